This is an optimization exercise on Yosys and OpenROAD, whose aim is small area and a short achievable clock period, not a production implementation.
RTL that was checked went through simulation tests only; none was proved equivalent to the original.
Runs are listed by start time; runs that overlapped did not see each other's results, and the first one shown may already differ from the original design.
Not every run is shown, and edits may drop behaviour that the tests do not exercise.
Function not checked in run 2: the RTL went through the layout flow alone.
No activity file was given, so power comes from the tool's default toggle rates.

--- design/flow/run.sh ---
#!/bin/bash
# synth_recipe.tcl (not shown) runs the flow's synth.tcl, then flattens the netlist and writes it again
# the make line also repeats each setting of config.mk as NAME=value (left out here)
make -C /OpenROAD-flow-scripts/flow DESIGN_CONFIG=/design/flow/config.mk WORK_HOME=/design/flow/orfs CLKGATE_MAP_FILE= SYNTH_SCRIPT=/design/flow/synth_recipe.tcl finish
--- design/flow/config.mk ---
export PLATFORM = sky130hd
export DESIGN_NAME = riscv
export DESIGN_NICKNAME = riscv
export VERILOG_FILES = /design/flow/design.v
export SDC_FILE = /design/flow/constraint.sdc
export NUM_CORES = 4
export LEC_CHECK = 0
export CAP_MARGIN = 20
export CORE_MARGIN = 2
export CORE_UTILIZATION = 40
export PLACE_DENSITY = 0.6
export SLEW_MARGIN = 20
--- design/flow/constraint.sdc ---
create_clock -name core_clock -period 10.0 [get_ports {clk_i}]
set_input_delay 2.0000 -clock core_clock [delete_from_list [all_inputs] [get_ports {clk_i}]]
set_output_delay 2.0000 -clock core_clock [all_outputs]
set_load 0.01 [all_outputs]
--- design/flow/design.v ---
module adder #(
    parameter  DW = 32
)(
    input  [   1:0]    opcode_i,
    input  [DW-1:0]    data0_i ,
    input  [DW-1:0]    data1_i ,
    output [DW-1:0]    result_o
);
    logic signed [DW-1:0]    data0_signed   ;
    logic signed [DW-1:0]    data1_signed   ;
    logic signed [DW-1:0]    result_signed  ;
    logic        [DW-1:0]    result_unsigned;
    assign data0_signed = data0_i;
    assign data1_signed = data1_i;
    assign result_signed   = data0_signed + data1_signed;
    assign result_unsigned = data0_i + data1_i;
    assign result_o = opcode_i[0] ? result_signed   :
                      opcode_i[1] ? result_unsigned : 'h0;
endmodule
module subtractor#(
    parameter  DW = 32
)(
    input              enable_i,
    input  [DW-1:0]    data0_i ,
    input  [DW-1:0]    data1_i ,
    output [DW-1:0]    result_o
);
    logic signed [DW-1:0]    data0_signed   ;
    logic signed [DW-1:0]    data1_signed   ;
    logic signed [DW-1:0]    result_signed  ;
    assign data0_signed = data0_i;
    assign data1_signed = data1_i;
    assign result_signed = (enable_i) ? (data0_signed - data1_signed) : 'h0;
    assign result_o = enable_i ? result_signed : 'h0;
endmodule
module shifter #(
    parameter DW          = 32 ,
    parameter SHIFT_WIDTH = 5
)(
    input  [   2:0]    opcode_i,
    input  [DW-1:0]    data0_i ,
    input  [DW-1:0]    data1_i ,
    output [DW-1:0]    result_o
);
    logic signed [DW-1:0]    data0_signed;
    logic signed [DW-1:0]    sra_res     ;
    assign data0_signed = data0_i;
    assign sra_res      = (data0_signed >>> data1_i[SHIFT_WIDTH-1:0]);
    assign result_o = (opcode_i[0]) ? (data0_i << data1_i[SHIFT_WIDTH-1:0]) :
                      (opcode_i[1]) ? (data0_i >> data1_i[SHIFT_WIDTH-1:0]) :
                      (opcode_i[2]) ? sra_res : 'h0;
endmodule
module comparator#(
    parameter DW = 32
)(
    input  [   5:0]    opcode_i,
    input  [DW-1:0]    data0_i ,
    input  [DW-1:0]    data1_i ,
    output [DW-1:0]    result_o
);
    logic signed [DW-1:0]    data0_signed;
    logic signed [DW-1:0]    data1_signed;
    logic                    compare_res ;
    assign data0_signed = data0_i;
    assign data1_signed = data1_i;
    assign compare_res = opcode_i[0] ? (data0_i == data1_i          ) :
                         opcode_i[1] ? (data0_i != data1_i          ) :
                         opcode_i[2] ? (data0_signed < data1_signed ) :
                         opcode_i[3] ? (data0_i < data1_i           ) :
                         opcode_i[4] ? (data0_signed >= data1_signed) :
                         opcode_i[5] ? (data0_i >= data1_i          ) : 'h0;
    assign result_o = {{(DW-1){1'b0}},compare_res};
endmodule
module alu #(
    parameter DW          = 32      ,  
    parameter SHIFT_WIDTH = 32         
)(
    input              clk_i        ,  
    input              resetn_i     ,  
    input  [   1:0]    adder_op_i   ,
    input  [   5:0]    compare_op_i ,
    input  [   2:0]    shift_op_i   ,
    input              sub_en_i     ,
    input              xor_en_i     ,
    input              or_en_i      ,
    input              and_en_i     ,
    input  [DW-1:0]    data0_i      ,
    input  [DW-1:0]    data1_i      ,
    output [DW-1:0]    result_o     ,
    input  [DW-1:0]    compare_data0,
    input  [DW-1:0]    compare_data1,
    output [DW-1:0]    compare_res_o
);
    logic [DW-1:0]    adder_res;
    logic             adder_en ;
    adder #(
        .DW          (DW                )
    ) adder_inst(
        .opcode_i    (adder_op_i        ),
        .data0_i     (data0_i           ),
        .data1_i     (data1_i           ),
        .result_o    (adder_res         )
    );
    assign adder_en = |adder_op_i;
    logic [DW-1:0]    sub_res;
    subtractor #(
        .DW          (DW                )
    ) subtractor_inst(
        .enable_i    (sub_en_i          ),
        .data0_i     (data0_i           ),
        .data1_i     (data1_i           ),
        .result_o    (sub_res           )
    );
    logic [DW-1:0]    shift_res;
    logic             shift_en ;
    shifter #(
        .DW            (DW                 ),
        .SHIFT_WIDTH   (SHIFT_WIDTH        )
    ) shifter_inst(
        .opcode_i       (shift_op_i        ),
        .data0_i        (data0_i           ),
        .data1_i        (data1_i           ),
        .result_o       (shift_res         )
    );
    assign shift_en = |shift_op_i;
    logic [DW-1:0]    compare_res;
    logic             compare_en ;
    comparator #(
        .DW          (DW           )
    ) comparator_inst(
        .opcode_i    (compare_op_i ),
        .data0_i     (compare_data0),
        .data1_i     (compare_data1),
        .result_o    (compare_res  )
    );
    assign compare_en = |compare_op_i;
    logic [DW-1:0]    xor_res;
    logic [DW-1:0]    or_res ;
    logic [DW-1:0]    and_res;
    assign xor_res = data0_i ^ data1_i;
    assign or_res  = data0_i | data1_i;
    assign and_res = data0_i & data1_i;
    assign result_o = adder_en   ? adder_res   :
                      sub_en_i   ? sub_res     :
                      shift_en   ? shift_res   :
                      compare_en ? compare_res :
                      xor_en_i   ? xor_res     :
                      or_en_i    ? or_res      :
                      and_en_i   ? and_res     : 'h0;
    assign compare_res_o = compare_res;
endmodule
module instr_fetch(
    input                 clk_i         ,  
    input                 clk_2x_i      ,  
    input                 resetn_i      ,  
    input  [32-1:0]    instr_i       ,  
    input  [32-1:0]    branch_addr_i ,  
    input                 branch_valid_i,  
    input                 branch_taken_i,  
    output [32-1:0]    pc_o          ,  
    output [32-1:0]    instr_o          
);
    logic branch_valid_d;
    logic [32-1:0]    pc_reg[0:1];
    always_ff @(posedge clk_i)
        begin
        if(!resetn_i)
            begin
            pc_reg[0] <= 32'h0;
            end
        else
            begin
            if(branch_valid_d & !branch_taken_i)
                begin
                pc_reg[0] <= pc_reg[1] + 4;
                end
            else if(branch_valid_i)
                begin
                pc_reg[0] <= branch_addr_i;
                end
            else
                begin
                pc_reg[0] <= pc_reg[0] + 4;
                end
            end
        end
    always_ff @(posedge clk_i)
        begin
        if(!resetn_i)
            begin
            pc_reg[1] <= 32'h0;
            end
        else
            begin
            if(branch_valid_i)
                begin
                pc_reg[1] <= pc_reg[0] + 4;
                end
            end
        end
    always_ff @(posedge clk_i)
        begin
        if(!resetn_i)
            begin
            branch_valid_d <= 'h0;
            end
        else
            begin
            branch_valid_d <= branch_valid_i;
            end
        end
    assign pc_o    = (branch_valid_d & !branch_taken_i) ? pc_reg[1] : pc_reg[0];
    assign instr_o = instr_i;
endmodule
module instr_decode(
    input                           clk_i            ,  
    input                           resetn_i         ,  
    input                           halt_i           ,  
    input  [          32-1:0]    pc_i             ,  
    input  [          32-1:0]    instr_i          ,  
    input  [          32-1:0]    rs1_data_i       ,  
    input  [          32-1:0]    rs2_data_i       ,  
    input  [5-1:0]    forward_rd_addr_i,  
    input  [          32-1:0]    forward_rd_data_i,  
    output [          32-1:0]    pc_o             ,  
    output [  7-1:0]    opcode_o         ,  
    output [          32-1:0]    exec_op_o        ,  
    output [5-1:0]    rd_addr_o        ,  
    output [  3-1:0]    funct3_o         ,  
    output [5-1:0]    rs1_addr_o       ,  
    output [5-1:0]    rs2_addr_o       ,  
    output [          32-1:0]    rs1_data_o       ,  
    output [          32-1:0]    rs2_data_o       ,  
    output                          rs_read_en_o     ,  
    output [  7-1:0]    funct7_o         ,  
    output [          32-1:0]    imm_i_data_o     ,  
    output [          32-1:0]    imm_s_data_o     ,  
    output [          32-1:0]    imm_b_data_o     ,  
    output [          32-1:0]    imm_u_data_o     ,  
    output [          32-1:0]    imm_j_data_o     ,  
    output [          32-1:0]    branch_addr_o    ,
    output                          branch_valid_o
);
    logic [1:0]    resetn_pipe  ;
    logic          decode_enable;
    always_ff @(posedge clk_i)
        begin
        if(!resetn_i)
            begin
            resetn_pipe <= 'h0;
            end
        else
            begin
            resetn_pipe <= {resetn_pipe[0],resetn_i};
            end
        end
    assign decode_enable = resetn_pipe[0];
    logic [  7-1:0]    opcode     ;  
    logic [5-1:0]    rd_addr    ;  
    logic [  3-1:0]    funct3     ;  
    logic [5-1:0]    rs1_addr   ;  
    logic [5-1:0]    rs2_addr   ;  
    logic [  7-1:0]    funct7     ;  
    logic [          32-1:0]    imm_i_data ;  
    logic [          32-1:0]    imm_s_data ;  
    logic [          32-1:0]    imm_b_data ;  
    logic [          32-1:0]    imm_u_data ;  
    logic [          32-1:0]    imm_j_data ;  
    logic [          32-1:0]    branch_addr;  
    assign opcode     = instr_i[6:0 ];
    assign rd_addr    = instr_i[11:7 ];
    assign funct3     = instr_i[14:12 ];
    assign rs1_addr   = instr_i[19:15];
    assign rs2_addr   = instr_i[24:20];
    assign funct7     = instr_i[31:25 ];
    assign imm_i_data  = {{20{instr_i[31]}},instr_i[31:20]}; 
    assign imm_s_data  = {{20{instr_i[31]}},instr_i[31:25],instr_i[11:7]}; 
    assign imm_b_data  = {{20{instr_i[31]}},instr_i[7],instr_i[30:25],instr_i[11:8],1'b0};  
    assign imm_u_data  = {instr_i[31:12],12'b0};  
    assign imm_j_data  = {{12{instr_i[31]}},instr_i[19:12],instr_i[20],instr_i[30:21],1'b0};  
    assign branch_addr = pc_i + $signed(imm_b_data);
    localparam [32:0] NOP        = 32'h0000_0000,  
                      ALU_ADD    = 32'h0000_0001,  
                      ALU_ADDU   = 32'h0000_0002,  
                      ALU_SUB    = 32'h0000_0004,  
                      ALU_SLL    = 32'h0000_0008,  
                      ALU_SRL    = 32'h0000_0010,  
                      ALU_SRA    = 32'h0000_0020,  
                      ALU_SLT    = 32'h0000_0040,  
                      ALU_SLTU   = 32'h0000_0080,  
                      ALU_XOR    = 32'h0000_0100,  
                      ALU_OR     = 32'h0000_0200,  
                      ALU_AND    = 32'h0000_0400,  
                      ALU_BEQ    = 32'h0000_0800,  
                      ALU_BNE    = 32'h0000_1000,  
                      ALU_BLT    = 32'h0000_2000,  
                      ALU_BLTU   = 32'h0000_4000,  
                      ALU_BGE    = 32'h0000_8000,  
                      ALU_BGEU   = 32'h0001_0000,  
                      INSTR_JUMP = 32'h0002_0000,  
                      LUI_AUIPC  = 32'h0004_0000,  
                      MEM_LB     = 32'h0008_0000,  
                      MEM_LH     = 32'h0010_0000,  
                      MEM_LW     = 32'h0020_0000,  
                      MEM_LBU    = 32'h0040_0000,  
                      MEM_LHU    = 32'h0080_0000,  
                      MEM_SB     = 32'h0100_0000,  
                      MEM_SH     = 32'h0200_0000,  
                      MEM_SW     = 32'h0400_0000;  
    logic [32-1:0] exec_op     ;
    logic             imm_instr   ;
    logic             branch_instr;
    always_comb
        begin
        imm_instr    = 1'b0;
        branch_instr = 1'b0;
        case(opcode)
            7'b0110011 :
                begin
                case(funct3)
                    3'b000 : exec_op <= (funct7 == 7'b0000000) ? ALU_ADD  :
                                              (funct7 == 7'b0100000) ? ALU_SUB  : NOP;
                    3'b001     : exec_op <= (funct7 == 7'b0000000) ? ALU_SLL  : NOP;
                    3'b010     : exec_op <= (funct7 == 7'b0000000) ? ALU_SLT  : NOP;
                    3'b011    : exec_op <= (funct7 == 7'b0000000) ? ALU_SLTU : NOP;
                    3'b100     : exec_op <= (funct7 == 7'b0000000) ? ALU_XOR  : NOP;
                    3'b101 : exec_op <= (funct7 == 7'b0000000) ? ALU_SRL  :
                                              (funct7 == 7'b0100000) ? ALU_SRA  : NOP;
                    3'b110      : exec_op <= (funct7 == 7'b0000000) ? ALU_OR   : NOP;
                    3'b111     : exec_op <= (funct7 == 7'b0000000) ? ALU_AND  : NOP;
                    default      : exec_op <= NOP;
                endcase
                end
            7'b0010011 :
                begin
                imm_instr = 1'b1;
                case(funct3)
                    3'b000      : exec_op <= ALU_ADD;
                    3'b001      : exec_op <= (funct7 == 7'b0000000) ? ALU_SLL : NOP;
                    3'b010      : exec_op <= ALU_SLT ;
                    3'b011     : exec_op <= ALU_SLTU;
                    3'b100      : exec_op <= ALU_XOR ;
                    3'b101 : exec_op <= (funct7 == 7'b0000000) ? ALU_SRL :
                                                (funct7 == 7'b0100000) ? ALU_SRA : NOP;
                    3'b110       : exec_op <= ALU_OR ;
                    3'b111      : exec_op <= ALU_AND;
                    default        : exec_op <= NOP    ;
                endcase
                end
            7'b1100011 :
                begin
                branch_instr = 1'b1;
                case(funct3)
                    3'b000  : exec_op <= ALU_BEQ ;
                    3'b001  : exec_op <= ALU_BNE ;
                    3'b100  : exec_op <= ALU_BLT ;
                    3'b101  : exec_op <= ALU_BGE ;
                    3'b110 : exec_op <= ALU_BLTU;
                    3'b111 : exec_op <= ALU_BGEU;
                    default   : exec_op <= NOP;
                endcase
                end
            7'b0110111   : exec_op <= LUI_AUIPC ;
            7'b0010111 : exec_op <= LUI_AUIPC ;
            7'b1101111   : exec_op <= INSTR_JUMP;
            7'b1100111  : exec_op <= INSTR_JUMP;
            7'b0000011  :
                begin
                case(funct3)
                    3'b000  : exec_op <= MEM_LB ;
                    3'b001  : exec_op <= MEM_LH ;
                    3'b010  : exec_op <= MEM_LW ;
                    3'b100 : exec_op <= MEM_LBU;
                    3'b101 : exec_op <= MEM_LHU;
                    default  : exec_op <= NOP;
                endcase
                end
            7'b0100011 :
                begin
                case(funct3)
                    3'b000  : exec_op <= MEM_SB;
                    3'b001  : exec_op <= MEM_SH;
                    3'b010  : exec_op <= MEM_SW;
                    default  : exec_op <= NOP   ;
                endcase
                end
            default : exec_op <= NOP;
        endcase
        end
    logic [          32-1:0]    pc_reg        ;  
    logic [          32-1:0]    pc_d_reg      ;  
    logic [          32-1:0]    rs1_addr_reg  ;  
    logic [          32-1:0]    rs2_addr_reg  ;  
    logic [5-1:0]    rd_addr_reg   ;  
    logic [  7-1:0]    opcode_reg    ;  
    logic [          32-1:0]    exec_op_reg   ;  
    logic [  3-1:0]    funct3_reg    ;  
    logic [  7-1:0]    funct7_reg    ;  
    logic [          32-1:0]    imm_i_data_reg;  
    logic [          32-1:0]    imm_s_data_reg;  
    logic [          32-1:0]    imm_b_data_reg;  
    logic [          32-1:0]    imm_u_data_reg;  
    logic [          32-1:0]    imm_j_data_reg;  
    logic [                2:0]    imm_instr_reg ;
    always_ff @(posedge clk_i)
        begin
        if(!resetn_i)
            begin
            pc_reg         <= 'h0;
            pc_d_reg       <= 'h0;
            rs1_addr_reg   <= 'h0;
            rs2_addr_reg   <= 'h0;
            opcode_reg     <= 'h0;
            exec_op_reg    <= 'h0;
            rd_addr_reg    <= 'h0;
            funct3_reg     <= 'h0;
            funct7_reg     <= 'h0;
            imm_i_data_reg <= 'h0;
            imm_s_data_reg <= 'h0;
            imm_b_data_reg <= 'h0;
            imm_u_data_reg <= 'h0;
            imm_j_data_reg <= 'h0;
            imm_instr_reg  <= 'h0;
            end
        else
            begin
                pc_reg         <= pc_i      ;
                pc_d_reg       <= pc_reg    ;
                rs1_addr_reg   <= rs1_addr  ;
                rs2_addr_reg   <= rs2_addr  ;
                opcode_reg     <= opcode    ;
                funct3_reg     <= funct3    ;
                funct7_reg     <= funct7    ;
                imm_i_data_reg <= imm_i_data;
                imm_s_data_reg <= imm_s_data;
                imm_b_data_reg <= imm_b_data;
                imm_u_data_reg <= imm_u_data;
                imm_j_data_reg <= imm_j_data;
                imm_instr_reg  <= {imm_instr_reg[1:0],imm_instr};
            if(halt_i)
                begin
                rd_addr_reg <= 'h0;
                exec_op_reg <= NOP;
                end
            else
                begin
                rd_addr_reg <= rd_addr;
                exec_op_reg <= exec_op;
                end
            end
        end
    logic                forward_en          ;
    logic [      2:0]    forward_rs1         ;
    logic [      2:0]    forward_rs2         ;
    logic [32-1:0]    forward_rd_addr[0:1];
    logic [32-1:0]    forward_rd_data[0:1];
    always_ff @(posedge clk_i)
        begin
        if(!resetn_i)
            begin
            forward_en         <= 'h0;
            forward_rd_addr[0] <= 'h0;
            forward_rd_data[0] <= 'h0;
            forward_rd_addr[1] <= 'h0;
            forward_rd_data[1] <= 'h0;
            end
        else
            begin
            forward_en         <= decode_enable     ;
            forward_rd_addr[0] <= forward_rd_addr_i ;
            forward_rd_data[0] <= forward_rd_data_i ;
            forward_rd_addr[1] <= forward_rd_addr[0];
            forward_rd_data[1] <= forward_rd_data[0];
            end
        end
    assign forward_rs1[0] = (forward_rd_addr_i == rs1_addr_reg) ? forward_en : 1'b0;
    assign forward_rs2[0] = (forward_rd_addr_i == rs2_addr_reg) ? forward_en & ~imm_instr_reg[0] : 1'b0;
    assign forward_rs1[1] = (forward_rd_addr[0] == rs1_addr_reg) ? forward_en : 1'b0;
    assign forward_rs2[1] = (forward_rd_addr[0] == rs2_addr_reg) ? forward_en & ~imm_instr_reg[1] : 1'b0;
    assign forward_rs1[2] = (forward_rd_addr[1] == rs1_addr_reg) ? forward_en : 1'b0;
    assign forward_rs2[2] = (forward_rd_addr[1] == rs2_addr_reg) ? forward_en & ~imm_instr_reg[2] : 1'b0;
    assign pc_o         = decode_enable ? pc_d_reg       : 'h0;
    assign opcode_o     = decode_enable ? opcode_reg     : 'h0;
    assign exec_op_o    = decode_enable ? exec_op_reg    : 'h0;
    assign rd_addr_o    = decode_enable ? rd_addr_reg    : 'h0;
    assign funct3_o     = decode_enable ? funct3_reg     : 'h0;
    assign funct7_o     = decode_enable ? funct7_reg     : 'h0;
    assign imm_i_data_o = decode_enable ? imm_i_data_reg : 'h0;
    assign imm_s_data_o = decode_enable ? imm_s_data_reg : 'h0;
    assign imm_b_data_o = decode_enable ? imm_b_data_reg : 'h0;
    assign imm_u_data_o = decode_enable ? imm_u_data_reg : 'h0;
    assign imm_j_data_o = decode_enable ? imm_j_data_reg : 'h0;
    assign rs1_addr_o   = decode_enable ? rs1_addr       : 'h0;
    assign rs2_addr_o   = decode_enable ? rs2_addr       : 'h0;
    assign rs_read_en_o = decode_enable;
    assign rs1_data_o   = forward_rs1[0] ? forward_rd_data_i  :
                          forward_rs1[1] ? forward_rd_data[0] :
                          forward_rs1[2] ? forward_rd_data[1] : rs1_data_i;
    assign rs2_data_o   = forward_rs2[0] ? forward_rd_data_i  :
                          forward_rs2[1] ? forward_rd_data[0] :
                          forward_rs2[2] ? forward_rd_data[1] : rs2_data_i;
    assign branch_addr_o  = branch_addr ;
    assign branch_valid_o = branch_instr;
endmodule
module instr_exec(
    input                           clk_i           ,  
    input                           resetn_i        ,  
    input                           halt_i          ,  
    input  [          32-1:0]    pc_i            ,  
    input  [  7-1:0]    opcode_i        ,  
    input  [          32-1:0]    exec_op_i       ,  
    input  [  3-1:0]    funct3_i        ,  
    input  [  7-1:0]    funct7_i        ,  
    input  [5-1:0]    rd_addr_i       ,  
    input  [          32-1:0]    imm_i_data_i    ,  
    input  [          32-1:0]    imm_s_data_i    ,  
    input  [          32-1:0]    imm_b_data_i    ,  
    input  [          32-1:0]    imm_u_data_i    ,  
    input  [          32-1:0]    imm_j_data_i    ,  
    input  [          32-1:0]    rs1_data_i      ,  
    input  [          32-1:0]    rs2_data_i      ,  
    output                          branch_en_o     ,  
    output [          32-1:0]    branch_addr_o   ,  
    output [          32-1:0]    mem_addr_o      ,  
    output                          mem_read_en_o   ,  
    output                          mem_write_en_o  ,  
    output [          32-1:0]    mem_write_data_o,  
    output [5-1:0]    rd_addr_o       ,  
    output                          rd_write_en_o   ,  
    output [                4:0]    rd_write_fmt_o  ,  
    output [          32-1:0]    rd_data_o          
);
    logic [1:0]    resetn_pipe;
    logic          exec_enable;
    always_ff @(posedge clk_i)
        begin
        if(!resetn_i)
            begin
            resetn_pipe <= 'h0;
            end
        else
            begin
            resetn_pipe <= {resetn_pipe[0],resetn_i};
            end
        end
    assign exec_enable = resetn_pipe[1];
    logic [      1:0]    adder_op     ;
    logic [      5:0]    compare_op   ;
    logic [      2:0]    shift_op     ;
    logic                sub_en       ;
    logic                xor_en       ;
    logic                and_en       ;
    logic                or_en        ;
    logic                branch_en    ;
    logic                rd_write_en  ;
    logic                mem_read_en  ;
    logic                mem_write_en ;
    logic [32-1:0]    compare_data0;
    logic [32-1:0]    compare_data1;
    logic [32-1:0]    compare_res  ;
    logic [      4:0]    rd_write_fmt ;
    assign adder_op   = exec_op_i[ 1:0] | exec_op_i[18] | {1'b0,(branch_en | mem_read_en | mem_write_en)};
    assign sub_en     = exec_op_i[   2];
    assign shift_op   = exec_op_i[ 5:3];
    assign compare_op = {exec_op_i[7:6],2'b00} | exec_op_i[16:11];
    assign xor_en = exec_op_i[ 8];
    assign or_en  = exec_op_i[ 9];
    assign and_en = exec_op_i[10];
    assign rd_write_en  = |exec_op_i & !exec_op_i[16:11] & !mem_write_en;
    assign rd_write_fmt = exec_op_i[23:19] ;
    assign mem_read_en  = |exec_op_i[23:19];
    assign mem_write_en = |exec_op_i[26:24];
    assign branch_en = exec_op_i[17] | (exec_op_i[16:11] && compare_res[0]);
    logic [32-1:0]    data0         ;
    logic [32-1:0]    data1         ;
    logic [32-1:0]    mem_addr      ;
    logic [32-1:0]    mem_write_data;
    logic [32-1:0]    rd_data       ;
    logic [32-1:0]    alu_result    ;
    logic [32-1:0]    branch_addr   ;
    always_comb
        begin
        case(opcode_i)
            7'b0110011 :
                begin
                data0         <= rs1_data_i;
                data1         <= rs2_data_i;
                compare_data0 <= rs1_data_i;
                compare_data1 <= rs2_data_i;
                rd_data       <= alu_result;
                mem_addr      <= 'h0       ;
                branch_addr   <= 'h0       ;
                end
            7'b0010011 :
                begin
                data0         <= rs1_data_i  ;
                data1         <= imm_i_data_i;
                compare_data0 <= rs1_data_i  ;
                compare_data1 <= rs2_data_i  ;
                rd_data       <= alu_result  ;
                mem_addr      <= 'h0         ;
                branch_addr   <= 'h0         ;
                end
            7'b1100011 :
                begin
                data0         <= pc_i        ;
                data1         <= imm_b_data_i;
                compare_data0 <= rs1_data_i  ;
                compare_data1 <= rs2_data_i  ;
                rd_data       <= 'h0         ;
                mem_addr      <= 'h0         ;
                branch_addr   <= alu_result  ;
                end
            7'b0110111 :
                begin
                data0         <= 'h0         ;
                data1         <= 'h0         ;
                compare_data0 <= 'h0         ;
                compare_data1 <= 'h0         ;
                rd_data       <= imm_u_data_i;
                mem_addr      <= 'h0         ;
                branch_addr   <= 'h0         ;
                end
            7'b0010111 :
                begin
                data0         <= pc_i        ;
                data1         <= imm_u_data_i;
                rd_data       <= alu_result  ;
                compare_data0 <= 'h0         ;
                compare_data1 <= 'h0         ;
                mem_addr      <= 'h0         ;
                branch_addr   <= 'h0         ;
                end
            7'b1101111 :
                begin
                data0         <= pc_i          ;
                data1         <= imm_j_data_i  ;
                compare_data0 <= 'h0           ;
                compare_data1 <= 'h0           ;
                rd_data       <= pc_i + 4;
                mem_addr      <= 'h0           ;
                branch_addr   <= alu_result    ;
                end
            7'b1100111 :
                begin
                data0         <= rs1_data_i    ;
                data1         <= imm_i_data_i  ;
                compare_data0 <= 'h0           ;
                compare_data1 <= 'h0           ;
                rd_data       <= pc_i + 4;
                mem_addr      <= 'h0           ;
                branch_addr   <= alu_result    ;
                end
            7'b0000011 :
                begin
                data0         <= rs1_data_i  ;
                data1         <= imm_i_data_i;
                compare_data0 <= 'h0         ;
                compare_data1 <= 'h0         ;
                rd_data       <= 'h0         ;
                mem_addr      <= alu_result  ;
                branch_addr   <= 'h0         ;
                end
            7'b0100011 :
                begin
                data0         <= rs1_data_i  ;
                data1         <= imm_s_data_i;
                compare_data0 <= 'h0         ;
                compare_data1 <= 'h0         ;
                rd_data       <= 'h0         ;
                mem_addr      <= alu_result  ;
                branch_addr   <= 'h0         ;
                end
            default :
                begin
                data0         <= 'h0;
                data1         <= 'h0;
                compare_data0 <= 'h0;
                compare_data1 <= 'h0;
                rd_data       <= 'h0;
                mem_addr      <= 'h0;
                branch_addr   <= 'h0;
                end
        endcase
        end
    assign mem_write_data = exec_op_i[24] ? {{(32-8){1'b0}},rs2_data_i[7:0]}   :
                            exec_op_i[25] ? {{(32-16){1'b0}},rs2_data_i[15:0]} :
                            exec_op_i[26] ? rs2_data_i : 'h0;
    alu #(
        .DW              (32         ),
        .SHIFT_WIDTH     (5  )
    ) alu_inst(
        .clk_i           (clk_i         ),
        .resetn_i        (resetn_i      ),
        .adder_op_i      (adder_op      ),
        .compare_op_i    (compare_op    ),
        .shift_op_i      (shift_op      ),
        .sub_en_i        (sub_en        ),
        .xor_en_i        (xor_en        ),
        .and_en_i        (and_en        ),
        .or_en_i         (or_en         ),
        .data0_i         (data0         ),
        .data1_i         (data1         ),
        .compare_data0   (compare_data0 ),
        .compare_data1   (compare_data1 ),
        .compare_res_o   (compare_res   ),
        .result_o        (alu_result    )
    );
    logic                          branch_en_reg     ;
    logic [          32-1:0]    branch_addr_reg   ;
    logic                          mem_write_en_reg  ;
    logic                          mem_read_en_reg   ;
    logic [          32-1:0]    mem_addr_reg      ;
    logic [          32-1:0]    mem_write_data_reg;
    logic [5-1:0]    rd_addr_reg       ;
    logic [                4:0]    rd_write_fmt_reg  ;
    logic [          32-1:0]    rd_data_reg       ;
    logic                          rd_write_en_reg   ;
    always_ff @(posedge clk_i)
        begin
        if(!resetn_i)
            begin
            branch_en_reg      <= 'h0;
            branch_addr_reg    <= 'h0;
            rd_addr_reg        <= 'h0;
            rd_write_en_reg    <= 'h0;
            rd_write_fmt_reg   <= 'h0;
            rd_data_reg        <= 'h0;
            mem_addr_reg       <= 'h0;
            mem_read_en_reg    <= 'h0;
            mem_write_en_reg   <= 'h0;
            mem_write_data_reg <= 'h0;
            end
        else
            begin
            if(!halt_i)
                begin
                branch_addr_reg    <= branch_addr   ;
                branch_en_reg      <= branch_en     ;
                rd_addr_reg        <= rd_addr_i     ;
                rd_write_en_reg    <= rd_write_en   ;
                rd_write_fmt_reg   <= rd_write_fmt  ;
                rd_data_reg        <= rd_data       ;
                mem_addr_reg       <= mem_addr      ;
                mem_read_en_reg    <= mem_read_en   ;
                mem_write_en_reg   <= mem_write_en  ;
                mem_write_data_reg <= mem_write_data;
                end
            else
                begin
                branch_en_reg      <= branch_en     ;
                branch_addr_reg    <= branch_addr   ;
                rd_addr_reg        <= rd_addr_i     ;
                rd_write_en_reg    <= 'h0           ;
                rd_write_fmt_reg   <= 'h0           ;
                rd_data_reg        <= rd_data       ;
                mem_addr_reg       <= mem_addr      ;
                mem_read_en_reg    <= 'h0           ;
                mem_write_en_reg   <= 'h0           ;
                mem_write_data_reg <= mem_write_data;
                end
            end
        end
    assign branch_en_o      = branch_en         ;
    assign branch_addr_o    = branch_addr_reg   ;
    assign rd_data_o        = rd_data_reg       ;
    assign rd_write_en_o    = rd_write_en_reg & exec_enable;
    assign rd_write_fmt_o   = rd_write_fmt_reg  ;
    assign rd_addr_o        = rd_addr_reg       ;
    assign mem_addr_o       = mem_addr_reg      ;
    assign mem_read_en_o    = mem_read_en_reg & exec_enable;
    assign mem_write_en_o   = mem_write_en_reg & exec_enable;
    assign mem_write_data_o = mem_write_data_reg;
endmodule
module mem_access(
    input                           clk_i           ,  
    input                           resetn_i        ,  
    input                           halt_i          ,  
    input  [          32-1:0]    mem_addr_i      ,  
    input                           mem_read_en_i   ,  
    input  [          32-1:0]    mem_read_data_i ,  
    input                           mem_write_en_i  ,  
    input  [          32-1:0]    mem_write_data_i,  
    input  [5-1:0]    rd_addr_i       ,  
    input                           rd_write_en_i   ,  
    input  [                4:0]    rd_write_fmt_i  ,  
    input  [          32-1:0]    rd_data_i       ,  
    output [          32-1:0]    mem_addr_o      ,  
    output                          mem_read_en_o   ,  
    output                          mem_write_en_o  ,  
    output [          32-1:0]    mem_write_data_o,  
    output [5-1:0]    rd_addr_o       ,  
    output                          rd_write_en_o   ,  
    output [          32-1:0]    rd_data_o          
);
    logic [2:0]    resetn_pipe;
    logic          mem_enable ;
    always_ff @(posedge clk_i)
        begin
        if(!resetn_i)
            begin
            resetn_pipe <= 'h0;
            end
        else
            begin
            resetn_pipe <= {resetn_pipe[1:0],resetn_i};
            end
        end
    assign mem_enable = resetn_pipe[2];
    logic                          mem_read_en_reg ;
    logic [5-1:0]    rd_addr_reg     ;
    logic                          rd_write_en_reg ;
    logic [                4:0]    rd_write_fmt_reg;
    logic [          32-1:0]    rd_data_reg     ;
    always_ff @(posedge clk_i)
        begin
        if(!resetn_i)
            begin
            mem_read_en_reg  <= 'h0;
            rd_addr_reg      <= 'h0;
            rd_write_en_reg  <= 'h0;
            rd_write_fmt_reg <= 'h0;
            rd_data_reg      <= 'h0;
            end
        else
            begin
            mem_read_en_reg  <= mem_read_en_i ;
            rd_addr_reg      <= rd_addr_i     ;
            rd_write_en_reg  <= rd_write_en_i ;
            rd_write_fmt_reg <= rd_write_fmt_i;
            rd_data_reg      <= rd_data_i     ;
            end
        end
    logic [32-1:0]    mem_addr_reg        ;
    logic                mem_write_en_reg    ;
    logic [32-1:0]    mem_write_data_reg  ;
    logic [32-1:0]    mem_read_data       ;
    logic                forward_mem_en      ;
    logic                forward_mem_en_reg  ;
    logic [32-1:0]    forward_mem_data_reg;
    always_ff @(posedge clk_i)
        begin
        if(!resetn_i)
            begin
            mem_addr_reg         <= 'h0;
            mem_write_en_reg     <= 'h0;
            mem_write_data_reg   <= 'h0;
            forward_mem_en_reg   <= 'h0;
            forward_mem_data_reg <= 'h0;
            end
        else
            begin
            mem_addr_reg         <= mem_addr_i        ;
            mem_write_en_reg     <= mem_write_en_i    ;
            mem_write_data_reg   <= mem_write_data_i  ;
            forward_mem_en_reg   <= forward_mem_en    ;
            forward_mem_data_reg <= mem_write_data_reg;
            end
        end
    assign forward_mem_en = (mem_addr_reg == mem_addr_i) ? (mem_write_en_reg & mem_read_en_i): 'h0;
    assign mem_read_data  = forward_mem_en_reg ? forward_mem_data_reg : mem_read_data_i;
    logic [32-1:0]    mem2rd_data;
    assign mem2rd_data = (mem_enable & mem_read_en_reg & rd_write_fmt_reg[0]) ? {{(32-8){mem_read_data[7]}},mem_read_data[7:0]}    :
                         (mem_enable & mem_read_en_reg & rd_write_fmt_reg[1]) ? {{(32-16){mem_read_data[15]}},mem_read_data[15:0]} :
                         (mem_enable & mem_read_en_reg & rd_write_fmt_reg[2]) ? mem_read_data :
                         (mem_enable & mem_read_en_reg & rd_write_fmt_reg[3]) ? {{(32-8){1'b0}},mem_read_data[7:0]}   :
                         (mem_enable & mem_read_en_reg & rd_write_fmt_reg[4]) ? {{(32-16){1'b0}},mem_read_data[15:0]} : 'h0;
    assign mem_addr_o       = mem_enable ? mem_addr_i : 'h0;
    assign mem_read_en_o    = mem_read_en_i & !halt_i & mem_enable;
    assign mem_write_en_o   = mem_write_en_i & !halt_i & mem_enable;
    assign mem_write_data_o = mem_enable ? mem_write_data_i : 'h0;
    assign rd_data_o        = (mem_read_en_reg & mem_enable ) ? mem2rd_data :
                              (!mem_read_en_reg & mem_enable) ? rd_data_reg : 'h0;
    assign rd_addr_o        = mem_enable ? rd_addr_reg     : 'h0;
    assign rd_write_en_o    = mem_enable ? rd_write_en_reg : 'h0;
endmodule
module reg_write(
    input                           clk_i        ,  
    input                           resetn_i     ,  
    input                           halt_i       ,  
    input  [5-1:0]    rd_addr_i    ,  
    input                           rd_write_en_i,  
    input  [          32-1:0]    rd_data_i    ,  
    output [5-1:0]    rd_addr_o    ,  
    output                          rd_write_en_o,  
    output [          32-1:0]    rd_data_o       
);
    logic          reg_enable ;
    logic [2:0]    resetn_pipe;
    always_ff @(posedge clk_i)
        begin
        if(!resetn_i)
            begin
            resetn_pipe <= 'h0;
            end
        else
            begin
            resetn_pipe <= {resetn_pipe[1:0],resetn_i};
            end
        end
    assign reg_enable = resetn_pipe[2];
    assign rd_addr_o     = rd_addr_i;
    assign rd_write_en_o = reg_enable & rd_write_en_i & !halt_i;
    assign rd_data_o     = rd_data_i;
endmodule
module sys_regs(
    input                           clk_i        ,  
    input                           resetn_i     ,  
    input  [5-1:0]    rs1_addr_i   ,  
    input  [5-1:0]    rs2_addr_i   ,  
    input                           read_en_i    ,  
    input  [5-1:0]    rd_addr_i    ,  
    input                           rd_write_en_i,  
    input  [          32-1:0]    rd_data_i    ,  
    output [          32-1:0]    rs1_data_o   ,  
    output [          32-1:0]    rs2_data_o      
);
    logic [32-1:0]    x0 ;  
    logic [32-1:0]    x1 ;
    logic [32-1:0]    x2 ;
    logic [32-1:0]    x3 ;
    logic [32-1:0]    x4 ;
    logic [32-1:0]    x5 ;
    logic [32-1:0]    x6 ;
    logic [32-1:0]    x7 ;
    logic [32-1:0]    x8 ;
    logic [32-1:0]    x9 ;
    logic [32-1:0]    x10;
    logic [32-1:0]    x11;
    logic [32-1:0]    x12;
    logic [32-1:0]    x13;
    logic [32-1:0]    x14;
    logic [32-1:0]    x15;
    logic [32-1:0]    x16;
    logic [32-1:0]    x17;
    logic [32-1:0]    x18;
    logic [32-1:0]    x19;
    logic [32-1:0]    x20;
    logic [32-1:0]    x21;
    logic [32-1:0]    x22;
    logic [32-1:0]    x23;
    logic [32-1:0]    x24;
    logic [32-1:0]    x25;
    logic [32-1:0]    x26;
    logic [32-1:0]    x27;
    logic [32-1:0]    x28;
    logic [32-1:0]    x29;
    logic [32-1:0]    x30;
    logic [32-1:0]    x31;
    always_ff @(posedge clk_i)
        begin
        if(!resetn_i)
            begin
            x0  <= 32'h0;;
            x1  <= 32'h0;;
            x2  <= 32'h0;;
            x3  <= 32'h0;;
            x4  <= 32'h0;;
            x5  <= 32'h0;;
            x6  <= 32'h0;;
            x7  <= 32'h0;;
            x8  <= 32'h0;;
            x9  <= 32'h0;;
            x10 <= 32'h0;;
            x11 <= 32'h0;;
            x12 <= 32'h0;;
            x13 <= 32'h0;;
            x14 <= 32'h0;;
            x15 <= 32'h0;;
            x16 <= 32'h0;;
            x17 <= 32'h0;;
            x18 <= 32'h0;;
            x19 <= 32'h0;;
            x20 <= 32'h0;;
            x21 <= 32'h0;;
            x22 <= 32'h0;;
            x23 <= 32'h0;;
            x24 <= 32'h0;;
            x25 <= 32'h0;;
            x26 <= 32'h0;;
            x27 <= 32'h0;;
            x28 <= 32'h0;;
            x29 <= 32'h0;;
            x30 <= 32'h0;;
            x31 <= 32'h0;;
            end
        else
            begin
            if(rd_write_en_i)
                case(rd_addr_i)
                    5'h01  : x1  <= rd_data_i;
                    5'h02  : x2  <= rd_data_i;
                    5'h03  : x3  <= rd_data_i;
                    5'h04  : x4  <= rd_data_i;
                    5'h05  : x5  <= rd_data_i;
                    5'h06  : x6  <= rd_data_i;
                    5'h07  : x7  <= rd_data_i;
                    5'h08  : x8  <= rd_data_i;
                    5'h09  : x9  <= rd_data_i;
                    5'h0A : x10 <= rd_data_i;
                    5'h0B : x11 <= rd_data_i;
                    5'h0C : x12 <= rd_data_i;
                    5'h0D : x13 <= rd_data_i;
                    5'h0E : x14 <= rd_data_i;
                    5'h0F : x15 <= rd_data_i;
                    5'h10 : x16 <= rd_data_i;
                    5'h11 : x17 <= rd_data_i;
                    5'h12 : x18 <= rd_data_i;
                    5'h13 : x19 <= rd_data_i;
                    5'h14 : x20 <= rd_data_i;
                    5'h15 : x21 <= rd_data_i;
                    5'h16 : x22 <= rd_data_i;
                    5'h17 : x23 <= rd_data_i;
                    5'h18 : x24 <= rd_data_i;
                    5'h19 : x25 <= rd_data_i;
                    5'h1A : x26 <= rd_data_i;
                    5'h1B : x27 <= rd_data_i;
                    5'h1C : x28 <= rd_data_i;
                    5'h1D : x29 <= rd_data_i;
                    5'h1E : x30 <= rd_data_i;
                    5'h1F : x31 <= rd_data_i;
                    default : ;
                endcase
            end
        end
    logic [32-1:0]    rs1_data_reg;
    always_ff @(posedge clk_i)
        begin
        if(!resetn_i)
            begin
            rs1_data_reg <= 32'h0;
            end
        else
            begin
            if(read_en_i)
                begin
                case(rs1_addr_i)
                    5'h00  : rs1_data_reg <= 32'h0;
                    5'h01  : rs1_data_reg <= x1;
                    5'h02  : rs1_data_reg <= x2;
                    5'h03  : rs1_data_reg <= x3;
                    5'h04  : rs1_data_reg <= x4;
                    5'h05  : rs1_data_reg <= x5;
                    5'h06  : rs1_data_reg <= x6;
                    5'h07  : rs1_data_reg <= x7;
                    5'h08  : rs1_data_reg <= x8;
                    5'h09  : rs1_data_reg <= x9;
                    5'h0A : rs1_data_reg <= x10;
                    5'h0B : rs1_data_reg <= x11;
                    5'h0C : rs1_data_reg <= x12;
                    5'h0D : rs1_data_reg <= x13;
                    5'h0E : rs1_data_reg <= x14;
                    5'h0F : rs1_data_reg <= x15;
                    5'h10 : rs1_data_reg <= x16;
                    5'h11 : rs1_data_reg <= x17;
                    5'h12 : rs1_data_reg <= x18;
                    5'h13 : rs1_data_reg <= x19;
                    5'h14 : rs1_data_reg <= x20;
                    5'h15 : rs1_data_reg <= x21;
                    5'h16 : rs1_data_reg <= x22;
                    5'h17 : rs1_data_reg <= x23;
                    5'h18 : rs1_data_reg <= x24;
                    5'h19 : rs1_data_reg <= x25;
                    5'h1A : rs1_data_reg <= x26;
                    5'h1B : rs1_data_reg <= x27;
                    5'h1C : rs1_data_reg <= x28;
                    5'h1D : rs1_data_reg <= x29;
                    5'h1E : rs1_data_reg <= x30;
                    5'h1F : rs1_data_reg <= x31;
                    default : ;
                endcase
                end
            end
        end
    assign rs1_data_o = rs1_data_reg;
    logic [32-1:0]    rs2_data_reg;
    always_ff @(posedge clk_i)
        begin
        if(!resetn_i)
            begin
            rs2_data_reg <= 32'h0;
            end
        else
            begin
            if(read_en_i)
                begin
                case(rs2_addr_i)
                    5'h00  : rs2_data_reg <= 32'h0;
                    5'h01  : rs2_data_reg <= x1;
                    5'h02  : rs2_data_reg <= x2;
                    5'h03  : rs2_data_reg <= x3;
                    5'h04  : rs2_data_reg <= x4;
                    5'h05  : rs2_data_reg <= x5;
                    5'h06  : rs2_data_reg <= x6;
                    5'h07  : rs2_data_reg <= x7;
                    5'h08  : rs2_data_reg <= x8;
                    5'h09  : rs2_data_reg <= x9;
                    5'h0A : rs2_data_reg <= x10;
                    5'h0B : rs2_data_reg <= x11;
                    5'h0C : rs2_data_reg <= x12;
                    5'h0D : rs2_data_reg <= x13;
                    5'h0E : rs2_data_reg <= x14;
                    5'h0F : rs2_data_reg <= x15;
                    5'h10 : rs2_data_reg <= x16;
                    5'h11 : rs2_data_reg <= x17;
                    5'h12 : rs2_data_reg <= x18;
                    5'h13 : rs2_data_reg <= x19;
                    5'h14 : rs2_data_reg <= x20;
                    5'h15 : rs2_data_reg <= x21;
                    5'h16 : rs2_data_reg <= x22;
                    5'h17 : rs2_data_reg <= x23;
                    5'h18 : rs2_data_reg <= x24;
                    5'h19 : rs2_data_reg <= x25;
                    5'h1A : rs2_data_reg <= x26;
                    5'h1B : rs2_data_reg <= x27;
                    5'h1C : rs2_data_reg <= x28;
                    5'h1D : rs2_data_reg <= x29;
                    5'h1E : rs2_data_reg <= x30;
                    5'h1F : rs2_data_reg <= x31;
                    default : ;
                endcase
                end
            end
        end
    assign rs2_data_o  = rs2_data_reg;
endmodule
module halt_ctrl(
    input     clk_i           ,
    input     resetn_i        ,
    input     branch_en_i     ,
    output    halt_decode_o   ,
    output    halt_exec_o     ,
    output    halt_mem_o      ,
    output    halt_reg_write_o
);
    logic [3:0] halt_pipe;
    always_ff @(posedge clk_i)
        begin
        if(!resetn_i)
            begin
            halt_pipe <= 'h0;
            end
        else
            begin
            halt_pipe <= {halt_pipe[2:0],branch_en_i};
            end
        end
    assign halt_decode_o    = 1'b0; 
    assign halt_exec_o      = 1'b0; 
    assign halt_mem_o       = 1'b0; 
    assign halt_reg_write_o = 1'b0; 
endmodule
module riscv(
    input                 clk_i           ,  
    input                 resetn_i        ,  
    output [32-1:0]    instr_addr_o    ,  
    input  [32-1:0]    instr_i         ,  
    output [32-1:0]    mem_addr_o      ,  
    output                mem_read_en_o   ,  
    input  [32-1:0]    mem_read_data_i ,  
    output                mem_write_en_o  ,  
    output [32-1:0]    mem_write_data_o   
);
    logic [32-1:0]    fetch_instr   ;  
    logic [32-1:0]    fetch_pc      ;  
    logic [32-1:0]    fetch_rs1_data;  
    logic [32-1:0]    fetch_rs2_data;  
    logic [          32-1:0]    decode_pc          ;  
    logic [  7-1:0]    decode_opcode      ;  
    logic [          32-1:0]    decode_exec_op     ;  
    logic [5-1:0]    decode_rd_addr     ;  
    logic [  3-1:0]    decode_funct3      ;  
    logic [5-1:0]    decode_rs1_addr    ;  
    logic [5-1:0]    decode_rs2_addr    ;  
    logic                          decode_rs_read_en  ;  
    logic [  7-1:0]    decode_funct7      ;  
    logic [          32-1:0]    decode_rs1_data    ;  
    logic [          32-1:0]    decode_rs2_data    ;  
    logic [          32-1:0]    decode_imm_i_data  ;  
    logic [          32-1:0]    decode_imm_s_data  ;  
    logic [          32-1:0]    decode_imm_b_data  ;  
    logic [          32-1:0]    decode_imm_u_data  ;  
    logic [          32-1:0]    decode_imm_j_data  ;  
    logic [          32-1:0]    decode_branch_addr ;
    logic                          decode_branch_valid;
    logic [          32-1:0]    exec_mem_addr      ;  
    logic                          exec_mem_read_en   ;  
    logic                          exec_mem_write_en  ;  
    logic [          32-1:0]    exec_mem_write_data;  
    logic [5-1:0]    exec_rd_addr       ;  
    logic                          exec_rd_write_en   ;  
    logic [                4:0]    exec_rd_write_fmt  ;  
    logic [          32-1:0]    exec_rd_data       ;  
    logic                          exec_branch_en     ;  
    logic [          32-1:0]    exec_branch_addr   ;  
    logic [5-1:0]    mem_rd_addr    ;  
    logic                          mem_rd_write_en;  
    logic [          32-1:0]    mem_rd_data    ;  
    logic [          32-1:0]    mem_addr       ;  
    logic                          mem_read_en    ;  
    logic                          mem_write_en   ;  
    logic [          32-1:0]    mem_write_data ;  
    logic [5-1:0]    reg_write_rd_addr    ;  
    logic                          reg_write_rd_write_en;  
    logic [          32-1:0]    reg_write_rd_data    ;  
    logic    halt_decode    ;  
    logic    halt_exec      ;  
    logic    halt_mem       ;  
    logic    halt_reg_write ;  
    instr_fetch instr_fetch_inst(
        .clk_i             (clk_i                        ),
        .resetn_i          (resetn_i                     ),
        .instr_i           (instr_i                      ),
        .branch_valid_i    (decode_branch_valid          ),
        .branch_addr_i     (decode_branch_addr           ),
        .branch_taken_i    (exec_branch_en               ),
        .pc_o              (fetch_pc                     ),
        .instr_o           (fetch_instr                  )
    );
    assign instr_addr_o = fetch_pc;  
    instr_decode instr_decode_inst(
        .clk_i             (clk_i                        ),
        .resetn_i          (resetn_i                     ),
        .halt_i            (halt_decode                  ),
        .pc_i              (fetch_pc                     ),
        .instr_i           (fetch_instr                  ),
        .rs1_data_i        (fetch_rs1_data               ),
        .rs2_data_i        (fetch_rs2_data               ),
        .forward_rd_addr_i (exec_rd_addr                 ),
        .forward_rd_data_i (exec_rd_data                 ),
        .pc_o              (decode_pc                    ),
        .opcode_o          (decode_opcode                ),
        .exec_op_o         (decode_exec_op               ),
        .funct3_o          (decode_funct3                ),
        .funct7_o          (decode_funct7                ),
        .rs1_addr_o        (decode_rs1_addr              ),
        .rs2_addr_o        (decode_rs2_addr              ),
        .rs1_data_o        (decode_rs1_data              ),
        .rs2_data_o        (decode_rs2_data              ),
        .rs_read_en_o      (decode_rs_read_en            ),
        .rd_addr_o         (decode_rd_addr               ),
        .imm_i_data_o      (decode_imm_i_data            ),
        .imm_s_data_o      (decode_imm_s_data            ),
        .imm_b_data_o      (decode_imm_b_data            ),
        .imm_u_data_o      (decode_imm_u_data            ),
        .imm_j_data_o      (decode_imm_j_data            ),
        .branch_addr_o     (decode_branch_addr           ),
        .branch_valid_o    (decode_branch_valid          )
    );
    instr_exec instr_exec_inst (
        .clk_i             (clk_i                        ),
        .resetn_i          (resetn_i                     ),
        .halt_i            (halt_exec                    ),
        .pc_i              (decode_pc                    ),
        .opcode_i          (decode_opcode                ),
        .exec_op_i         (decode_exec_op               ),
        .funct3_i          (decode_funct3                ),
        .funct7_i          (decode_funct7                ),
        .rd_addr_i         (decode_rd_addr               ),
        .imm_i_data_i      (decode_imm_i_data            ),
        .imm_s_data_i      (decode_imm_s_data            ),
        .imm_b_data_i      (decode_imm_b_data            ),
        .imm_u_data_i      (decode_imm_u_data            ),
        .imm_j_data_i      (decode_imm_j_data            ),
        .rs1_data_i        (decode_rs1_data              ),
        .rs2_data_i        (decode_rs2_data              ),
        .branch_en_o       (exec_branch_en               ),
        .branch_addr_o     (exec_branch_addr             ),
        .mem_addr_o        (exec_mem_addr                ),
        .mem_read_en_o     (exec_mem_read_en             ),
        .mem_write_en_o    (exec_mem_write_en            ),
        .mem_write_data_o  (exec_mem_write_data          ),
        .rd_addr_o         (exec_rd_addr                 ),
        .rd_write_en_o     (exec_rd_write_en             ),
        .rd_write_fmt_o    (exec_rd_write_fmt            ),
        .rd_data_o         (exec_rd_data                 )
    );
    mem_access mem_access_inst(
        .clk_i             (clk_i                        ),
        .resetn_i          (resetn_i                     ),
        .halt_i            (halt_mem                     ),
        .mem_addr_i        (exec_mem_addr                ),
        .mem_read_en_i     (exec_mem_read_en             ),
        .mem_read_data_i   (mem_read_data_i              ),
        .mem_write_en_i    (exec_mem_write_en            ),
        .mem_write_data_i  (exec_mem_write_data          ),
        .rd_addr_i         (exec_rd_addr                 ),
        .rd_write_en_i     (exec_rd_write_en             ),
        .rd_write_fmt_i    (exec_rd_write_fmt            ),
        .rd_data_i         (exec_rd_data                 ),
        .mem_addr_o        (mem_addr                     ),
        .mem_read_en_o     (mem_read_en                  ),
        .mem_write_en_o    (mem_write_en                 ),
        .mem_write_data_o  (mem_write_data               ),
        .rd_addr_o         (mem_rd_addr                  ),
        .rd_write_en_o     (mem_rd_write_en              ),
        .rd_data_o         (mem_rd_data                  )
    );
    assign mem_addr_o       = mem_addr      ;
    assign mem_read_en_o    = mem_read_en   ;
    assign mem_write_en_o   = mem_write_en  ;
    assign mem_write_data_o = mem_write_data;
    reg_write reg_write_inst(
        .clk_i             (clk_i                        ),
        .resetn_i          (resetn_i                     ),
        .halt_i            (halt_reg_write               ),
        .rd_addr_i         (mem_rd_addr                  ),
        .rd_write_en_i     (mem_rd_write_en              ),
        .rd_data_i         (mem_rd_data                  ),
        .rd_addr_o         (reg_write_rd_addr            ),
        .rd_write_en_o     (reg_write_rd_write_en        ),
        .rd_data_o         (reg_write_rd_data            )
    );
    sys_regs sys_regs_inst(
        .clk_i             (clk_i                        ),
        .resetn_i          (resetn_i                     ),
        .read_en_i         (decode_rs_read_en            ),
        .rs1_addr_i        (decode_rs1_addr              ),
        .rs2_addr_i        (decode_rs2_addr              ),
        .rs1_data_o        (fetch_rs1_data               ),
        .rs2_data_o        (fetch_rs2_data               ),
        .rd_addr_i         (reg_write_rd_addr            ),
        .rd_write_en_i     (reg_write_rd_write_en        ),
        .rd_data_i         (reg_write_rd_data            )
    );
    halt_ctrl halt_ctrl_inst(
        .clk_i             (clk_i                        ),
        .resetn_i          (resetn_i                     ),
        .branch_en_i       (exec_branch_en               ),
        .halt_decode_o     (halt_decode                  ),
        .halt_exec_o       (halt_exec                    ),
        .halt_mem_o        (halt_mem                     ),
        .halt_reg_write_o  (halt_reg_write               )
    );
endmodule
==> results by group, run 1 <==
Clock tree
  – H-tree levels: 4
  – Root Driver: clkbuf_16
  – Num CTS Buffers: 167
  – Hold Buf Count CTS: 0
  – Worst-path clk slew: 0.06 ns
  – Clock Latency Late Sink: 0.90 ns
  – CTS Buffer Depth: 3
  – Clk sink count: 1537
  – CTS tree: built

Route
  – DR vias/cell: 7.05
  – Via count: 81800
  – Routed WL: 421000 µm
  – Wirelength per Cell: 36.3 µm
  – ANT nets after route: 0
  – 1st-iter DRT viols: 16400
  – TritonRoute pass-1 iters: 13
  – Post-route DRC: 0

Setup path
  – Critical Path AT: 7.53 ns
  – R2R Setup Slk: 1.07 ns
  – Worst r2r src: instr_decode_inst.imm_j_data_reg[1]$_SDFF_PN0_
  – CP Launch Type: register
  – Worst setup path class: register to output pin
  – Required @ worst endpoint: 8.00 ns
  – Reg2reg end: instr_fetch_inst.pc_reg[0][30]$_SDFF_PN0_
  – CP max FO: 47
  – Worst Setup End Kind: output pin
  – FF-to-FF path depth: 31

STA
  – Setup Viol. Count Final: 0
  – Post-route minimum period: 9.53 ns
  – RSZ-0062 raised after global routing: false
  – Least-Margin Pin Slew: 1.26 ns
  – Maximum clock rate: 105 MHz
  – Period utilization: 0.953
  – Fin Clk Skew: 0.0891 ns
  – Max Slew Vio Count: 0
  – Aggregate negative setup slack: 0 ns
  – Rel. slew slack: 0.159
  – Fin. Hold Viols: 0

Yosys
  – Number of flops mapped to enable cells by yosys: 0
  – Synthesized area: 77600 µm²
  – Asr flop ratio synth: 0
  – Post-Syn Area per Cell: 8.41 µm²
  – Synth cell types: 94
  – Prevailing post-synth register cell: dfxtp_1
  – Post-synth net total: 9455
  – #FFs+latches synth: 1537
  – Yosys warns: 10
  – Sequential area share after synthesis: 0.397
  – Mapped Cells: 9222

Floorplanning
  – DIE HEIGHT: 444 µm
  – Die outline width: 444 µm
  – Starting density of the core: 0.403
  – Top Ports: 164
  – Core area: 193000 µm²
  – Die footprint: 198000 µm²
  – Num rows: 161

Power
  – Combinational Power Share: 0.038
  – Leak: 29.2 nW
  – Part of the power in registers: 0.463
  – Pwr per Cell Area: 151 nW/µm²
  – Clock Power Share: 0.498
  – Switching power: 0.00323 W
  – VDD IR max: 0.147 mV
  – Sw Share: 0.243
  – P_int: 0.0101 W

Min path
  – Hold EP: mem_access_inst.forward_mem_data_reg[25]$_SDFF_PN0_
  – Worst Hold Class: register to register
  – Hold depth: 1
  – Hold wc startpoint: mem_access_inst.mem_write_data_reg[25]$_SDFF_PN0_

Cells and area
  – Share of cells above drive strength 1: 0.0866
  – Finished Core Util: 0.458
  – Max reg flops: 64
  – # nets final: 9153
  – Filler cells: 18600
  – Area growth, synth to finish: 13.6%

Global routing
  – Grt met2 use: 0.557
  – Total grt overflow: 0
  – Met3 GRT Util: 0.150
  – M1 GR Usage: 0.542
  – First-pass GRT wire length: 579000 µm
  – Total track usage: 0.407
  – Vias in the first global route: 74000
  – Global route hottest layer: met2
  – Initial antenna violation count: 32
  – Largest net degree at the start of global routing: 195

Placement
  – DP HPWL: 265000 µm
  – Port buffer count: 163
  – Routability cong.: 1.02

Flow run
  – Maxcap violations: 0

Run status
  – Status: complete, no violations
[power groups by stage]
stage | clock network [W] | logic (W) | registers [W]
after detailed placement | 0 | 0.000481 | 0.00630
after global placement | 0 | 0.000479 | 0.00630
after floorplan | 0 | 0.000271 | 0.00628
after CTS | 0.00664 | 0.000482 | 0.00616
final | 0.00663 | 0.000510 | 0.00616
after global routing | 0.00689 | 0.000517 | 0.00616
[layout make-up]
type | count | area (µm²) | area share
multi-input combinational | 6670 | 44200 | 0.501
sequential | 1537 | 30800 | 0.349
clock buffer | 231 | 4730 | 0.0537
timing repair buffer | 431 | 3720 | 0.0422
tap | 2526 | 3160 | 0.0358
clock inverter | 74 | 1130 | 0.0128
inverter | 113 | 433 | 0.00491
antenna | 27 | 67.6 | 0.000766
[worst max-delay path, cell delays in order (launching register included)]
cell	delay (ns)
dfxtp_1	0.53
xnor2_1	0.22
nand4_1	0.37
nor2_4	0.20
buf_4	0.21
mux2i_1	0.09
a211oi_1	0.24
a21oi_1	0.12
or2_2	0.33
ha_1	0.37
nand4_1	0.30
nor4_1	0.52
nand4_1	0.38
a211o_1	0.36
a211oi_1	0.39
or3b_2	0.32
a31o_2	0.37
buf_6	0.39
mux2i_1	0.37
inv_1	0.07
clkdlybuf4s50_1	0.48
[cell usage after synthesis (22+ instances only)]
| cell | instances | area, µm² |
|---|---|---|
| a21oi_1 | 341 | 1710 |
| nand2_1 | 365 | 1370 |
| o31ai_1 | 23 | 173 |
| o22ai_1 | 46 | 288 |
| o21a_1 | 41 | 308 |
| a221oi_1 | 212 | 1860 |
| nor4_1 | 22 | 138 |
| a22o_1 | 184 | 1610 |
| a31oi_1 | 60 | 375 |
| o211ai_1 | 70 | 526 |
| o21ai_0 | 169 | 846 |
| buf_2 | 45 | 225 |
| nand3_1 | 182 | 911 |
| nand4_1 | 184 | 1150 |
| a21o_1 | 29 | 218 |
| mux2i_1 | 244 | 2440 |
| nor2_1 | 1497 | 5620 |
| nor2b_1 | 22 | 138 |
| or2_2 | 41 | 257 |
| ha_1 | 164 | 2050 |
| clkbuf_1 | 783 | 2940 |
| and3_1 | 43 | 269 |
| o21bai_1 | 24 | 180 |
| buf_1 | 54 | 203 |
| a211oi_1 | 1104 | 8290 |
| nor3_1 | 187 | 936 |
| a222oi_1 | 145 | 1450 |
| a22oi_1 | 510 | 3830 |
| inv_1 | 108 | 405 |
| and2_1 | 322 | 2010 |
| xnor2_1 | 102 | 893 |
| xor2_1 | 72 | 631 |
| dfxtp_1 | 1537 | 30800 |
[metal layers]
metal / vias up / part of all wire
li1: 34100 / -
met1: 39000 / 0.39
met2: 6910 / 0.39
met3: 1803 / 0.15
met4: 26 / 0.070
met5: - / 0.00049
[layout by cell type, fill, tap and decap left out, drive strengths merged, types with 231 or more instances in the layout]
master	n
a211oi	1104
a21oi	344
a22oi	510
and2	322
buf	269
clkbuf	231
dfxtp	1537
mux2i	246
nand2	365
nor2	1497
[how the worst max path moves through the flow]
stage | start | end | slack, ns | cells past startpoint
finish | instr_decode_inst.imm_j_data_reg[1]$_SDFF_PN0_ | instr_addr_o[31] | 0.47 | 20
global route | instr_decode_inst.imm_j_data_reg[1]$_SDFF_PN0_ | instr_addr_o[31] | 0.06 | 20
CTS | instr_decode_inst.imm_j_data_reg[1]$_SDFF_PN0_ | instr_addr_o[31] | 0.04 | 20
detailed placement | instr_decode_inst.imm_j_data_reg[1]$_SDFF_PN0_ | instr_fetch_inst.pc_reg[0][30]$_SDFF_PN0_ | 0.93 | 31
global placement | instr_decode_inst.imm_j_data_reg[1]$_SDFF_PN0_ | instr_fetch_inst.pc_reg[0][30]$_SDFF_PN0_ | 1.12 | 31
floorplan | instr_decode_inst.imm_j_data_reg[1]$_SDFF_PN0_ | instr_fetch_inst.pc_reg[0][30]$_SDFF_PN0_ | 2.16 | 34
[metrics by stage]
stage                     worst slack [ns]  cell area [µm²]  hold WS [ns]  power, W  instances
after floorplan                       2.16            77600         0.412   0.00655       9222
after global placement                1.12            82100         0.415   0.00677      11300
after detailed placement             0.930            82100         0.417   0.00678      11300
after CTS                           0.0388            88000         0.412    0.0133      11600
after global routing                0.0636            88100         0.426    0.0136      11600
final                                0.466            88200         0.394    0.0133      11600
[timing repair]
item                                    in CTS  in global routing
endpoints found under the setup margin       0                 23
buffers inserted                             0                  6
gates resized for setup                      0                  2
[kinds of logic (layout without fill, tap and decap cells)]
family	after synthesis	count (layout)	share of synthesized area
AOI/OAI and AO/OA	3128	3128	0.299
and+or+nand+nor	2945	2945	0.173
DFF	1537	1537	0.397
buffers and inverters	1015	849	0.0510
muxes	256	256	0.0333
xor gates and xnor gates	174	174	0.0196
adders and majority gates	167	167	0.0272
other	0	27	0
==> run 2, diff against run 1 <==
==> design/flow/design.v (replaced) <==
module riscv(
    input                 clk_i           ,
    input                 resetn_i        ,
    output [32-1:0]    instr_addr_o    ,
    input  [32-1:0]    instr_i         ,
    output [32-1:0]    mem_addr_o      ,
    output                mem_read_en_o   ,
    input  [32-1:0]    mem_read_data_i ,
    output                mem_write_en_o  ,
    output [32-1:0]    mem_write_data_o
);
    logic s0, s1;
    always_ff @(posedge clk_i)
        begin
        s0 <= resetn_i;
        s1 <= resetn_i & s0;
        end
    wire [31:0] ins = instr_i;
    wire [ 6:0] opc = ins[6:0];
    wire [ 2:0] f3  = ins[14:12];
    wire [ 6:0] f7  = ins[31:25];
    wire [ 4:0] rs1 = ins[19:15];
    wire [ 4:0] rs2 = ins[24:20];
    wire is_op    = (opc == 7'b0110011    );
    wire is_opi   = (opc == 7'b0010011);
    wire is_lui   = (opc == 7'b0110111   );
    wire is_auipc = (opc == 7'b0010111 );
    wire is_jal   = (opc == 7'b1101111   );
    wire is_jalr  = (opc == 7'b1100111  );
    wire is_br    = (opc == 7'b1100011);
    wire is_ld    = (opc == 7'b0000011  );
    wire is_st    = (opc == 7'b0100011 );
    wire f7_0 = (f7 == 7'b0000000);
    wire f7_1 = (f7 == 7'b0100000);
    wire op_ok  = is_op & f7_0;
    wire d_add  = (op_ok | (is_op & f7_1) | is_opi) & (f3 == 3'd0);
    wire d_sub  = is_op & f7_1 & (f3 == 3'd0);
    wire d_sll  = (is_op | is_opi) & f7_0 & (f3 == 3'd1);
    wire d_sr   = (is_op | is_opi) & (f7_0 | f7_1) & (f3 == 3'd5);
    wire d_slt  = (op_ok | is_opi) & (f3 == 3'd2);
    wire d_sltu = (op_ok | is_opi) & (f3 == 3'd3);
    wire d_xor  = (op_ok | is_opi) & (f3 == 3'd4);
    wire d_or   = (op_ok | is_opi) & (f3 == 3'd6);
    wire d_and  = (op_ok | is_opi) & (f3 == 3'd7);
    wire d_u    = is_lui | is_auipc | is_jal | is_jalr;
    wire d_ld   = is_ld & ((f3 == 3'd0) | (f3 == 3'd1) | (f3 == 3'd2) |
                           (f3 == 3'd4) | (f3 == 3'd5));
    wire d_st   = is_st & ((f3 == 3'd0) | (f3 == 3'd1) | (f3 == 3'd2));
    wire d_rdwe = d_add | d_sll | d_sr | d_slt | d_sltu | d_xor | d_or |
                  d_and | d_u | d_ld;
    logic e_add, e_sub, e_sll, e_sr, e_sra, e_slt, e_sltu, e_xor, e_or, e_and;
    logic e_u, e_ld, e_st, e_rdwe;
    logic imm0, imm1;
    always_ff @(posedge clk_i)
        begin
        if(!resetn_i)
            begin
            {e_add, e_sub, e_sll, e_sr, e_slt, e_sltu, e_xor, e_or, e_and} <= '0;
            {e_u, e_ld, e_st, e_rdwe} <= '0;
            imm0 <= 1'b0;
            imm1 <= 1'b0;
            end
        else
            begin
            e_add  <= d_add ;
            e_sub  <= d_sub ;
            e_sll  <= d_sll ;
            e_sr   <= d_sr  ;
            e_slt  <= d_slt ;
            e_sltu <= d_sltu;
            e_xor  <= d_xor ;
            e_or   <= d_or  ;
            e_and  <= d_and ;
            e_u    <= d_u   ;
            e_ld   <= d_ld  ;
            e_st   <= d_st  ;
            e_rdwe <= d_rdwe;
            imm0   <= is_opi;
            imm1   <= imm0;
            end
        end
    logic [11:0] e_imm    ;
    logic [ 4:0] e_rd     ;
    logic        e_use_rs2;
    logic        e_sra_f  ;
    logic [ 2:0] e_fmt    ;  
    logic [ 1:0] e_stsz   ;  
    logic        e_br_eq  ;
    logic        e_br_u   ;
    logic        e_br_inv ;
    logic [31:0] e_u_val  ;
    logic [31:0] pc_d     ;
    wire [31:0] imm_u  = {ins[31:12], 12'b0};
    wire [31:0] pc_d4  = pc_d + 32'd4;                          
    wire [31:0] pc_du  = {pc_d[31:12] + ins[31:12], pc_d[11:0]};  
    always_ff @(posedge clk_i)
        begin
        e_imm     <= is_st ? {ins[31:25], ins[11:7]} : ins[31:20];
        e_rd      <= ins[11:7];
        e_use_rs2 <= is_op;
        e_sra_f   <= f7_1;
        e_fmt     <= {(f3[1:0] == 2'b00), (f3[1:0] == 2'b01), ~f3[2]};
        e_stsz    <= {(f3[1:0] == 2'b10), (f3[1:0] == 2'b01)};
        e_br_eq   <= ~f3[2];
        e_br_u    <= f3[1];
        e_br_inv  <= f3[0];
        e_u_val   <= is_lui ? imm_u : is_auipc ? pc_du : pc_d4;
        end
    logic [31:0] pc0, pc1;
    logic        br_f, br_c;  
    logic        sel_pc1;
    wire [31:0] imm_b = {{20{ins[31]}}, ins[7], ins[30:25], ins[11:8], 1'b0};
    wire [31:0] pc_o  = sel_pc1 ? pc1 : pc0;
    always_ff @(posedge clk_i)
        begin
        if(!resetn_i)
            begin
            pc0  <= 32'h0;
            br_f <= 1'b0;
            br_c <= 1'b0;
            pc_d <= 32'h0;
            end
        else
            begin
            pc0  <= sel_pc1 ? pc1 + 32'd4 : is_br ? pc0 + imm_b : pc0 + 32'd4;
            br_f <= is_br & ~f3[2] &  f3[1];
            br_c <= is_br & ( f3[2] | ~f3[1]);
            pc_d <= pc_o;
            end
        pc1 <= pc0 + 32'd4;
        end
    assign instr_addr_o = pc_o;
    logic [31:0] op_a, op_b_rs2;    
    logic [31:0] ex_rd;             
    logic [31:0] mem_rd;            
    logic [ 4:0] ex_rd_addr;
    logic [ 4:0] mem_rd_addr;
    wire [31:0] imm_s = {{20{e_imm[11]}}, e_imm};
    wire [31:0] op_b  = e_use_rs2 ? op_b_rs2 : imm_s;
    wire [31:0] sum = op_a + (op_b ^ {32{e_sub}}) + {31'b0, e_sub};
    wire        cmp_eq  = (op_a == op_b_rs2);
    wire        cmp_ltu = (op_a < op_b_rs2);
    wire        cmp_lt  = cmp_ltu ^ op_a[31] ^ op_b_rs2[31];
    logic [31:0] sh_in, sh_rev;
    always_comb
        for (int i = 0; i < 32; i++)
            sh_in[i] = e_sll ? op_a[31-i] : op_a[i];
    wire        sh_fill = e_sr & e_sra_f & op_a[31];
    wire [32:0] sh_ext  = {sh_fill, sh_in};
    wire [32:0] sh_res  = $signed(sh_ext) >>> op_b[4:0];
    always_comb
        for (int i = 0; i < 32; i++)
            sh_rev[i] = sh_res[31-i];
    wire [31:0] rd_data = ({32{e_add }} & sum                     ) |
                          ({32{e_sll }} & sh_rev                  ) |
                          ({32{e_sr  }} & sh_res[31:0]            ) |
                          ({32{e_slt }} & {31'b0, cmp_lt }        ) |
                          ({32{e_sltu}} & {31'b0, cmp_ltu}        ) |
                          ({32{e_xor }} & (op_a ^ op_b)           ) |
                          ({32{e_or  }} & (op_a | op_b)           ) |
                          ({32{e_and }} & (op_a & op_b)           ) |
                          ({32{e_u   }} & e_u_val                 );
    wire br_cond = e_br_eq ? cmp_eq : (e_br_u ? cmp_ltu : cmp_lt);
    assign sel_pc1 = br_f | (br_c & (br_cond ~^ e_br_inv));
    logic [31:0] ex_addr, ex_wdata, st_hold;
    logic        ex_addr_eq;
    logic        ex_rdwe, ex_ld, ex_st, ex_re_o, ex_we_o;
    logic [ 2:0] ex_fmt;
    always_ff @(posedge clk_i)
        begin
        if(!resetn_i)
            begin
            ex_rdwe <= 1'b0;
            ex_ld   <= 1'b0;
            ex_st   <= 1'b0;
            ex_re_o <= 1'b0;
            ex_we_o <= 1'b0;
            end
        else
            begin
            ex_rdwe <= e_rdwe;
            ex_ld   <= e_ld;
            ex_st   <= e_st;
            ex_re_o <= e_ld & s1;
            ex_we_o <= e_st & s1;
            end
        ex_rd      <= rd_data;
        ex_rd_addr <= e_rd;
        ex_addr    <= sum;
        ex_addr_eq <= (sum == ex_addr);
        ex_wdata   <= {e_stsz[1] ? op_b_rs2[31:16] : 16'h0,
                       (e_stsz[1] | e_stsz[0]) ? op_b_rs2[15:8] : 8'h0,
                       op_b_rs2[7:0]};
        ex_fmt     <= e_fmt;
        if(ex_st)
            st_hold <= ex_wdata;
        end
    assign mem_addr_o       = ex_addr ;
    assign mem_read_en_o    = ex_re_o ;
    assign mem_write_en_o   = ex_we_o ;
    assign mem_write_data_o = ex_wdata;
    logic       m_we, m_st, m_fwd, m_ld;
    logic [2:0] m_fmt;
    always_ff @(posedge clk_i)
        begin
        if(!resetn_i)
            begin
            m_we  <= 1'b0;
            m_st  <= 1'b0;
            m_fwd <= 1'b0;
            end
        else
            begin
            m_we  <= ex_rdwe & s1;
            m_st  <= ex_st;
            m_fwd <= ex_addr_eq & m_st & ex_ld;
            end
        m_ld        <= ex_ld & s1;
        m_fmt       <= ex_fmt;
        mem_rd      <= ex_rd;
        mem_rd_addr <= ex_rd_addr;
        end
    wire [31:0] mrd = m_fwd ? st_hold : mem_read_data_i;
    wire        m_sb = m_fmt[0] & mrd[7];
    wire        m_sh = m_fmt[0] & mrd[15];
    wire [31:0] ld_val = {m_fmt[2] ? {16{m_sb}} : m_fmt[1] ? {16{m_sh}} : mrd[31:16],
                          m_fmt[2] ? { 8{m_sb}} : mrd[15:8],
                          mrd[7:0]};
    wire [31:0] wb_data = m_ld ? ld_val : mem_rd;
    logic [31:0] xr [1:31];
    logic [31:1] xv;
    always_ff @(posedge clk_i)
        for (int k = 1; k < 32; k++)
            if(m_we && mem_rd_addr == k)
                xr[k] <= wb_data;
    always_ff @(posedge clk_i)
        if(!resetn_i)
            xv <= '0;
        else
            for (int k = 1; k < 32; k++)
                if(m_we && mem_rd_addr == k)
                    xv[k] <= 1'b1;
    wire fe = resetn_i & s0;
    wire f1e = fe & (e_rd        == rs1);
    wire f10 = fe & (ex_rd_addr  == rs1);
    wire f11 = fe & s1 & (mem_rd_addr == rs1);
    wire f2e = fe & ~is_opi & (e_rd        == rs2);
    wire f20 = fe & ~imm0   & (ex_rd_addr  == rs2);
    wire f21 = fe & ~imm1 & s1 & (mem_rd_addr == rs2);
    logic [31:0] rf1, rf2;
    always_comb
        begin
        rf1 = '0;
        rf2 = '0;
        for (int k = 1; k < 32; k++)
            begin
            rf1 = rf1 | ({32{xv[k] & (rs1 == k)}} & xr[k]);
            rf2 = rf2 | ({32{xv[k] & (rs2 == k)}} & xr[k]);
            end
        end
    always_ff @(posedge clk_i)
        begin
        op_a     <= f1e ? rd_data : f10 ? ex_rd : f11 ? mem_rd : rf1;
        op_b_rs2 <= f2e ? rd_data : f20 ? ex_rd : f21 ? mem_rd : rf2;
        end
endmodule
--- a/design/flow/config.mk
+++ b/design/flow/config.mk
@@ -11,2 +11,3 @@
 export PLACE_DENSITY = 0.6
+export SETUP_SLACK_MARGIN = 5
 export SLEW_MARGIN = 20
==> results by group, run 2 <==
Setup path
  – Worst Setup End Kind: output pin
  – Required @ worst endpoint: 8.00 ns (about the same)
  – R2R Setup Slk: 5.02 ns (+3.95 ns)
  – CP cell instances: inv_1 > ha_1 > nand4_1 > nor2b_2 > nor2_1 > a21oi_1 > o211ai_1 > xor2_1 > o22ai_2 > xnor2_2 > a21o_4 > buf_12 > buf_12 > mux2_4 > buf_6
  – Slowest stage cell, crit path: dfxtp_2
  – CP Launch Type: register
  – CP max stage delay: 0.34 ns (-0.19 ns)
  – Worst setup path class: register to output pin
  – Buf+Inv Stages, Crit Path: 4 (unchanged)
  – CP max FO: 7 (-85%)
  – Crit-path leading delay family: compound AO/OA/AOI/OAI gates
  – CP dominant cell by count: buf_12
  – Critical Path AT: 4.01 ns (-3.52 ns)

Power
  – VDD IR max: 0.192 mV (+31%)
  – Switching power: 0.00294 W (-9.1%)
  – Pwr per Cell Area: 162 nW/µm² (+7.6%)
  – Sw Share: 0.227 (-0.0156)
  – Clock Power Share: 0.465 (-0.033)
  – P_int: 0.00998 W (-0.87%)
  – Part of the power in registers: 0.495 (+0.032)
  – Combinational Power Share: 0.040 (+0.002)
  – Leak: 29.4 nW (+0.48%)

Clock tree
  – CTS tree: built
  – CTS Buffer Depth: 3 (unchanged)
  – H-tree levels: 4 (unchanged)
  – Clock Latency Late Sink: 0.83 ns (-0.07 ns)
  – Worst-path clk slew: 0.07 ns (about the same)
  – Clk sink count: 1445 (-6.0%)
  – Root Driver: clkbuf_16
  – Num CTS Buffers: 155 (-7.2%)

Yosys
  – Post-synth top area share: 0.452 (+0.0555)
  – Yosys warns: 2 (-8)
  – Largest cells by area after synthesis: edfxtp_1 (45%), dfxtp_1 (12%), a22oi_1 (4.2%), a221oi_1 (3.7%), a22o_1 (3.6%)
  – Prevailing post-synth register cell: edfxtp_1
  – Synth cell count leaders: edfxtp_1 (1024), dfxtp_1 (421), clkbuf_1 (385), a22oi_1 (379), nor2_1 (367)
  – Mapped Cells: 5807 (-37%)
  – Post-synth net total: 6054 (-36%)
  – Sequential area share after synthesis: 0.576 (+0.179)
  – Number of flops mapped to enable cells by yosys: 1024 (+1024)
  – Synth area leader: edfxtp_1
  – Asr flop ratio synth: 0 (unchanged)
  – Synthesized area: 68000 µm² (-12%)
  – Synth cell types: 82 (-13%)
  – #FFs+latches synth: 1445 (-6.0%)
  – Post-Syn Area per Cell: 11.7 µm² (+39%)
  – Most common cell in the netlist: edfxtp_1

Cells and area
  – Most frequent cells in the layout: edfxtp_1 (1024), a22oi_1 (379), dfxtp_1 (367)
  – Area of the multi-input gates: 27900 µm² (-37%)
  – Commonest non-fill, non-tap cell in the layout: edfxtp_1
  – Filler cells: 15100 (-19%)
  – Share of cells above drive strength 1: 0.151 (+0.0646)
  – Area growth, synth to finish: 17.0%
  – Max reg flops: 992 (+1500%)
  – # nets final: 6178 (-33%)
  – FF/Latch Area: 39300 µm² (+28%)

STA
  – Aggregate negative setup slack: 0 ns (unchanged)
  – Setup Viol. Count Final: 0 (unchanged)
  – Fin Clk Skew: 0.0497 ns (-0.0394 ns)
  – Least-Margin Pin Slew: 1.21 ns (-0.0514 ns)
  – Period utilization: 0.601 (-0.353)
  – Fin worst setup slack: 3.99 ns (+3.53 ns)
  – Rel. slew slack: 0.193 (+0.0343)
  – Fin. Hold Viols: 0 (unchanged)
  – Post-route minimum period: 6.01 ns (-3.53 ns)
  – RSZ-0062 raised after global routing: true
  – Maximum clock rate: 166 MHz (+59%)
  – Max Slew Vio Count: 0 (unchanged)

Floorplanning
  – Top Ports: 164 (unchanged)
  – Die footprint: 173000 µm² (-12%)
  – Num rows: 151 (-6.2%)
  – Core area: 169000 µm² (-12%)
  – Die outline width: 416 µm (-6.3%)
  – Starting density of the core: 0.402 (-0.000673)
  – DIE HEIGHT: 416 µm (-6.3%)

Global routing
  – Initial antenna violation count: 22 (-31%)
  – Largest net degree at the start of global routing: 65 (-67%)
  – Total grt overflow: 0 (unchanged)
  – Vias in the first global route: 55100 (-26%)
  – First-pass GRT wire length: 436000 µm (-25%)
  – Total track usage: 0.358 (-0.0493)

Route
  – DR vias/cell: 7.12 (+0.95%)
  – TritonRoute pass-1 iters: 14 (+1)
  – ANT nets after route: 0 (unchanged)
  – Wirelength per Cell: 38.8 µm (+6.8%)
  – 1st-iter DRT viols: 13000 (-20%)
  – Post-route DRC: 0 (unchanged)
  – Routed WL: 321000 µm (-24%)
  – Via count: 58900 (-28%)

Placement
  – Routability cong.: 1.00 (-2.2%)
  – Port buffer count: 163 (unchanged)
  – DP Worst Slack: 3.42 ns (+2.49 ns)
  – DP HPWL: 193000 µm (-27%)

Min path
  – Worst Hold Class: register to register

Run status
  – Status: complete, no violations

Flow run
  – Maxcap violations: 0 (unchanged)
## run 2: cells by family after synthesis
kind of cell             share of synthesized area
AO/OA/AOI/OAI                                0.198
XOR/XNOR                                    0.0314
adder cells (fa/ha/maj)                     0.0336
buffers and inverters                       0.0329
flip-flops                                   0.576
multiplexers                                0.0288
AND/OR/NAND/NOR                             0.0990
## run 2: area by class of cell
| class | instances | share of cell area |
|---|---|---|
| diodes | 4 | 0.000126 |
| clock buffers | 186 | 0.0518 |
| clock inverters | 98 | 0.0148 |
| inverters | 149 | 0.00706 |
| multi-input cells | 3777 | 0.351 |
| flip-flops and latches | 1445 | 0.494 |
| well taps | 2218 | 0.0349 |
| repair buffers | 403 | 0.0466 |
## run 2: per-layer routing
metal | vias to the layer above | global-route usage | routed length (µm) | part of all wire
li1 | 23100 | - | - | -
met1 | 28600 | 0.466 | 116000 | 0.36
met2 | 5681 | 0.496 | 128000 | 0.40
met3 | 1525 | 0.145 | 51300 | 0.16
met4 | 21 | 0.214 | 25200 | 0.079
met5 | - | 0.00250 | 200 | 0.00062
## run 2: metrics by stage
| step | cells | utilization | hold WS, ns | total power (W) | instance area, µm² |
|---|---|---|---|---|---|
| global route | 8279 | 0.471 | 0.335 | 0.0132 | 79600 |
| global placement | 7920 | 0.429 | 0.314 | 0.00699 | 72500 |
| detailed placement | 7920 | 0.429 | 0.313 | 0.00699 | 72500 |
| floorplan | 5807 | - | 0.310 | 0.00678 | 68000 |
| CTS | 8258 | 0.467 | 0.327 | 0.0129 | 78900 |
| finish | 8280 | 0.471 | 0.327 | 0.0129 | 79600 |
## run 2: power by group through the flow
stage	combinational [W]	sequential [W]	clock, W
2_1_floorplan	0.000272	0.00651	0
3_3_place_gp	0.000461	0.00653	0
3_5_place_dp	0.000461	0.00653	0
4_1_cts	0.000492	0.00639	0.00602
5_1_grt	0.000545	0.00639	0.00626
6_report	0.000514	0.00640	0.00601
## run 2: final timing paths
path	from	endpoint	cells after the start
worst max-delay path	op_b_rs2[5]$_DFF_P_	instr_addr_o[30]	15
worst min-delay path	e_fmt[2]$_DFF_P_	ex_fmt[2]$_DFF_P_	0
worst max register to register	e_use_rs2$_DFF_P_	op_b_rs2[28]$_DFF_P_	18
worst min register to register	e_fmt[2]$_DFF_P_	ex_fmt[2]$_DFF_P_	0
## run 2: timing repair
action,CTS,global route
cloned,6,2
pin swaps,15,9
buffers inserted,48,15
hold buffers,0,0
resized for setup,347,116
setup endpoints to repair,120,96
## run 2: worst register-to-register path, stage by stage (launching register included)
cell	delay (ns)
dfxtp_4	0.40
buf_12	0.20
nor2b_1	0.16
buf_6	0.31
a21oi_1	0.16
xnor2_1	0.34
ha_2	0.45
a21o_1	0.22
a21o_1	0.20
a21o_1	0.21
a21oi_1	0.18
nor2_1	0.06
a311o_2	0.44
a21o_1	0.25
a31o_1	0.25
a21oi_2	0.15
xnor2_1	0.17
a221o_1	0.43
mux2_2	0.28
==> run 3, diff against run 2 <==
--- a/design/flow/design.v
+++ b/design/flow/design.v
@@ -1 +1,59 @@
+module br_unit(
+    input  [31:0] rs1_i    ,
+    input  [31:0] rs2_i    ,
+    input         sgn_i    ,  
+    input         br_f_i   ,  
+    input         k_eq_i   ,  
+    input         k_ne_i   ,  
+    input         k_lt_i   ,  
+    input         k_ge_i   ,  
+    input  [31:0] pc0_i    ,
+    input  [31:0] pc1_i    ,
+    output        sel_pc1_o,
+    output [31:0] pc_o     ,
+    output        lt_o
+);
+    logic [31:0] cg [0:5];
+    logic [31:0] cp [0:5];
+    always_comb
+        begin
+        for (int i = 0; i < 32; i++)
+            begin
+            cg[0][i] = (i == 31) ? ((rs1_i[31] ^ sgn_i) & ~(rs2_i[31] ^ sgn_i))
+                                 : (rs1_i[i] & ~rs2_i[i]);
+            cp[0][i] = ~(rs1_i[i] ^ rs2_i[i]);
+            end
+        for (int l = 1; l < 6; l++)
+            begin
+            cg[l] = '0;
+            cp[l] = '0;
+            for (int i = 0; i < (32 >> l); i++)
+                begin
+                cg[l][i] = cg[l-1][2*i+1] | (cp[l-1][2*i+1] & cg[l-1][2*i]);
+                cp[l][i] = cp[l-1][2*i+1] & cp[l-1][2*i];
+                end
+            end
+        end
+    wire ge = cg[5][0] | cp[5][0];   
+    wire eq = cp[5][0];
+    assign lt_o      = ~ge;
+    assign sel_pc1_o = br_f_i | (k_eq_i & ~eq) | (k_ne_i & eq) |
+                       (k_lt_i & ge) | (k_ge_i & ~ge);
+    assign pc_o      = sel_pc1_o ? pc1_i : pc0_i;
+endmodule
+module br_target(
+    input  [31:0] pc_i    ,
+    input  [31:0] instr_i ,
+    output [31:0] target_o
+);
+    wire [12:0] lo_b = {instr_i[31], instr_i[7], instr_i[30:25], instr_i[11:8], 1'b0};
+    wire [13:0] lo   = {1'b0, pc_i[12:0]} + {1'b0, lo_b};
+    wire [18:0] hp   = pc_i[31:13] + 19'd1;
+    wire [18:0] hm   = pc_i[31:13] - 19'd1;
+    wire        hk   = lo[13] == instr_i[31];
+    wire [18:0] hi   = ({19{hk}} & pc_i[31:13]) |
+                       ({19{~hk &  lo[13]}} & hp) |
+                       ({19{~hk & ~lo[13]}} & hm);
+    assign target_o = {hi, lo[12:0]};
+endmodule
 module riscv(
@@ -35,3 +93,4 @@
     wire op_ok  = is_op & f7_0;
-    wire d_add  = (op_ok | (is_op & f7_1) | is_opi) & (f3 == 3'd0);
+    wire d_u    = is_lui | is_auipc | is_jal | is_jalr;  
+    wire d_add  = ((op_ok | (is_op & f7_1) | is_opi) & (f3 == 3'd0)) | d_u;
     wire d_sub  = is_op & f7_1 & (f3 == 3'd0);
@@ -39,4 +98,3 @@
     wire d_sr   = (is_op | is_opi) & (f7_0 | f7_1) & (f3 == 3'd5);
-    wire d_slt  = (op_ok | is_opi) & (f3 == 3'd2);
-    wire d_sltu = (op_ok | is_opi) & (f3 == 3'd3);
+    wire d_slt  = (op_ok | is_opi) & ((f3 == 3'd2) | (f3 == 3'd3));
     wire d_xor  = (op_ok | is_opi) & (f3 == 3'd4);
@@ -44,3 +102,2 @@
     wire d_and  = (op_ok | is_opi) & (f3 == 3'd7);
-    wire d_u    = is_lui | is_auipc | is_jal | is_jalr;
     wire d_ld   = is_ld & ((f3 == 3'd0) | (f3 == 3'd1) | (f3 == 3'd2) |
@@ -48,6 +105,6 @@
     wire d_st   = is_st & ((f3 == 3'd0) | (f3 == 3'd1) | (f3 == 3'd2));
-    wire d_rdwe = d_add | d_sll | d_sr | d_slt | d_sltu | d_xor | d_or |
-                  d_and | d_u | d_ld;
-    logic e_add, e_sub, e_sll, e_sr, e_sra, e_slt, e_sltu, e_xor, e_or, e_and;
-    logic e_u, e_ld, e_st, e_rdwe;
+    wire d_rdwe = d_add | d_sll | d_sr | d_slt | d_xor | d_or |
+                  d_and | d_ld;
+    logic e_add, e_sub, e_sll, e_sr, e_sra, e_slt, e_xor, e_or, e_and;
+    logic e_ld, e_st, e_rdwe;
     logic imm0, imm1;
@@ -57,4 +114,4 @@
             begin
-            {e_add, e_sub, e_sll, e_sr, e_slt, e_sltu, e_xor, e_or, e_and} <= '0;
-            {e_u, e_ld, e_st, e_rdwe} <= '0;
+            {e_add, e_sub, e_sll, e_sr, e_slt, e_xor, e_or, e_and} <= '0;
+            {e_ld, e_st, e_rdwe} <= '0;
             imm0 <= 1'b0;
@@ -69,3 +126,2 @@
             e_slt  <= d_slt ;
-            e_sltu <= d_sltu;
             e_xor  <= d_xor ;
@@ -73,3 +129,2 @@
             e_and  <= d_and ;
-            e_u    <= d_u   ;
             e_ld   <= d_ld  ;
@@ -81,5 +136,3 @@
         end
-    logic [11:0] e_imm    ;
     logic [ 4:0] e_rd     ;
-    logic        e_use_rs2;
     logic        e_sra_f  ;
@@ -87,15 +140,7 @@
     logic [ 1:0] e_stsz   ;  
-    logic        e_br_eq  ;
-    logic        e_br_u   ;
-    logic        e_br_inv ;
-    logic [31:0] e_u_val  ;
+    logic        e_sgn    ;  
     logic [31:0] pc_d     ;
-    wire [31:0] imm_u  = {ins[31:12], 12'b0};
-    wire [31:0] pc_d4  = pc_d + 32'd4;                          
-    wire [31:0] pc_du  = {pc_d[31:12] + ins[31:12], pc_d[11:0]};  
     always_ff @(posedge clk_i)
         begin
-        e_imm     <= is_st ? {ins[31:25], ins[11:7]} : ins[31:20];
         e_rd      <= ins[11:7];
-        e_use_rs2 <= is_op;
         e_sra_f   <= f7_1;
@@ -103,12 +148,17 @@
         e_stsz    <= {(f3[1:0] == 2'b10), (f3[1:0] == 2'b01)};
-        e_br_eq   <= ~f3[2];
-        e_br_u    <= f3[1];
-        e_br_inv  <= f3[0];
-        e_u_val   <= is_lui ? imm_u : is_auipc ? pc_du : pc_d4;
+        e_sgn     <= ~f3[1] | (f3 == 3'd2);
         end
     logic [31:0] pc0, pc1;
-    logic        br_f, br_c;  
+    logic        br_f;        
+    logic        k_eq, k_ne, k_lt, k_ge;  
     logic        sel_pc1;
-    wire [31:0] imm_b = {{20{ins[31]}}, ins[7], ins[30:25], ins[11:8], 1'b0};
-    wire [31:0] pc_o  = sel_pc1 ? pc1 : pc0;
+    wire [31:0] br_tgt;
+    wire [31:0] pc_o;
+    br_target br_target_inst(
+        .pc_i      (pc0     ),
+        .instr_i   (ins     ),
+        .target_o  (br_tgt  )
+    );
+    wire [31:0] pc0_4 = pc0 + 32'd4;
+    wire [31:0] pc1_4 = pc1 + 32'd4;
     always_ff @(posedge clk_i)
@@ -119,4 +169,6 @@
             br_f <= 1'b0;
-            br_c <= 1'b0;
-            pc_d <= 32'h0;
+            k_eq <= 1'b0;
+            k_ne <= 1'b0;
+            k_lt <= 1'b0;
+            k_ge <= 1'b0;
             end
@@ -124,8 +176,13 @@
             begin
-            pc0  <= sel_pc1 ? pc1 + 32'd4 : is_br ? pc0 + imm_b : pc0 + 32'd4;
+            pc0  <= ({32{ sel_pc1         }} & pc1_4 ) |
+                    ({32{~sel_pc1 &  is_br}} & br_tgt) |
+                    ({32{~sel_pc1 & ~is_br}} & pc0_4 );
             br_f <= is_br & ~f3[2] &  f3[1];
-            br_c <= is_br & ( f3[2] | ~f3[1]);
-            pc_d <= pc_o;
+            k_eq <= is_br & (f3 == 3'd0);
+            k_ne <= is_br & (f3 == 3'd1);
+            k_lt <= is_br & f3[2] & ~f3[0];
+            k_ge <= is_br & f3[2] &  f3[0];
             end
-        pc1 <= pc0 + 32'd4;
+        pc1 <= pc0_4;
+        pc_d <= pc_o;  
         end
@@ -133,2 +190,3 @@
     logic [31:0] op_a, op_b_rs2;    
+    logic [31:0] op_b;              
     logic [31:0] ex_rd;             
@@ -137,8 +195,19 @@
     logic [ 4:0] mem_rd_addr;
-    wire [31:0] imm_s = {{20{e_imm[11]}}, e_imm};
-    wire [31:0] op_b  = e_use_rs2 ? op_b_rs2 : imm_s;
     wire [31:0] sum = op_a + (op_b ^ {32{e_sub}}) + {31'b0, e_sub};
-    wire        cmp_eq  = (op_a == op_b_rs2);
-    wire        cmp_ltu = (op_a < op_b_rs2);
-    wire        cmp_lt  = cmp_ltu ^ op_a[31] ^ op_b_rs2[31];
+    wire        cmp_lt;
+    br_unit br_unit_inst(
+        .rs1_i     (op_a    ),
+        .rs2_i     (op_b_rs2),
+        .sgn_i     (e_sgn   ),
+        .br_f_i    (br_f    ),
+        .k_eq_i    (k_eq    ),
+        .k_ne_i    (k_ne    ),
+        .k_lt_i    (k_lt    ),
+        .k_ge_i    (k_ge    ),
+        .pc0_i     (pc0     ),
+        .pc1_i     (pc1     ),
+        .sel_pc1_o (sel_pc1 ),
+        .pc_o      (pc_o    ),
+        .lt_o      (cmp_lt  )
+    );
     logic [31:0] sh_in, sh_rev;
@@ -157,3 +226,2 @@
                           ({32{e_slt }} & {31'b0, cmp_lt }        ) |
-                          ({32{e_sltu}} & {31'b0, cmp_ltu}        ) |
                           ({32{e_xor }} & (op_a ^ op_b)           ) |
@@ -161,6 +229,4 @@
                           ({32{e_and }} & (op_a & op_b)           ) |
-                          ({32{e_u   }} & e_u_val                 );
-    wire br_cond = e_br_eq ? cmp_eq : (e_br_u ? cmp_ltu : cmp_lt);
-    assign sel_pc1 = br_f | (br_c & (br_cond ~^ e_br_inv));
-    logic [31:0] ex_addr, ex_wdata, st_hold;
+                          32'h0;
+    logic [31:0] ex_addr, ex_wdata;
     logic        ex_addr_eq;
@@ -186,3 +252,3 @@
             end
-        ex_rd      <= rd_data;
+        ex_rd      <= e_ld ? ex_wdata : rd_data;
         ex_rd_addr <= e_rd;
@@ -194,4 +260,2 @@
         ex_fmt     <= e_fmt;
-        if(ex_st)
-            st_hold <= ex_wdata;
         end
@@ -201,3 +265,3 @@
     assign mem_write_data_o = ex_wdata;
-    logic       m_we, m_st, m_fwd, m_ld;
+    logic       m_we, m_st, m_fwd, m_ld, m_ldf;
     logic [2:0] m_fmt;
@@ -218,2 +282,3 @@
         m_ld        <= ex_ld & s1;
+        m_ldf       <= ex_ld;
         m_fmt       <= ex_fmt;
@@ -222,3 +287,3 @@
         end
-    wire [31:0] mrd = m_fwd ? st_hold : mem_read_data_i;
+    wire [31:0] mrd = m_fwd ? mem_rd : mem_read_data_i;
     wire        m_sb = m_fmt[0] & mrd[7];
@@ -246,2 +311,5 @@
     wire f11 = fe & s1 & (mem_rd_addr == rs1);
+    wire g10 = f10 & ~ex_ld;           
+    wire g11 = ~f10 & f11 & ~m_ldf;    
+    wire g1r = ~f10 & ~f11;            
     wire f2e = fe & ~is_opi & (e_rd        == rs2);
@@ -249,2 +317,10 @@
     wire f21 = fe & ~imm1 & s1 & (mem_rd_addr == rs2);
+    wire g20 = f20 & ~ex_ld;
+    wire g21 = ~f20 & f21 & ~m_ldf;
+    wire g2r = ~f20 & ~f21;
+    wire [31:0] imm_is = is_st               ? {{20{ins[31]}}, ins[31:25], ins[11:7]} :
+                         (is_lui | is_auipc) ? {ins[31:12], 12'b0}                    :
+                         (is_jal | is_jalr)  ? 32'd4                                  :
+                                               {{20{ins[31]}}, ins[31:20]};
+    wire        a_pc   = is_auipc | is_jal | is_jalr;  
     logic [31:0] rf1, rf2;
@@ -260,6 +336,11 @@
         end
+    wire [31:0] fwd1 = ({32{g10}} & ex_rd) | ({32{g11}} & mem_rd) | ({32{g1r}} & rf1);
+    wire [31:0] fwd2 = ({32{g20}} & ex_rd) | ({32{g21}} & mem_rd) | ({32{g2r}} & rf2);
     always_ff @(posedge clk_i)
         begin
-        op_a     <= f1e ? rd_data : f10 ? ex_rd : f11 ? mem_rd : rf1;
-        op_b_rs2 <= f2e ? rd_data : f20 ? ex_rd : f21 ? mem_rd : rf2;
+        op_a     <= is_lui ? 32'h0 : a_pc ? (s0 ? pc_d : 32'h0) :
+                    f1e ? rd_data : fwd1;
+        op_b_rs2 <= f2e ? rd_data : fwd2;
+        op_b     <= ~is_op ? imm_is :
+                    f2e ? rd_data : fwd2;
         end
==> design/flow/flow/run.sh (new file) <==
#!/bin/bash
set -euo pipefail
export CTS_ARGS="-sink_clustering_enable -repair_clock_nets -dont_use_dummy_load -sink_clustering_size 30 -sink_clustering_max_diameter 100"
export BUFFER_PORTS_ARGS="-buffer_cell sky130_fd_sc_hd__buf_2"
bash standard.sh > standard.log 2>&1
==> design/flow/standard.sh (new file) <==
#!/bin/bash
# synth_recipe.tcl (not shown) runs the flow's synth.tcl, then flattens the netlist and writes it again
# the make line also repeats each setting of config.mk as NAME=value (left out here)
make -C /OpenROAD-flow-scripts/flow DESIGN_CONFIG=/design/flow/config.mk WORK_HOME=/design/flow/orfs CLKGATE_MAP_FILE= SYNTH_SCRIPT=/design/flow/synth_recipe.tcl "${@:-finish}"
--- a/design/flow/config.mk
+++ b/design/flow/config.mk
@@ -13 +13,2 @@
 export SLEW_MARGIN = 20
+export SYNTH_HIERARCHICAL = 1
removed: design/flow/run.sh
==> results by group, run 3 <==
STA
  – Max Slew Vio Count: 0 (unchanged)
  – Period utilization: 0.553 (-0.0483)
  – Setup Viol. Count Final: 0 (unchanged)
  – Aggregate negative setup slack: 0 ns (unchanged)
  – Rel. slew slack: 0.182 (-0.0106)
  – Fin Clk Skew: 0.159 ns (+0.109 ns)
  – Fin. Hold Viols: 0 (unchanged)
  – Post-route minimum period: 5.53 ns (-0.483 ns)
  – Least-Margin Pin Slew: 1.23 ns (+0.0159 ns)
  – Maximum clock rate: 181 MHz (+8.7%)
  – RSZ-0062 raised after global routing: true

Yosys
  – Post-Synth Simple-Gate Area: 0.0981 (-0.000934)
  – Largest cells by area after synthesis: edfxtp_1 (44%), dfxtp_1 (12%), a221oi_1 (5.3%), a22o_1 (5.0%), ha_1 (2.7%)
  – Main combinational cell family by area after synthesis: compound AO/OA/AOI/OAI gates
  – #FFs+latches synth: 1401 (-3.0%)
  – Mux contribution to synthesized area: 0.0372 (+0.00841)
  – Post-synth net total: 5874 (-3.0%)
  – Mapped Cells: 5662 (-2.5%)
  – Post-Syn Area per Cell: 11.9 µm² (+1.9%)
  – Sequential area share after synthesis: 0.562 (-0.0139)
  – Synth area leader: edfxtp_1
  – Synth cell count leaders: edfxtp_1 (992), a221oi_1 (412), dfxtp_1 (409), a22o_1 (385), clkbuf_1 (362)
  – Synth cell types: 116 (+41%)
  – Yosys warns: 11 (+9)
  – Asr flop ratio synth: 0 (unchanged)
  – Post-synthesis compound-gate area fraction: 0.210 (+0.0120)
  – Synthesized area: 67600 µm² (-0.66%)
  – Number of flops mapped to enable cells by yosys: 992 (-3.1%)
  – Most common cell in the netlist: edfxtp_1
  – Adder-Cell Fraction of Synth Area: 0.0273 (-0.00637)
  – Xor/xnor share of the synthesized area: 0.0249 (-0.00657)
  – Post-synth top area share: 0.441 (-0.0112)
  – Prevailing post-synth register cell: edfxtp_1

Cells and area
  – Post-Layout Cell Count: 7861 (-5.1%)
  – Most frequent cells in the layout: edfxtp_1 (992), a221oi_1 (410), a22o_1 (385)
  – Filler cells: 15300 (+1.8%)
  – FF/Latch Area: 38100 µm² (-3.1%)
  – # nets final: 5862 (-5.1%)
  – Area growth, synth to finish: 9.35%
  – Max reg flops: 992 (unchanged)
  – Share of cells above drive strength 1: 0.153 (+0.00177)
  – Area of the multi-input gates: 27900 µm² (-0.21%)
  – Commonest non-fill, non-tap cell in the layout: edfxtp_1

Global routing
  – Total grt overflow: 0 (unchanged)
  – Initial antenna violation count: 22 (unchanged)
  – Vias in the first global route: 54400 (-1.3%)
  – First-pass GRT wire length: 448000 µm (+2.7%)
  – Largest net degree at the start of global routing: 59 (-9.2%)
  – Total track usage: 0.368 (+0.00988)

Setup path
  – Critical path launch point: op_a[19]$_SDFF_PN0_
  – R2R Setup Slk: 5.23 ns (+0.21 ns)
  – Setup crit end: instr_addr_o[6]
  – Reg2reg end: op_b[24]$_DFF_P_
  – Critical Path AT: 3.53 ns (-0.48 ns)
  – CP Launch Type: register
  – Required @ worst endpoint: 8.00 ns (about the same)
  – Worst r2r src: op_b[0]$_DFF_P_
  – CP max FO: 23 (+16)
  – Worst Setup End Kind: output pin
  – Worst setup path class: register to output pin
  – FF-to-FF path depth: 14 (-4)

Floorplanning
  – Top Ports: 164 (unchanged)
  – Core area: 167000 µm² (-0.99%)
  – Num rows: 150 (-0.66%)
  – Die outline width: 415 µm (-0.33%)
  – DIE HEIGHT: 415 µm (-0.33%)
  – Starting density of the core: 0.404 (+0.00136)
  – Die footprint: 172000 µm² (-0.65%)

Route
  – TritonRoute pass-1 iters: 15 (+1)
  – DR vias/cell: 7.44 (+4.5%)
  – 1st-iter DRT viols: 12900 (-0.76%)
  – ANT nets after route: 0 (unchanged)
  – Via count: 58500 (-0.77%)
  – Wirelength per Cell: 42.1 µm (+8.7%)
  – Post-route DRC: 0 (unchanged)
  – Routed WL: 331000 µm (+3.2%)

Placement
  – Routability cong.: 1.02 (+1.9%)
  – DP HPWL: 203000 µm (+5.1%)
  – Placed instance count: 7723 (-2.5%)
  – Port buffer count: 163 (unchanged)

Clock tree
  – Hold Buf Count CTS: 0 (unchanged)
  – Num CTS Buffers: 60 (-61%)
  – Worst-path clk slew: 0.12 ns (+0.05 ns)
  – H-tree levels: 2 (-2)
  – CTS tree: built
  – CTS Buffer Depth: 3 (unchanged)
  – Root Driver: clkbuf_16
  – Clk sink count: 1401 (-3.0%)
  – Clock Latency Late Sink: 0.79 ns (-0.04 ns)

Flow run
  – Maxcap violations: 0 (unchanged)

Run status
  – Status: complete, no violations

Min path
  – Worst Hold Class: register to register

Power
  – Leak: 26.9 nW (-8.5%)
  – VDD IR max: 0.176 mV (-8.2%)
  – Pwr per Cell Area: 147 nW/µm² (-9.2%)
run 3: cell types whose count changed after synthesis, moves of 44 or more:
cell | previous run | this run
a211oi_1 | 102 | 29
a221oi_1 | 286 | 412
a22o_1 | 277 | 385
a22oi_1 | 379 | 165
nor2_1 | 367 | 323
xnor2_1 | 154 | 80
a21oi_1 | 261 | 210
run 3: worst min-delay path by stage:
stage	depth (start not counted)	to	from
floorplan	0	ex_fmt[0]$_DFF_P_	e_fmt[0]$_DFF_P_
global placement	0	m_fmt[0]$_DFF_P_	ex_fmt[0]$_DFF_P_
detailed placement	0	ex_fmt[2]$_DFF_P_	e_fmt[2]$_DFF_P_
CTS	0	m_fmt[2]$_DFF_P_	ex_fmt[2]$_DFF_P_
global route	0	m_fmt[2]$_DFF_P_	ex_fmt[2]$_DFF_P_
finish	0	m_fmt[2]$_DFF_P_	ex_fmt[2]$_DFF_P_
run 3: critical path, cell delays in order, from the launching register on:
cell       delay, ns
dfxtp_4         0.37
ha_4            0.23
and2_4          0.15
a221o_1         0.34
a221oi_2        0.38
o2111ai_4       0.16
buf_12          0.18
buf_12          0.14
nor2_4          0.20
buf_12          0.22
a311o_1         0.24
buf_2           0.15
run 3: area by class of cell:
class                   count  share of cell area
inverters                 157             0.00808
clock buffers              60              0.0203
flip-flops and latches   1401               0.515
diodes                      9            0.000305
well taps                2204              0.0373
repair buffers            397              0.0411
multi-input cells        3633               0.377
run 3: what timing repair did:
action / 4_1_cts / 5_1_grt
cloned: 13 / 2
setup buffers: 40 / 11
pin swaps: 27 / 16
setup endpoints to repair: 48 / 64
resized for setup: 149 / 51
run 3: cell families after synthesis:
family	after synthesis
and+or+nand+nor	1282
buffers and inverters	631
DFF	1401
AOI/OAI and AO/OA	1826
xor gates and xnor gates	190
adders and majority gates	146
muxes	186
run 3: power breakdown:
part           internal [W]  leakage [nW]  switching [W]  total (W)
Clock               0.00107         0.739        0.00183    0.00290
Sequential          0.00624          14.0       0.000228    0.00647
Combinational      0.000637          12.1       0.000881    0.00152
Total               0.00795          26.9        0.00294     0.0109
run 3: through the flow:
step / utilization / hold WS [ns] / instance area (µm²) / power [W] / setup WS (ns)
floorplan: - / 0.310 / 67600 / 0.00732 / 5.27
global route: 0.441 / 0.347 / 73900 / 0.0111 / 4.40
finish: 0.441 / 0.344 / 73900 / 0.0109 / 4.47
CTS: 0.439 / 0.342 / 73400 / 0.0108 / 4.50
detailed placement: 0.422 / 0.320 / 70700 / 0.00777 / 4.10
global placement: 0.422 / 0.312 / 70700 / 0.00777 / 4.11
run 3: routing by layer:
| metal | vias up | wire length [µm] | global-route usage |
|---|---|---|---|
| li1 | 22500 | - | - |
| met1 | 28300 | 110000 | 0.433 |
| met2 | 5863 | 139000 | 0.549 |
| met3 | 1832 | 49000 | 0.135 |
| met4 | 14 | 32400 | 0.271 |
| met5 | - | 213 | 0.00583 |
run 3: Yosys stat by module, one instance, submodules excluded:
| module | cells | copies in the design | flip-flops and latches | cell area (µm²) |
|---|---|---|---|---|
| br_target | 242 | 1 | 0 | 1620 |
| br_unit | 325 | 1 | 0 | 2540 |
| riscv | 5095 | 1 | 1401 | 63400 |

re-timing with driven ports:
Ports are ideal in the flow. The routed layouts listed here were re-timed in OpenROAD. Step 1 assumes that a clkbuf_16 drives the clock port and a buf_2 every other input. Step 2 adds t to the input delays and takes it off the output delays; t is the mean of the earliest and latest rising clock arrival at the registers after step 1. Input paths then give back, and output paths get back, about the clock's delay inside the block. Slacks: ideal / step 1 / step 2; pairs: ideal / step 1.
run | t, ns | setup slack, ns | worst register clock-pin slew, ns | worst data-port slew with drivers (ns) | cell pins on the clock port's net
run 1 | 0.941 | 0.466 / 0.380 / 1.073 | 0.07 / 0.07 | 0.25 | 1
run 2 | 0.887 | 3.992 / 3.910 / 4.007 | 0.07 / 0.07 | 0.10 | 1
run 3 | 0.803 | 4.475 / 4.390 / 3.978 | 0.13 / 0.13 | 0.26 | 1
After both steps every run listed still meets setup and hold. The setup slack of run 3, which loses most, moves by -0.085 ns with the drivers and by -0.497 ns with both steps.
